Background: an optimization exercise with open tools, aiming at small area. Do not read the settings as production practice.
In this exercise RTL edits were held to simulation tests only and were not proved equivalent to the original.
Order is by start time. A run may have started before the one above it ended, and the first run may already hold edits.
Some runs may be left out. An edit can pass the tests and still lose a function that they never use.
The clock cells of run 11 come from the design's own scripts or RTL, not from TritonCTS.
The clock port is modelled as an ideal driver, which makes a skipped or thinned clock tree look cheaper than it is; a real chip needs a root buffer or a tree.
Power and IR drop assume default switching activity.

==> design/flow/design.v <==
`timescale 1ns / 1ps
module LCD(input clk,input rst,output reg LCD_E,
output reg LCD_RS,
output reg LCD_RW,
output reg SF_D11,
output reg SF_D10,
output reg SF_D9,
output reg SF_D8);
reg [49:0]count;
always @(posedge clk)begin
if(rst)
count<=0;
else if(count==28100000)
count<=0;
else
count<=count+1;
end
always @(posedge clk)begin
if(rst)begin
LCD_E<=0;
LCD_RS<=0;
LCD_RW<=0;
SF_D11<=0;
SF_D10<=0;
SF_D9<=0;
SF_D8<=0;
end
else if(count==0)
LCD_E<=0;
else if(count==750000)begin
LCD_E<=1;
SF_D11<=0;
SF_D10<=0;
SF_D9<=1;
SF_D8<=1;
end
else if(count==750012)begin
LCD_E<=0;
end
else if(count==955012)begin
LCD_E<=1;
SF_D11<=0;
SF_D10<=0;
SF_D9<=1;
SF_D8<=1;
end
else if(count==955024)begin
LCD_E<=0;
end
else if(count==960024)begin
LCD_E<=1;
SF_D11<=0;
SF_D10<=0;
SF_D9<=1;
SF_D8<=1;
end
else if(count==960036)begin
LCD_E<=0;
end
else if(count==962036)begin
LCD_E<=1;
SF_D11<=0;
SF_D10<=0;
SF_D9<=1;
SF_D8<=0;
end
else if(count==962048)begin
LCD_E<=0;
end 
else if(count==964048)begin
LCD_E<=1;
LCD_RS<=0;
LCD_RW<=0;
SF_D11<=0;
SF_D10<=0;
SF_D9<=1;
SF_D8<=0;
end
else if(count==964060)begin
LCD_E<=0;
end
else if(count==964110)begin
LCD_E<=1;
LCD_RS<=0;
LCD_RW<=0;
SF_D11<=1;
SF_D10<=0;
SF_D9<=0;
SF_D8<=0;
end
else if(count==964122)begin
LCD_E<=0;
end 
else if(count==966122)begin
LCD_E<=1;
LCD_RS<=0;
LCD_RW<=0;
SF_D11<=0;
SF_D10<=0;
SF_D9<=0;
SF_D8<=0;
end
else if(count==966134)begin
LCD_E<=0;
end
else if(count==966184)begin
LCD_E<=1;
LCD_RS<=0;
LCD_RW<=0;
SF_D11<=0;
SF_D10<=1;
SF_D9<=0;
SF_D8<=0;
end
else if(count==966196)begin
LCD_E<=0;
end 
else if(count==968196)begin
LCD_E<=1;
LCD_RS<=0;
LCD_RW<=0;
SF_D11<=0;
SF_D10<=0;
SF_D9<=0;
SF_D8<=0;
end
else if(count==968208)begin
LCD_E<=0;
end
else if(count==968258)begin
LCD_E<=1;
LCD_RS<=0;
LCD_RW<=0;
SF_D11<=1;
SF_D10<=1;
SF_D9<=0;
SF_D8<=0;
end
else if(count==968270)begin
LCD_E<=0;
end 
else if(count==970270)begin
LCD_E<=1;
LCD_RS<=0;
LCD_RW<=0;
SF_D11<=0;
SF_D10<=0;
SF_D9<=0;
SF_D8<=0;
end
else if(count==970282)begin
LCD_E<=0;
end
else if(count==970332)begin
LCD_E<=1;
LCD_RS<=0;
LCD_RW<=0;
SF_D11<=0;
SF_D10<=0;
SF_D9<=0;
SF_D8<=1;
end
else if(count==970344)begin
LCD_E<=0;
end 
else if(count==1052344)begin
LCD_E<=1;
LCD_RS<=1;
LCD_RW<=0;
SF_D11<=0;
SF_D10<=0;
SF_D9<=1;
SF_D8<=1;
end
else if(count==1052356)begin
LCD_E<=0;
end
else if(count==1052406)begin
LCD_E<=1;
LCD_RS<=1;
LCD_RW<=0;
SF_D11<=0;
SF_D10<=0;
SF_D9<=0;
SF_D8<=0;
end
else if(count==1052418)begin
LCD_E<=0;
end 
else if(count==1054418)begin
LCD_E<=1;
LCD_RS<=0;
LCD_RW<=0;
SF_D11<=1;
SF_D10<=0;
SF_D9<=0;
SF_D8<=0;
end
else if(count==1054430)begin
LCD_E<=0;
end
else if(count==1054480)begin
LCD_E<=1;
LCD_RS<=0;
LCD_RW<=0;
SF_D11<=0;
SF_D10<=0;
SF_D9<=0;
SF_D8<=1;
end
else if(count==1054492)begin
LCD_E<=0;
end 
else if(count==2056492)begin
LCD_E<=1;
LCD_RS<=1;
LCD_RW<=0;
SF_D11<=0;
SF_D10<=0;
SF_D9<=1;
SF_D8<=1;
end
else if(count==2056504)begin
LCD_E<=0;
end
else if(count==2056554)begin
LCD_E<=1;
LCD_RS<=1;
LCD_RW<=0;
SF_D11<=0;
SF_D10<=0;
SF_D9<=1;
SF_D8<=0;
end
else if(count==2056566)begin
LCD_E<=0;
end 
else if(count==3058566)begin
LCD_E<=1;
LCD_RS<=0;
LCD_RW<=0;
SF_D11<=1;
SF_D10<=0;
SF_D9<=0;
SF_D8<=0;
end
else if(count==3058578)begin
LCD_E<=0;
end
else if(count==3058628)begin
LCD_E<=1;
LCD_RS<=0;
LCD_RW<=0;
SF_D11<=0;
SF_D10<=0;
SF_D9<=1;
SF_D8<=0;
end
else if(count==3058640)begin
LCD_E<=0;
end 
else if(count==4060640)begin
LCD_E<=1;
LCD_RS<=1;
LCD_RW<=0;
SF_D11<=0;
SF_D10<=0;
SF_D9<=1;
SF_D8<=1;
end
else if(count==4060652)begin
LCD_E<=0;
end
else if(count==4060702)begin
LCD_E<=1;
LCD_RS<=1;
LCD_RW<=0;
SF_D11<=0;
SF_D10<=0;
SF_D9<=0;
SF_D8<=1;
end
else if(count==4060714)begin
LCD_E<=0;
end 
else if(count==5062714)begin
LCD_E<=1;
LCD_RS<=0;
LCD_RW<=0;
SF_D11<=1;
SF_D10<=0;
SF_D9<=0;
SF_D8<=0;
end
else if(count==5062726)begin
LCD_E<=0;
end
else if(count==5062776)begin
LCD_E<=1;
LCD_RS<=0;
LCD_RW<=0;
SF_D11<=0;
SF_D10<=0;
SF_D9<=1;
SF_D8<=1;
end
else if(count==5062788)begin
LCD_E<=0;
end 
else if(count==6064788)begin
LCD_E<=1;
LCD_RS<=1;
LCD_RW<=0;
SF_D11<=0;
SF_D10<=0;
SF_D9<=1;
SF_D8<=1;
end
else if(count==6064800)begin
LCD_E<=0;
end
else if(count==6064850)begin
LCD_E<=1;
LCD_RS<=1;
LCD_RW<=0;
SF_D11<=0;
SF_D10<=0;
SF_D9<=0;
SF_D8<=1;
end
else if(count==6064862)begin
LCD_E<=0;
end 
else if(count==7066862)begin
LCD_E<=1;
LCD_RS<=0;
LCD_RW<=0;
SF_D11<=1;
SF_D10<=0;
SF_D9<=0;
SF_D8<=0;
end
else if(count==7066874)begin
LCD_E<=0;
end
else if(count==7066924)begin
LCD_E<=1;
LCD_RS<=0;
LCD_RW<=0;
SF_D11<=0;
SF_D10<=1;
SF_D9<=0;
SF_D8<=0;
end
else if(count==7066936)begin
LCD_E<=0;
end 
else if(count==8068936)begin
LCD_E<=1;
LCD_RS<=1;
LCD_RW<=0;
SF_D11<=0;
SF_D10<=0;
SF_D9<=1;
SF_D8<=1;
end
else if(count==8068948)begin
LCD_E<=0;
end
else if(count==8068998)begin
LCD_E<=1;
LCD_RS<=1;
LCD_RW<=0;
SF_D11<=0;
SF_D10<=0;
SF_D9<=1;
SF_D8<=0;
end
else if(count==8069010)begin
LCD_E<=0;
end 
else if(count==9071010)begin
LCD_E<=1;
LCD_RS<=0;
LCD_RW<=0;
SF_D11<=1;
SF_D10<=0;
SF_D9<=0;
SF_D8<=0;
end
else if(count==9071022)begin
LCD_E<=0;
end
else if(count==9071072)begin
LCD_E<=1;
LCD_RS<=0;
LCD_RW<=0;
SF_D11<=0;
SF_D10<=1;
SF_D9<=0;
SF_D8<=1;
end
else if(count==9071084)begin
LCD_E<=0;
end 
else if(count==10073084)begin
LCD_E<=1;
LCD_RS<=1;
LCD_RW<=0;
SF_D11<=0;
SF_D10<=0;
SF_D9<=1;
SF_D8<=1;
end
else if(count==10073096)begin
LCD_E<=0;
end
else if(count==10073146)begin
LCD_E<=1;
LCD_RS<=1;
LCD_RW<=0;
SF_D11<=0;
SF_D10<=1;
SF_D9<=1;
SF_D8<=0;
end
else if(count==10073158)begin
LCD_E<=0;
end 
else if(count==11075158)begin
LCD_E<=1;
LCD_RS<=0;
LCD_RW<=0;
SF_D11<=1;
SF_D10<=0;
SF_D9<=0;
SF_D8<=0;
end
else if(count==11075170)begin
LCD_E<=0;
end
else if(count==11075220)begin
LCD_E<=1;
LCD_RS<=0;
LCD_RW<=0;
SF_D11<=0;
SF_D10<=1;
SF_D9<=1;
SF_D8<=0;
end
else if(count==11075232)begin
LCD_E<=0;
end 
else if(count==12077232)begin
LCD_E<=1;
LCD_RS<=1;
LCD_RW<=0;
SF_D11<=0;
SF_D10<=0;
SF_D9<=1;
SF_D8<=1;
end
else if(count==12077244)begin
LCD_E<=0;
end
else if(count==12077294)begin
LCD_E<=1;
LCD_RS<=1;
LCD_RW<=0;
SF_D11<=0;
SF_D10<=0;
SF_D9<=0;
SF_D8<=1;
end
else if(count==12077306)begin
LCD_E<=0;
end 
else if(count==13079306)begin
LCD_E<=1;
LCD_RS<=0;
LCD_RW<=0;
SF_D11<=1;
SF_D10<=1;
SF_D9<=0;
SF_D8<=0;
end
else if(count==13079318)begin
LCD_E<=0;
end
else if(count==13079368)begin
LCD_E<=1;
LCD_RS<=0;
LCD_RW<=0;
SF_D11<=0;
SF_D10<=0;
SF_D9<=0;
SF_D8<=0;
end
else if(count==13079380)begin
LCD_E<=0;
end 
else if(count==14081380)begin
LCD_E<=1;
LCD_RS<=1;
LCD_RW<=0;
SF_D11<=0;
SF_D10<=0;
SF_D9<=1;
SF_D8<=1;
end
else if(count==14081392)begin
LCD_E<=0;
end
else if(count==14081442)begin
LCD_E<=1;
LCD_RS<=1;
LCD_RW<=0;
SF_D11<=0;
SF_D10<=0;
SF_D9<=0;
SF_D8<=0;
end
else if(count==14081454)begin
LCD_E<=0;
end 
else if(count==15083454)begin
LCD_E<=1;
LCD_RS<=0;
LCD_RW<=0;
SF_D11<=1;
SF_D10<=1;
SF_D9<=0;
SF_D8<=0;
end
else if(count==15083466)begin
LCD_E<=0;
end
else if(count==15083516)begin
LCD_E<=1;
LCD_RS<=0;
LCD_RW<=0;
SF_D11<=0;
SF_D10<=0;
SF_D9<=0;
SF_D8<=1;
end
else if(count==15083528)begin
LCD_E<=0;
end 
else if(count==16085528)begin
LCD_E<=1;
LCD_RS<=1;
LCD_RW<=0;
SF_D11<=0;
SF_D10<=0;
SF_D9<=1;
SF_D8<=1;
end
else if(count==16085540)begin
LCD_E<=0;
end
else if(count==16085590)begin
LCD_E<=1;
LCD_RS<=1;
LCD_RW<=0;
SF_D11<=0;
SF_D10<=0;
SF_D9<=1;
SF_D8<=0;
end
else if(count==16085602)begin
LCD_E<=0;
end 
else if(count==17087602)begin
LCD_E<=1;
LCD_RS<=0;
LCD_RW<=0;
SF_D11<=1;
SF_D10<=1;
SF_D9<=0;
SF_D8<=0;
end
else if(count==17087614)begin
LCD_E<=0;
end
else if(count==17087664)begin
LCD_E<=1;
LCD_RS<=0;
LCD_RW<=0;
SF_D11<=0;
SF_D10<=0;
SF_D9<=1;
SF_D8<=0;
end
else if(count==17087676)begin
LCD_E<=0;
end 
else if(count==18089676)begin
LCD_E<=1;
LCD_RS<=1;
LCD_RW<=0;
SF_D11<=0;
SF_D10<=0;
SF_D9<=1;
SF_D8<=1;
end
else if(count==18089688)begin
LCD_E<=0;
end
else if(count==18089738)begin
LCD_E<=1;
LCD_RS<=1;
LCD_RW<=0;
SF_D11<=0;
SF_D10<=0;
SF_D9<=0;
SF_D8<=1;
end
else if(count==18089750)begin
LCD_E<=0;
end 
else if(count==19091750)begin
LCD_E<=1;
LCD_RS<=0;
LCD_RW<=0;
SF_D11<=1;
SF_D10<=1;
SF_D9<=0;
SF_D8<=0;
end
else if(count==19091762)begin
LCD_E<=0;
end
else if(count==19091812)begin
LCD_E<=1;
LCD_RS<=0;
LCD_RW<=0;
SF_D11<=0;
SF_D10<=0;
SF_D9<=1;
SF_D8<=1;
end
else if(count==19091824)begin
LCD_E<=0;
end 
else if(count==20093824)begin
LCD_E<=1;
LCD_RS<=1;
LCD_RW<=0;
SF_D11<=0;
SF_D10<=0;
SF_D9<=1;
SF_D8<=1;
end
else if(count==20093836)begin
LCD_E<=0;
end
else if(count==20093886)begin
LCD_E<=1;
LCD_RS<=1;
LCD_RW<=0;
SF_D11<=0;
SF_D10<=0;
SF_D9<=0;
SF_D8<=1;
end
else if(count==20093898)begin
LCD_E<=0;
end 
else if(count==21095898)begin
LCD_E<=1;
LCD_RS<=0;
LCD_RW<=0;
SF_D11<=1;
SF_D10<=1;
SF_D9<=0;
SF_D8<=0;
end
else if(count==21095910)begin
LCD_E<=0;
end
else if(count==21095960)begin
LCD_E<=1;
LCD_RS<=0;
LCD_RW<=0;
SF_D11<=0;
SF_D10<=1;
SF_D9<=0;
SF_D8<=0;
end
else if(count==21095972)begin
LCD_E<=0;
end 
else if(count==22097972)begin
LCD_E<=1;
LCD_RS<=1;
LCD_RW<=0;
SF_D11<=0;
SF_D10<=0;
SF_D9<=1;
SF_D8<=1;
end
else if(count==22097984)begin
LCD_E<=0;
end
else if(count==22098034)begin
LCD_E<=1;
LCD_RS<=1;
LCD_RW<=0;
SF_D11<=0;
SF_D10<=0;
SF_D9<=1;
SF_D8<=0;
end
else if(count==22098046)begin
LCD_E<=0;
end 
else if(count==23000046)begin
LCD_E<=1;
LCD_RS<=0;
LCD_RW<=0;
SF_D11<=1;
SF_D10<=1;
SF_D9<=0;
SF_D8<=0;
end
else if(count==23000058)begin
LCD_E<=0;
end
else if(count==23000108)begin
LCD_E<=1;
LCD_RS<=0;
LCD_RW<=0;
SF_D11<=0;
SF_D10<=1;
SF_D9<=0;
SF_D8<=1;
end
else if(count==23000120)begin
LCD_E<=0;
end 
else if(count==24002120)begin
LCD_E<=1;
LCD_RS<=1;
LCD_RW<=0;
SF_D11<=0;
SF_D10<=0;
SF_D9<=1;
SF_D8<=1;
end
else if(count==24002132)begin
LCD_E<=0;
end
else if(count==24002182)begin
LCD_E<=1;
LCD_RS<=1;
LCD_RW<=0;
SF_D11<=0;
SF_D10<=1;
SF_D9<=1;
SF_D8<=0;
end
else if(count==24002194)begin
LCD_E<=0;
end 
else if(count==25004194)begin
LCD_E<=1;
LCD_RS<=0;
LCD_RW<=0;
SF_D11<=1;
SF_D10<=1;
SF_D9<=0;
SF_D8<=0;
end
else if(count==25004206)begin
LCD_E<=0;
end
else if(count==25004256)begin
LCD_E<=1;
LCD_RS<=0;
LCD_RW<=0;
SF_D11<=0;
SF_D10<=1;
SF_D9<=1;
SF_D8<=0;
end
else if(count==25004268)begin
LCD_E<=0;
end 
else if(count==26006268)begin
LCD_E<=1;
LCD_RS<=1;
LCD_RW<=0;
SF_D11<=0;
SF_D10<=0;
SF_D9<=1;
SF_D8<=1;
end
else if(count==26006280)begin
LCD_E<=0;
end
else if(count==26006330)begin
LCD_E<=1;
LCD_RS<=1;
LCD_RW<=0;
SF_D11<=0;
SF_D10<=0;
SF_D9<=0;
SF_D8<=1;
end
else if(count==26006342)begin
LCD_E<=0;
end 
else if(count==27008342)begin
LCD_E<=1;
LCD_RS<=0;
LCD_RW<=0;
SF_D11<=1;
SF_D10<=0;
SF_D9<=0;
SF_D8<=0;
end
else if(count==27008354)begin
LCD_E<=0;
end
else if(count==27008404)begin
LCD_E<=1;
LCD_RS<=0;
LCD_RW<=0;
SF_D11<=0;
SF_D10<=0;
SF_D9<=0;
SF_D8<=0;
end
else if(count==27008416)begin
LCD_E<=0;
end 
else if(count==28010416)begin
LCD_E<=1;
LCD_RS<=0;
LCD_RW<=1;
SF_D11<=1;
SF_D10<=0;
SF_D9<=0;
SF_D8<=0;
end
else if(count==28010428)begin
LCD_E<=0;
end
else
LCD_E<=LCD_E;
end
endmodule
==> design/flow/run.sh <==
#!/bin/bash
# synth_recipe.tcl (not shown) runs the flow's synth.tcl, then flattens the netlist and writes it again
# the make line also repeats each setting of config.mk as NAME=value (left out here)
make -C /OpenROAD-flow-scripts/flow DESIGN_CONFIG=/design/flow/config.mk WORK_HOME=/design/flow/orfs CLKGATE_MAP_FILE= SYNTH_SCRIPT=/design/flow/synth_recipe.tcl finish
==> design/flow/config.mk <==
export PLATFORM = sky130hd
export DESIGN_NAME = LCD
export DESIGN_NICKNAME = LCD
export VERILOG_FILES = /design/flow/design.v
export SDC_FILE = /design/flow/constraint.sdc
export NUM_CORES = 4
export LEC_CHECK = 0
export CAP_MARGIN = 20
export CORE_MARGIN = 2
export CORE_UTILIZATION = 40
export SLEW_MARGIN = 20
==> design/flow/constraint.sdc <==
create_clock -name core_clock -period 20.0 [get_ports {clk}]
set_input_delay 4.0000 -clock core_clock [delete_from_list [all_inputs] [get_ports {clk}]]
set_output_delay 4.0000 -clock core_clock [all_outputs]
set_load 0.01 [all_outputs]
==> results of run 1 <==
[through the flow]
step           setup slack (ns)  hold slack (ns)  total power [uW]
3_5_place_dp              14.17            0.447               128
4_1_cts                   14.49            0.456               291
2_1_floorplan             14.88            0.441               125
5_1_grt                   14.35            0.487               297
6_report                  14.49            0.455               290
3_3_place_gp              14.20            0.441               129
[placed cells by master (no fill, tap or decap), types with 7 or more instances in the layout]
master | Yosys | layout
nand2_1 | 91 | 91
a21oi_1 | 15 | 15
xnor2_1 | 15 | 15
buf_4 | 9 | 7
a22oi_1 | 10 | 10
xor2_1 | 30 | 30
nor2b_1 | 17 | 17
and4b_1 | 13 | 13
nand3_1 | 62 | 62
nor4b_1 | 8 | 8
clkdlybuf4s50_1 | 0 | 8
nor2_1 | 100 | 100
and3_1 | 13 | 13
inv_1 | 10 | 10
nor4_1 | 40 | 40
or3_1 | 8 | 8
and3b_1 | 8 | 8
dfxtp_1 | 57 | 57
clkbuf_16 | 0 | 9
nor4bb_1 | 10 | 10
o21ai_0 | 23 | 23
o22ai_1 | 9 | 9
nor3_1 | 51 | 51
nand4_1 | 41 | 41
[tightest hold or removal path, cell delays in order (launching register included)]
cell      delay [ns]
dfxtp_1         0.31
inv_1           0.05
a211oi_1        0.05
[logic make-up (layout without fill, tap and decap cells)]
group	after synthesis	count (layout)	synth area share
AO/OA/AOI/OAI	121	121	0.145
XOR/XNOR	45	45	0.0675
adder cells (fa/ha/maj)	3	3	0.00643
buffers and inverters	68	41	0.0585
flip-flops	57	57	0.195
AND/OR/NAND/NOR	527	527	0.528
[state kept, by name (all words and copies together), names as in the netlist]
signal	count
LCD_RW	1
LCD_E	1
count	50
SF_D11	1
SF_D10	1
LCD_RS	1
SF_D9	1
SF_D8	1
[worst min path at each step]
| stage | start | endpoint | slack, ns | cells past startpoint |
|---|---|---|---|---|
| after CTS | LCD_RS | LCD_RS | 0.46 | 2 |
| after detailed placement | LCD_RS | LCD_RS | 0.45 | 2 |
| final | LCD_RW | LCD_RW | 0.46 | 2 |
| after global routing | LCD_RW | LCD_RW | 0.49 | 2 |
| after global placement | LCD_RS | LCD_RS | 0.44 | 2 |
| after floorplan | count[0] | count[0] | 0.44 | 1 |
[power by group]
part	switching, uW	internal [uW]	total [uW]
sequential	1.13	114	115
combinational	8.58	2.95	11.5
clock	60.1	103	163
total	69.8	220	290
[per-layer routing]
layer,global-route usage,vias up,share of wire
li1,-,3043,-
met4,0.152,0,0.061
met1,0.458,3251,0.41
met5,0.0131,-,0
met2,0.455,558,0.39
met3,0.130,162,0.14
[final cells by class]
class / count / area [um^2] / area share
Tap cell: 184 / 230 / 0.0371
Multi-Input combinational cell: 696 / 4360 / 0.702
Timing Repair Buffer: 15 / 133 / 0.0214
Clock inverter: 4 / 51.3 / 0.00826
Clock buffer: 12 / 256 / 0.0413
Sequential cell: 57 / 1140 / 0.184
Inverter: 10 / 37.5 / 0.00605
==> flow_metrics.py, run 1 <==
metrics = {
    "floorplanning": {
        "dieWidth_um": 125,
        "core_um2": 14400,
        "ioPinCount": 9,
        "die_y_um": 125,
        "start_util": 0.405,
        "fp-row-count": 44,
        "die_area_um2": 15600,
    },
    "yosys": {
        "ys.warnings.count": 1,
        "synth.top_cell.area_share": 0.195,
        "synth_edf_count": 0,
        "synthArstFlopShare": 0,
        "avgSynthCellArea_um2": 7.11,
        "ys_top_cells_by_area": "dfxtp_1 (20%), nor2_1 (6.4%), nand2_1 (5.8%), nand3_1 (5.3%), xor2_1 (4.5%)",
        "synth_commonest_cells": "nor2_1 (100), nand2_1 (91), nand3_1 (62)",
        "synth-seq-cells": 57,
        "synth_area_um2": 5840,
        "syn_nets": 826,
        "synth_most_common_cell": "nor2_1",
        "synth.distinct_cells": 81,
        "syn_inst": 821,
        "netlist.top_cell.by_area": "dfxtp_1",
        "synthFlopType": "dfxtp_1",
        "seq_area_frac_synth": 0.195,
    },
    "critical_path": {
        "slowest_stage": "a41o_2",
        "start_kind": "input pin",
        "path_depth": 3,
        "rr_startpoint": "count[20]",
        "r2r_slack_ns": 15.77,
        "end_kind": "register",
        "crit_family": "compound AO/OA/AOI/OAI gates",
        "crit_end": "count[27]",
        "crit_fanout": 50,
        "critPathKind": "in2reg",
        "critPathBufInv": 1,
        "cp_cell_sequence": "clkdlybuf4s50_1, a41o_2, nor2_1",
        "max_stage_delay_ns": 0.78,
        "critPathRequiredTime_ns": 20.18,
        "cp-startpoint": "rst",
        "cp.arrival_ns": 5.69,
        "r2r-end": "SF_D11",
        "r2r_cells": 9,
    },
    "sta": {
        "finClkSkew_ns": 0.0201,
        "finalSetupViolCount": 0,
        "rsz0062_at_grt": "false",
        "period_minus_slack_ns": 5.51,
        "max_freq_ghz": 0.182,
        "worst_slew_pin_slew_ns": 1.19,
        "drv_slew": 0,
        "post-route-period-util": 0.275,
        "maxSlewHeadroom": 0.201,
        "setup_tns_ns": 0,
        "finalHoldViolations": 0,
    },
    "global_routing": {
        "grt_usage": 0.333,
        "grt_max_degree": 51,
        "grt_antenna_before_repair": 0,
        "grt.overflow.total": 0,
        "grt_pass1_wl_um": 39900,
        "grt_pass1_vias": 6431,
    },
    "routing": {
        "wl_per_cell_um": 27.1,
        "drc_errors": 0,
        "wirelength_um": 26500,
        "post_drt_via_cell_ratio": 7.17,
        "firstDrtPassIters": 10,
        "ant_nets": 0,
        "via_count": 7014,
        "first_iter_violations": 1666,
    },
    "cts": {
        "cts_setup_buffers": 0,
        "cts_root_buf": "clkbuf_16",
        "cts.sinks": 57,
        "h-tree-depth": 3,
        "cts-buffers-inserted": 9,
        "cts_hold_buf": 0,
        "cts-resized-gates": 0,
        "cts.clk_slew.worst_paths_ns": 0.06,
        "clk_latency_ns": 0.35,
        "cts_tree": "done",
        "clk_path_buf_depth": 2,
    },
    "pwr": {
        "p_per_area_nw_per_um2": 46.8,
        "ir_drop_v": 0.0000383,
        "p_leak_uw": 0.00194,
    },
    "layout": {
        "fillerInstances": 1549,
        "syn_to_final_growth_pct": 6.30,
        "stdcell_area_um2": 6210,
        "finalNetCount": 794,
        "final_core_util": 0.430,
        "layout-drive-gt1-share": 0.0831,
        "diodes": 0,
        "final_cells": 978,
    },
    "run": {
        "maxCapViolCount": 0,
    },
    "placement": {
        "dp_cells": 962,
        "dp_hpwl_um": 19800,
        "numPortBuffers": 8,
        "place.gp.congestion": 1.08,
        "placed_cell_area_um2": 5900,
    },
    "outcome": {
        "status": "finished clean",
    },
    "worst_hold_path": {
        "hp-class": "reg2reg",
    },
}
==> run 2: changes to the inputs <==
==> design/flow/design.v (replaced) <==
module LCD(input clk,input rst,output reg LCD_E,
output reg LCD_RS,
output reg LCD_RW,
output reg SF_D11,
output reg SF_D10,
output reg SF_D9,
output reg SF_D8);
reg [19:0] t;
reg [6:0] k;
wire last = k[6] & k[2];             
wire k12 = (k == 7'd12);
wire k58 = (k == 7'd58);
wire c61 = k[0] & (k[6:2] != 5'd0);    
wire clong = ~k[0] & (k[6:4] != 3'd0);  
wire cshort = (~k[0] & (k[6:4] == 3'd0) & (k[3:2] != 2'd0) & ~k12) | (k == 7'd3);
wire fire =
  (c61 & (~t[6]&t[8]&t[12]&t[19])) |
  (cshort & (t[0]&~t[1]&~t[2]&~t[6]&~t[10]&~t[14]&~t[17]&t[18]&~t[19])) |
  ((clong & ~k58) & (t[0]&t[1]&~t[2]&t[3]&~t[4]&~t[5]&~t[6]&~t[7]&t[8]&~t[9]&t[10]&t[11]&~t[12]&t[13]&t[15]&~t[16]&t[17]&~t[18]&t[19])) |
  (k58 & (t[0]&t[1]&t[2]&~t[3]&~t[4]&t[5]&t[6]&~t[7]&t[8]&~t[9]&~t[10]&t[11]&~t[13]&t[14]&~t[15]&~t[16]&t[17]&~t[18]&t[19])) |
  (k12 & (~t[2]&~t[3]&t[4]&~t[6]&t[7]&t[9]&t[11]&t[12]&~t[13]&t[14]&t[15]&t[16]&t[18]&t[19])) |
  ((k == 7'd0) & (~t[0]&~t[1]&~t[2]&~t[3]&t[4]&t[5]&~t[6]&t[8]&~t[9]&~t[10]&t[12]&t[13]&t[14]&~t[15]&t[16]&~t[17]&~t[18]&t[19])) |
  ((k == 7'd1) & (~t[0]&t[1]&~t[3]&~t[4]&t[5]&~t[7]&~t[8]&t[10]&t[12]&~t[13]&t[15]&~t[16]&~t[17]&~t[18]&t[19])) |
  ((k == 7'd2) & (t[0]&~t[2]&t[6]&t[7]&t[10]&t[13]&~t[14]&t[15]&~t[16]&~t[17]));
wire endE = (t[9]&~t[14]);
reg [4:0] rom;   
always @(*) begin
  case (k)
    7'd0: rom = 5'b00011;
    7'd1: rom = 5'b00011;
    7'd2: rom = 5'b00011;
    7'd3: rom = 5'b00010;
    7'd4: rom = 5'b00010;
    7'd5: rom = 5'b01000;
    7'd6: rom = 5'b00000;
    7'd7: rom = 5'b00100;
    7'd8: rom = 5'b00000;
    7'd9: rom = 5'b01100;
    7'd10: rom = 5'b00000;
    7'd11: rom = 5'b00001;
    7'd12: rom = 5'b10011;
    7'd13: rom = 5'b10000;
    7'd14: rom = 5'b01000;
    7'd15: rom = 5'b00001;
    7'd16: rom = 5'b10011;
    7'd17: rom = 5'b10010;
    7'd18: rom = 5'b01000;
    7'd19: rom = 5'b00010;
    7'd20: rom = 5'b10011;
    7'd21: rom = 5'b10001;
    7'd22: rom = 5'b01000;
    7'd23: rom = 5'b00011;
    7'd24: rom = 5'b10011;
    7'd25: rom = 5'b10001;
    7'd26: rom = 5'b01000;
    7'd27: rom = 5'b00100;
    7'd28: rom = 5'b10011;
    7'd29: rom = 5'b10010;
    7'd30: rom = 5'b01000;
    7'd31: rom = 5'b00101;
    7'd32: rom = 5'b10011;
    7'd33: rom = 5'b10110;
    7'd34: rom = 5'b01000;
    7'd35: rom = 5'b00110;
    7'd36: rom = 5'b10011;
    7'd37: rom = 5'b10001;
    7'd38: rom = 5'b01100;
    7'd39: rom = 5'b00000;
    7'd40: rom = 5'b10011;
    7'd41: rom = 5'b10000;
    7'd42: rom = 5'b01100;
    7'd43: rom = 5'b00001;
    7'd44: rom = 5'b10011;
    7'd45: rom = 5'b10010;
    7'd46: rom = 5'b01100;
    7'd47: rom = 5'b00010;
    7'd48: rom = 5'b10011;
    7'd49: rom = 5'b10001;
    7'd50: rom = 5'b01100;
    7'd51: rom = 5'b00011;
    7'd52: rom = 5'b10011;
    7'd53: rom = 5'b10001;
    7'd54: rom = 5'b01100;
    7'd55: rom = 5'b00100;
    7'd56: rom = 5'b10011;
    7'd57: rom = 5'b10010;
    7'd58: rom = 5'b01100;
    7'd59: rom = 5'b00101;
    7'd60: rom = 5'b10011;
    7'd61: rom = 5'b10110;
    7'd62: rom = 5'b01100;
    7'd63: rom = 5'b00110;
    7'd64: rom = 5'b10011;
    7'd65: rom = 5'b10001;
    7'd66: rom = 5'b01000;
    7'd67: rom = 5'b00000;
    7'd68: rom = 5'b01000;
    default: rom = 5'b00000;
  endcase
end
always @(posedge clk) begin
  if (rst) begin
    t <= 20'd619554;
    k <= 7'd0;
  end else if (fire) begin
    t <= 20'd290081;
    k <= last ? 7'd0 : k + 7'd1;
  end else
    t <= {t[18:0], t[19] ^ t[16]};
end
always @(posedge clk) begin
  if (rst) begin
    LCD_E <= 1'b0;
    LCD_RW <= 1'b0;
    {LCD_RS,SF_D11,SF_D10,SF_D9,SF_D8} <= 5'b0;
  end else if (fire) begin
    LCD_E <= 1'b1;
    {LCD_RS,SF_D11,SF_D10,SF_D9,SF_D8} <= rom;
    if (last) LCD_RW <= 1'b1;
    else if (k[6:2] != 5'd0) LCD_RW <= 1'b0;
  end else if (endE)
    LCD_E <= 1'b0;
end
endmodule
==> run 2 against run 1 <==
Largest cell class unchanged. Synthesized cell count decreased by 71%. Sequential power down 36%. Non-clock buffer count shrank 7. Total power decreased by 51%. Die area fell by 62%. Cell count decreased by 69%. Largest power group is now sequential cells.
==> flow_metrics.py, run 2 <==
metrics = {
    "outcome": {
        "status": "finished clean",
    },
    "sta": {
        "layout_setup_ws_ns": 14.06,
        "period_minus_slack_ns": 5.94,
        "finClkSkew_ns": 0.00572,
        "rsz0062_at_grt": "false",
        "drv_slew": 0,
        "setup_tns_ns": 0,
        "post-route-period-util": 0.297,
        "worst_slew_pin_slew_ns": 0.912,
        "maxSlewHeadroom": 0.390,
        "max_freq_ghz": 0.168,
        "finalHoldViolations": 0,
        "finalSetupViolCount": 0,
    },
    "routing": {
        "drc_errors": 0,
        "post_drt_via_cell_ratio": 6.23,
        "firstDrtPassIters": 5,
        "via_count": 1906,
        "first_iter_violations": 190,
        "wirelength_um": 5520,
        "wl_per_cell_um": 18.1,
        "ant_nets": 0,
    },
    "yosys": {
        "synth_edf_count": 0,
        "seq_area_frac_synth": 0.321,
        "netlist.top_cell.by_area": "dfxtp_1",
        "ys.warnings.count": 1,
        "synth.top_cell.area_share": 0.321,
        "syn_inst": 239,
        "synth_commonest_cells": "dfxtp_1 (34), nand2_1 (16), o21ai_0 (11)",
        "avgSynthCellArea_um2": 8.87,
        "ys_top_cells_by_area": "dfxtp_1 (32%), ha_1 (4.7%), nand2_1 (2.8%), o21ai_0 (2.6%), and3_2 (2.5%)",
        "synth.distinct_cells": 74,
        "synth_most_common_cell": "dfxtp_1",
        "synthFlopType": "dfxtp_1",
        "synth_area_um2": 2120,
        "synth-seq-cells": 34,
        "synthArstFlopShare": 0,
        "syn_nets": 249,
    },
    "floorplanning": {
        "start_util": 0.415,
        "fp-row-count": 26,
        "core_um2": 5110,
        "dieWidth_um": 76.8,
        "die_y_um": 76.8,
        "ioPinCount": 9,
        "die_area_um2": 5900,
    },
    "placement": {
        "dp_cells": 299,
        "place.gp.congestion": 0.839,
        "pre_cts_slack_ns": 13.78,
        "dp_hpwl_um": 3680,
        "numPortBuffers": 8,
        "placed_cell_area_um2": 2180,
    },
    "critical_path": {
        "crit_fanout": 23,
        "start_kind": "input pin",
        "critPathKind": "in2reg",
        "cp.arrival_ns": 6.16,
        "critPathRequiredTime_ns": 20.22,
        "end_kind": "register",
    },
    "pwr": {
        "p_seq_frac": 0.509,
        "ir_drop_v": 0.0000654,
        "p_leak_uw": 0.000804,
        "swShare": 0.214,
        "total_power_uw": 144,
        "clockPowerShare": 0.450,
        "p_int_uw": 113,
        "p_per_area_nw_per_um2": 62.6,
        "p_switching_uw": 30.7,
        "combPwrFrac": 0.041,
    },
    "global_routing": {
        "grtUsageMet3": 0.0318,
        "use_met2": 0.290,
        "grt_usage": 0.194,
        "grt_max_degree": 24,
        "grt_antenna_before_repair": 0,
        "grt_pass1_wl_um": 9260,
        "grt-busiest-layer": "met2",
        "grt_pass1_vias": 1815,
        "grt.overflow.total": 0,
        "grtUsageMet1": 0.278,
    },
    "run": {
        "maxCapViolCount": 0,
    },
    "cts": {
        "cts_root_buf": "clkbuf_8",
        "clk_latency_ns": 0.29,
        "cts_setup_buffers": 0,
        "cts_tree": "done",
        "cts-resized-gates": 0,
        "cts_hold_buf": 0,
        "cts-buffers-inserted": 5,
        "cts.clk_slew.worst_paths_ns": 0.07,
        "h-tree-depth": 2,
        "clk_path_buf_depth": 2,
        "cts.sinks": 34,
    },
    "layout": {
        "diodes": 0,
        "final_cells": 306,
        "layout-drive-gt1-share": 0.148,
        "final_cell_mix": "dfxtp_1 (34), nand2_1 (16), o21ai_0 (11)",
        "syn_to_final_growth_pct": 8.08,
        "top_regs": "t: 20 flops, k: 7 flops",
        "stdcell_area_um2": 2290,
        "regMostFlops": "t",
        "largest_reg_flops": 20,
        "finalNetCount": 246,
        "final_common_cell": "dfxtp_1",
    },
    "worst_hold_path": {
        "hp-class": "reg2reg",
    },
}
## run 2: cells by family (layout without fill, tap and decap cells)
family                   after synthesis  after routing  share of synthesized area
buffers and inverters                 29             26                     0.0708
AND/OR/NAND/NOR                       86             86                      0.254
XOR/XNOR                               2              2                    0.00826
adder cells (fa/ha/maj)                8              8                     0.0472
multiplexers                           2              2                    0.00944
AO/OA/AOI/OAI                         78             78                      0.290
flip-flops                            34             34                      0.321
## run 2: per-layer routing
metal / routed length, um / vias up / share of wire
li1: - / 916 / -
met1: 2530 / 905 / 0.46
met2: 2570 / 74 / 0.47
met3: 330 / 11 / 0.060
met4: 90 / 0 / 0.016
met5: 0 / - / 0
## run 2: path summary, 6_finish.rpt
path | start | endpoint | slack [ns] | cells past startpoint
worst min-delay path | SF_D9 | SF_D9 | 0.47 | 2
worst max-delay path | rst | k[3] | 14.06 | 5
worst min register to register | SF_D9 | SF_D9 | 0.47 | 2
worst max register to register | k[0] | t[7] | 16.79 | 8
## run 2: critical path: stages
cell and delay [ns]:
clkdlybuf4s50_1 0.84, inv_1 0.72, nand2_1 0.14, or3_1 0.35
o211ai_1 0.09
## run 2: through the flow
step | utilization | hold slack [ns]
after floorplan | - | 0.440
after global placement | 0.427 | 0.463
after detailed placement | 0.427 | 0.457
after CTS | 0.449 | 0.477
after global routing | 0.449 | 0.495
final | 0.449 | 0.469
## run 2: power by group through the flow
stage | clock network (uW) | registers [uW] | logic (uW)
2_1_floorplan | 0 | 73.4 | 4.84
3_3_place_gp | 0 | 74.5 | 5.83
3_5_place_dp | 0 | 74.5 | 5.93
4_1_cts | 65.6 | 73.0 | 5.91
5_1_grt | 68.4 | 73.4 | 6.37
6_report | 64.5 | 73.1 | 5.90
## run 2: final cells by class
| class | count | area (um^2) |
|---|---|---|
| fill | 528 | 2820 |
| multi-input combinational | 176 | 1290 |
| sequential | 34 | 681 |
| tap | 70 | 87.6 |
| clock buffer | 6 | 82.6 |
| timing repair buffer | 8 | 80.1 |
| inverter | 11 | 41.3 |
| clock inverter | 1 | 30.0 |
==> run 3: changes to the inputs <==
--- a/design/flow/config.mk
+++ b/design/flow/config.mk
@@ -8,4 +8,7 @@
 export CAP_MARGIN = 20
 export CORE_MARGIN = 2
 export CORE_UTILIZATION = 40
+export CTS_BUF_LIST = sky130_fd_sc_hd__clkbuf_4
+export CTS_CLUSTER_DIAMETER = 200
+export CTS_CLUSTER_SIZE = 50
 export SLEW_MARGIN = 20
==> run 3 against run 2 <==
Clock skew rose by 0.0010 ns. Die area did not move. Total power fell by 11%. Count of clock-buffer cells in the layout fell by 1. Synthesized cell count did not move. Sequential power barely moved. Core utilization fell by 0.81 points. Critical path depth did not move. Clock power fell by 24%. Sequential share of layout area rose by 0.54 points.
==> flow_metrics.py, run 3 <==
metrics = {
    "global_routing": {
        "grt_pass1_wl_um": 9250,
        "grt_pass1_vias": 1805,
        "grt_usage": 0.193,
        "grtUsageMet3": 0.0353,
        "use_met2": 0.293,
        "grt-busiest-layer": "met2",
        "grt_antenna_before_repair": 0,
        "grt.overflow.total": 0,
        "grt_max_degree": 24,
        "grtUsageMet1": 0.278,
    },
    "cts": {
        "clk_path_buf_depth": 2,
        "cts_root_buf": "clkbuf_4",
        "h-tree-depth": 2,
        "cts.sinks": 34,
        "cts-resized-gates": 0,
        "cts-buffers-inserted": 5,
        "cts_setup_buffers": 0,
        "cts_hold_buf": 0,
        "cts_tree": "done",
        "cts.clk_slew.worst_paths_ns": 0.11,
        "clk_latency_ns": 0.35,
    },
    "yosys": {
        "synth_edf_count": 0,
        "synthFlopType": "dfxtp_1",
        "syn_inst": 239,
        "synth.top_cell.area_share": 0.321,
        "synth-seq-cells": 34,
        "avgSynthCellArea_um2": 8.87,
        "syn_nets": 249,
        "synth_commonest_cells": "dfxtp_1 (34), nand2_1 (16), o21ai_0 (11)",
        "synth_area_um2": 2120,
        "ys_top_cells_by_area": "dfxtp_1 (32%), ha_1 (4.7%), nand2_1 (2.8%), o21ai_0 (2.6%), and3_2 (2.5%)",
        "ys.warnings.count": 1,
        "synth.distinct_cells": 74,
        "synthArstFlopShare": 0,
        "synth_most_common_cell": "dfxtp_1",
        "netlist.top_cell.by_area": "dfxtp_1",
        "seq_area_frac_synth": 0.321,
    },
    "layout": {
        "layout-drive-gt1-share": 0.144,
        "top_regs": "t: 20 flops, k: 7 flops",
        "finalNetCount": 246,
        "final_cells": 306,
        "stdcell_area_um2": 2250,
        "syn_to_final_growth_pct": 6.14,
        "diodes": 0,
        "final_common_cell": "dfxtp_1",
        "final_cell_mix": "dfxtp_1 (34), nand2_1 (16), o21ai_0 (11)",
        "fillerInstances": 532,
        "regMostFlops": "t",
        "largest_reg_flops": 20,
    },
    "critical_path": {
        "critPathKind": "in2reg",
        "cp_cell_sequence": "clkdlybuf4s50_1, inv_1, and4_1, o21ai_0, o211ai_1",
        "slowest_stage": "clkdlybuf4s50_1",
        "cp.arrival_ns": 6.12,
        "r2r_slack_ns": 16.81,
        "start_kind": "input pin",
        "end_kind": "register",
        "critPathRequiredTime_ns": 20.24,
        "crit_fanout": 23,
        "max_stage_delay_ns": 1.04,
    },
    "placement": {
        "dp_hpwl_um": 3680,
        "placed_cell_area_um2": 2180,
        "numPortBuffers": 8,
        "place.gp.congestion": 0.839,
        "dp_cells": 299,
    },
    "floorplanning": {
        "fp-row-count": 26,
        "start_util": 0.415,
        "die_area_um2": 5900,
        "ioPinCount": 9,
        "die_y_um": 76.8,
        "dieWidth_um": 76.8,
        "core_um2": 5110,
    },
    "sta": {
        "setup_tns_ns": 0,
        "finClkSkew_ns": 0.00673,
        "finalSetupViolCount": 0,
        "maxSlewHeadroom": 0.404,
        "period_minus_slack_ns": 5.89,
        "rsz0062_at_grt": "false",
        "finalHoldViolations": 0,
        "max_freq_ghz": 0.170,
        "drv_slew": 0,
        "timing.hold.ws_ns": 0.476,
        "worst_slew_pin_slew_ns": 0.890,
        "post-route-period-util": 0.294,
    },
    "routing": {
        "firstDrtPassIters": 6,
        "drc_errors": 0,
        "first_iter_violations": 194,
        "wirelength_um": 5560,
        "post_drt_via_cell_ratio": 6.31,
        "ant_nets": 0,
        "wl_per_cell_um": 18.2,
        "via_count": 1932,
    },
    "pwr": {
        "p_per_area_nw_per_um2": 56.9,
        "ir_drop_v": 0.0000446,
        "p_leak_uw": 0.000786,
    },
    "outcome": {
        "status": "finished clean",
    },
    "run": {
        "maxCapViolCount": 0,
    },
    "worst_hold_path": {
        "hp-class": "reg2reg",
    },
}
==> run 3: worst paths after layout <==
check	start	endpoint	depth (start not counted)
worst max-delay path	rst	k[3]	5
worst min-delay path	SF_D9	SF_D9	2
worst min register to register	SF_D9	SF_D9	2
worst max register to register	k[0]	t[7]	8
==> run 3: critical path, delay by kind of cell <==
family / cells / cell delay (ns)
AO/OA/AOI/OAI: 2 / 0.17
buffers and inverters: 2 / 1.61
AND/OR/NAND/NOR: 1 / 0.34
==> run 3: kinds of logic (layout without fill, tap and decap cells) <==
| logic type | after synthesis | in the layout | synth area share |
|---|---|---|---|
| and+or+nand+nor | 86 | 86 | 0.254 |
| AOI/OAI and AO/OA | 78 | 78 | 0.290 |
| DFF | 34 | 34 | 0.321 |
| buffers and inverters | 29 | 26 | 0.0708 |
| adders and majority gates | 8 | 8 | 0.0472 |
| xor gates and xnor gates | 2 | 2 | 0.00826 |
| muxes | 2 | 2 | 0.00944 |
==> run 3: area by class of cell <==
class,count,area (um^2),area share
multi-input combinational,176,1290,0.573
tap,70,87.6,0.0389
timing repair buffer,8,80.1,0.0356
clock buffer,5,37.5,0.0167
sequential,34,681,0.302
inverter,11,41.3,0.0183
clock inverter,2,33.8,0.0150
==> run 3: per-layer routing <==
layer,vias up,part of all wire
li1,918,-
met1,904,0.45
met2,100,0.45
met3,10,0.082
met4,0,0.014
met5,-,0
==> run 3: per-stage QoR <==
step | power (uW) | util | worst slack [ns]
4_1_cts | 129 | 0.441 | 14.15
2_1_floorplan | 78.2 | - | 15.23
5_1_grt | 133 | 0.441 | 13.94
3_3_place_gp | 80.4 | 0.427 | 13.84
3_5_place_dp | 80.4 | 0.427 | 13.78
6_report | 128 | 0.441 | 14.11
==> run 3: power by group <==
part	internal, uW	leakage [uW]	switching [uW]
combinational	2.89	0.000468	3.06
clock	25.2	0.0000387	23.8
sequential	70.1	0.000279	2.97
==> run 4: changes to the inputs <==
--- a/design/flow/config.mk
+++ b/design/flow/config.mk
@@ -8,7 +8,7 @@
 export CAP_MARGIN = 20
 export CORE_MARGIN = 2
 export CORE_UTILIZATION = 40
-export CTS_BUF_LIST = sky130_fd_sc_hd__clkbuf_4
+export CTS_BUF_LIST = sky130_fd_sc_hd__clkbuf_8
 export CTS_CLUSTER_DIAMETER = 200
 export CTS_CLUSTER_SIZE = 50
 export SLEW_MARGIN = 20
==> run 4 against run 3 <==
Largest power group unchanged. Sequential share of layout area fell by 0.54 points. Routed wire length decreased by 0.56%. Sequential power hardly changed. Largest cell class unchanged. Cell area grew 1.8%. Combinational power is 0.8% lower.
==> flow_metrics.py, run 4 <==
metrics = {
    "outcome": {
        "status": "finished clean",
    },
    "global_routing": {
        "grt_pass1_vias": 1815,
        "grt_pass1_wl_um": 9260,
        "grt_antenna_before_repair": 0,
        "grt_max_degree": 24,
        "grt.overflow.total": 0,
        "grt_usage": 0.194,
    },
    "layout": {
        "largest_reg_flops": 20,
        "regMostFlops": "t",
        "final_common_cell": "dfxtp_1",
        "stdcell_area_um2": 2290,
        "layout-drive-gt1-share": 0.148,
        "diodes": 0,
        "top_regs": "t: 20 flops, k: 7 flops",
        "syn_to_final_growth_pct": 8.08,
        "finalNetCount": 246,
        "final_cell_mix": "dfxtp_1 (34), nand2_1 (16), o21ai_0 (11)",
    },
    "yosys": {
        "synth_edf_count": 0,
        "syn_inst": 239,
        "avgSynthCellArea_um2": 8.87,
        "ys.warnings.count": 1,
        "synth.distinct_cells": 74,
        "synth_commonest_cells": "dfxtp_1 (34), nand2_1 (16), o21ai_0 (11)",
        "synthFlopType": "dfxtp_1",
        "seq_area_frac_synth": 0.321,
        "ys_top_cells_by_area": "dfxtp_1 (32%), ha_1 (4.7%), nand2_1 (2.8%), o21ai_0 (2.6%), and3_2 (2.5%)",
        "synth-seq-cells": 34,
        "synth_most_common_cell": "dfxtp_1",
        "netlist.top_cell.by_area": "dfxtp_1",
        "synthArstFlopShare": 0,
        "synth.top_cell.area_share": 0.321,
        "synth_area_um2": 2120,
        "syn_nets": 249,
    },
    "critical_path": {
        "cp-startpoint": "rst",
        "slowest_stage": "clkdlybuf4s50_1",
        "cp_cell_sequence": "clkdlybuf4s50_1, inv_1, nand2_1, or3_1, o211ai_1",
        "rr_startpoint": "k[0]",
        "cp.arrival_ns": 6.16,
        "end_kind": "register",
        "r2r_cells": 8,
        "critPathBufInv": 2,
        "crit_family": "buffers and inverters",
        "path_depth": 5,
        "r2r_slack_ns": 16.79,
        "critPathKind": "in2reg",
        "start_kind": "input pin",
        "max_stage_delay_ns": 0.84,
        "critPathRequiredTime_ns": 20.22,
        "crit_fanout": 23,
    },
    "floorplanning": {
        "core_um2": 5110,
        "start_util": 0.415,
        "die_y_um": 76.8,
        "die_area_um2": 5900,
        "ioPinCount": 9,
        "fp-row-count": 26,
        "dieWidth_um": 76.8,
    },
    "pwr": {
        "swShare": 0.214,
        "p_per_area_nw_per_um2": 62.6,
        "total_power_uw": 144,
        "p_switching_uw": 30.7,
        "p_leak_uw": 0.000804,
        "p_seq_frac": 0.509,
        "ir_drop_v": 0.0000654,
        "clockPowerShare": 0.450,
        "combPwrFrac": 0.041,
        "p_int_uw": 113,
    },
    "cts": {
        "cts-buffers-inserted": 5,
        "clk_latency_ns": 0.29,
        "cts_hold_buf": 0,
        "cts_root_buf": "clkbuf_8",
        "cts-resized-gates": 0,
        "h-tree-depth": 2,
        "cts_setup_buffers": 0,
        "cts_tree": "done",
        "cts.sinks": 34,
        "cts.clk_slew.worst_paths_ns": 0.07,
        "clk_path_buf_depth": 2,
    },
    "sta": {
        "finClkSkew_ns": 0.00572,
        "post-route-period-util": 0.297,
        "setup_tns_ns": 0,
        "period_minus_slack_ns": 5.94,
        "maxSlewHeadroom": 0.390,
        "drv_slew": 0,
        "timing.hold.ws_ns": 0.469,
        "max_freq_ghz": 0.168,
        "rsz0062_at_grt": "false",
        "worst_slew_pin_slew_ns": 0.912,
        "finalSetupViolCount": 0,
        "finalHoldViolations": 0,
    },
    "routing": {
        "drc_errors": 0,
        "via_count": 1906,
        "firstDrtPassIters": 5,
        "wl_per_cell_um": 18.1,
        "ant_nets": 0,
        "first_iter_violations": 190,
        "wirelength_um": 5520,
        "post_drt_via_cell_ratio": 6.23,
    },
    "placement": {
        "numPortBuffers": 8,
        "place.gp.congestion": 0.839,
        "placed_cell_area_um2": 2180,
        "dp_hpwl_um": 3680,
    },
    "worst_hold_path": {
        "min_from": "SF_D9",
        "hp-class": "reg2reg",
        "holdPathStages": 2,
    },
    "run": {
        "maxCapViolCount": 0,
    },
}
==> run 4: worst paths after layout <==
path | to
worst max register to register | t[7]
worst min register to register | SF_D9
worst min-delay path | SF_D9
worst max-delay path | k[3]
==> run 4: metal layers <==
layer  track usage  vias up  wire length [um]
met5             0        -                 0
met1         0.278      905              2530
met2         0.290       74              2570
met3        0.0318       11               330
li1              -      916                 -
met4        0.0727        0                90
==> run 4: logic make-up (layout without fill, tap and decap cells) <==
group	Yosys count	after routing	synth area share
AOI/OAI and AO/OA	78	78	0.290
DFF	34	34	0.321
adders and majority gates	8	8	0.0472
xor gates and xnor gates	2	2	0.00826
and+or+nand+nor	86	86	0.254
muxes	2	2	0.00944
buffers and inverters	29	26	0.0708
==> run 4: area by class of cell <==
class                           count  area (um^2)
Multi-Input combinational cell    176         1290
Sequential cell                    34          681
Clock inverter                      1         30.0
Fill cell                         528         2820
Tap cell                           70         87.6
Inverter                           11         41.3
Clock buffer                        6         82.6
Timing Repair Buffer                8         80.1
==> run 4: tightest hold or removal path, delay by kind of cell (launching register included) <==
kind / cells / cell delay (ns)
flops: 1 / 0.31
simple gates: 1 / 0.05
compound gates: 1 / 0.06
==> run 4: stage by stage <==
stage	setup WS [ns]	cells	util
after global placement	13.84	299	0.427
final	14.06	306	0.449
after floorplan	15.23	239	-
after global routing	13.87	306	0.449
after CTS	14.09	306	0.449
after detailed placement	13.78	299	0.427
==> run 4: power by group through the flow <==
stage	combinational, uW	sequential, uW	clock, uW
floorplan	4.84	73.4	0
global placement	5.83	74.5	0
detailed placement	5.93	74.5	0
CTS	5.91	73.0	65.6
global route	6.37	73.4	68.4
finish	5.90	73.1	64.5
==> run 5: changes to the inputs <==
--- a/design/flow/config.mk
+++ b/design/flow/config.mk
@@ -8,7 +8,5 @@
 export CAP_MARGIN = 20
 export CORE_MARGIN = 2
 export CORE_UTILIZATION = 40
-export CTS_BUF_LIST = sky130_fd_sc_hd__clkbuf_8
-export CTS_CLUSTER_DIAMETER = 200
-export CTS_CLUSTER_SIZE = 50
+export CTS_BUF_LIST = sky130_fd_sc_hd__clkbuf_16
 export SLEW_MARGIN = 20
==> run 5 against run 4 <==
Still clean. Maximum frequency shrank 0.39%. Global-route usage grew 0.27 points. Count of clock-buffer cells in the layout shrank 1. Clock skew shrank 0.0013 ns. Clock power grew 32%. Synthesized area is the same. First-iteration DRC count grew 15%. Critical endpoint unchanged. Largest cell class unchanged.
==> flow_metrics.py, run 5 <==
metrics = {
    "placement": {
        "place.gp.congestion": 0.839,
        "numPortBuffers": 8,
        "dp_hpwl_um": 3680,
    },
    "critical_path": {
        "cp_cell_sequence": "clkdlybuf4s50_1, inv_1, and4_1, o21ai_0, o211ai_1",
        "crit_fanout": 23,
        "critPathRequiredTime_ns": 20.16,
        "critPathKind": "in2reg",
        "cp.arrival_ns": 6.12,
        "max_stage_delay_ns": 1.02,
        "end_kind": "register",
        "start_kind": "input pin",
        "slowest_stage": "clkdlybuf4s50_1",
    },
    "yosys": {
        "avgSynthCellArea_um2": 8.87,
        "syn_inst": 239,
        "synth.top_cell.area_share": 0.321,
        "synth_area_um2": 2120,
        "synth_commonest_cells": "dfxtp_1 (34), nand2_1 (16), o21ai_0 (11)",
        "netlist.top_cell.by_area": "dfxtp_1",
        "synth_edf_count": 0,
        "seq_area_frac_synth": 0.321,
        "synth_fa_ha_area_frac": 0.0472,
        "synthMuxAreaShare": 0.00944,
        "synth_top_family_by_area": "compound AO/OA/AOI/OAI gates",
        "synth.distinct_cells": 74,
        "synth-seq-cells": 34,
        "synthFlopType": "dfxtp_1",
        "synth_compound_area_frac": 0.290,
        "ys_top_cells_by_area": "dfxtp_1 (32%), ha_1 (4.7%), nand2_1 (2.8%), o21ai_0 (2.6%), and3_2 (2.5%)",
        "synthXorXnorAreaFrac": 0.00826,
        "synthArstFlopShare": 0,
        "syn_nets": 249,
        "ys.warnings.count": 1,
        "synth-simple-area-share": 0.254,
        "synth_most_common_cell": "dfxtp_1",
    },
    "global_routing": {
        "grt_usage": 0.197,
        "grt_antenna_before_repair": 0,
        "grt_pass1_wl_um": 9360,
        "grt.overflow.total": 0,
        "grt_pass1_vias": 1790,
        "grt_max_degree": 24,
    },
    "floorplanning": {
        "core_um2": 5110,
        "dieWidth_um": 76.8,
        "die_y_um": 76.8,
        "ioPinCount": 9,
        "die_area_um2": 5900,
        "fp-row-count": 26,
        "start_util": 0.415,
    },
    "sta": {
        "post-route-period-util": 0.298,
        "finClkSkew_ns": 0.00443,
        "finalSetupViolCount": 0,
        "rsz0062_at_grt": "false",
        "drv_slew": 0,
        "maxSlewHeadroom": 0.409,
        "finalHoldViolations": 0,
        "setup_tns_ns": 0,
        "timing.hold.ws_ns": 0.472,
        "worst_slew_pin_slew_ns": 0.883,
        "max_freq_ghz": 0.168,
        "period_minus_slack_ns": 5.97,
    },
    "routing": {
        "first_iter_violations": 218,
        "wl_per_cell_um": 18.4,
        "firstDrtPassIters": 4,
        "post_drt_via_cell_ratio": 6.20,
        "ant_nets": 0,
        "drc_errors": 0,
        "wirelength_um": 5630,
        "via_count": 1896,
    },
    "layout": {
        "ff_latch_area_um2": 681,
        "largest_reg_flops": 20,
        "syn_to_final_growth_pct": 10.3,
        "finalNetCount": 246,
        "top_regs": "t: 20 flops, k: 7 flops",
        "final_cell_mix": "dfxtp_1 (34), nand2_1 (16), o21ai_0 (11)",
        "layout-drive-gt1-share": 0.144,
        "final_common_cell": "dfxtp_1",
        "regMostFlops": "t",
        "fillerInstances": 525,
        "diodes": 0,
        "multi_input_area_um2": 1290,
    },
    "worst_hold_path": {
        "hp-class": "reg2reg",
    },
    "pwr": {
        "clockPowerShare": 0.519,
        "ir_drop_v": 0.0000540,
        "p_per_area_nw_per_um2": 70.4,
        "p_seq_frac": 0.445,
        "combPwrFrac": 0.036,
        "swShare": 0.206,
        "p_leak_uw": 0.000824,
        "p_int_uw": 131,
        "p_switching_uw": 33.9,
    },
    "outcome": {
        "status": "finished clean",
    },
    "cts": {
        "cts_setup_buffers": 0,
        "cts.clk_slew.worst_paths_ns": 0.05,
        "cts_hold_buf": 0,
        "cts_tree": "done",
        "clk_path_buf_depth": 2,
        "cts-buffers-inserted": 5,
        "clk_latency_ns": 0.28,
        "cts-resized-gates": 0,
        "cts_root_buf": "clkbuf_16",
        "cts.sinks": 34,
        "h-tree-depth": 2,
    },
    "run": {
        "maxCapViolCount": 0,
    },
}
run 5: cell count changes in the layout (fill, tap and decap cells not counted), sizes merged:
cell / before / now
clkbuf: 6 / 5
clkinv: 0 / 1
run 5: worst max-delay path, delay by kind of cell:
family,cells,cell delay (ns)
AOI/OAI and AO/OA,2,0.17
and+or+nand+nor,1,0.35
buffers and inverters,2,1.60
run 5: routing by layer:
metal / part of all wire / track usage / vias up
met2: 0.45 / 0.301 / 70
met1: 0.46 / 0.280 / 899
met3: 0.075 / 0.0318 / 9
li1: - / - / 918
met5: 0 / 0 / -
met4: 0.018 / 0.0636 / 0
run 5: kinds of logic after synthesis:
group                    Yosys count
adder cells (fa/ha/maj)            8
flip-flops                        34
buffers and inverters             29
AO/OA/AOI/OAI                     78
XOR/XNOR                           2
AND/OR/NAND/NOR                   86
multiplexers                       2
run 5: final timing paths:
path	depth (start not counted)	slack, ns	start	to
setup reg to reg	8	16.80	k[0]	t[15]
hold reg to reg	2	0.47	SF_D9	SF_D9
hold / removal	2	0.47	SF_D9	SF_D9
setup / recovery	5	14.03	rst	k[3]
run 5: power by group through the flow:
stage	logic (uW)	registers, uW	clock network (uW)
2_1_floorplan	4.84	73.4	0
3_3_place_gp	5.83	74.5	0
3_5_place_dp	5.93	74.5	0
4_1_cts	5.95	73.1	86.6
5_1_grt	6.40	73.5	88.8
6_report	5.94	73.2	85.4
run 5: layout make-up:
class,count,share of cell area
multi-input combinational,176,0.552
timing repair buffer,8,0.0342
clock buffer,5,0.0535
tap,70,0.0375
clock inverter,2,0.0144
sequential,34,0.291
inverter,11,0.0177
run 5: stage by stage:
step	utilization	cell area (um^2)	setup WS, ns	power [uW]	instances
3_3_place_gp	0.427	2180	13.84	80.4	299
6_report	0.458	2340	14.03	165	306
4_1_cts	0.458	2340	14.07	166	306
3_5_place_dp	0.427	2180	13.78	80.4	299
2_1_floorplan	-	2120	15.23	78.2	239
5_1_grt	0.458	2340	13.86	169	306
==> run 6: changes to the inputs <==
==> design/flow/flow/run.sh (new file) <==
#!/bin/bash
# Own layout flow: the standard ORFS flow (standard.sh, unchanged synthesis, floorplan,
# power grid and tap cells), with two changes made through ORFS's own variables:
#  - port buffers use the smallest buffer cell (buf_1) instead of the resizer's default pick;
#  - clock tree synthesis uses clkbuf_4 buffers and inserts no dummy loads.
# Every tool's full output stays in orfs/logs; make's own output goes to standard.log here.
set -euo pipefail
export BUFFER_PORTS_ARGS="-buffer_cell sky130_fd_sc_hd__buf_1"
export CTS_ARGS="-sink_clustering_enable -repair_clock_nets -dont_use_dummy_load -buf_list sky130_fd_sc_hd__clkbuf_4"
bash standard.sh finish > standard.log 2>&1
==> design/flow/standard.sh (new file) <==
#!/bin/bash
# synth_recipe.tcl (not shown) runs the flow's synth.tcl, then flattens the netlist and writes it again
# the make line also repeats each setting of config.mk as NAME=value (left out here)
make -C /OpenROAD-flow-scripts/flow DESIGN_CONFIG=/design/flow/config.mk WORK_HOME=/design/flow/orfs CLKGATE_MAP_FILE= SYNTH_SCRIPT=/design/flow/synth_recipe.tcl "${@:-finish}"
--- a/design/flow/config.mk
+++ b/design/flow/config.mk
@@ -8,5 +8,4 @@
 export CAP_MARGIN = 20
 export CORE_MARGIN = 2
 export CORE_UTILIZATION = 40
-export CTS_BUF_LIST = sky130_fd_sc_hd__clkbuf_16
 export SLEW_MARGIN = 20
removed: design/flow/run.sh
==> run 6 against run 5 <==
Core utilization down 3.2 points. Combinational power grew 0.8%. Clock skew up 0.017 ns. Maximum frequency increased by 17%. Cell area decreased by 7.0%. First-iteration DRC count decreased by 7.8%. Count of clock-buffer cells in the layout unchanged. Via count decreased by 0.79%. Hold slack gained 0.0078 ns. Register-to-register slack better by 0.06 ns. Critical endpoint unchanged.
==> flow_metrics.py, run 6 <==
metrics = {
    "sta": {
        "period_minus_slack_ns": 5.10,
        "finClkSkew_ns": 0.0210,
        "finalHoldViolations": 0,
        "drv_slew": 0,
        "layout_setup_ws_ns": 14.90,
        "max_freq_ghz": 0.196,
        "rsz0062_at_grt": "false",
        "timing.hold.ws_ns": 0.479,
        "worst_slew_pin_slew_ns": 0.833,
        "finalSetupViolCount": 0,
        "post-route-period-util": 0.255,
        "setup_tns_ns": 0,
        "maxSlewHeadroom": 0.443,
    },
    "critical_path": {
        "critPathRequiredTime_ns": 20.26,
        "max_stage_delay_ns": 0.49,
        "start_kind": "input pin",
        "critPathKind": "in2reg",
        "crit_fanout": 23,
        "cp.arrival_ns": 5.36,
        "end_kind": "register",
        "crit_family": "buffers and inverters",
        "slowest_stage": "inv_1",
        "critPathBufInv": 3,
        "cp_cell_sequence": "buf_1, buf_4, inv_1, nand2_1, or3_1, o211ai_1",
    },
    "yosys": {
        "synth_compound_area_frac": 0.290,
        "synth.distinct_cells": 74,
        "netlist.top_cell.by_area": "dfxtp_1",
        "synthMuxAreaShare": 0.00944,
        "synth-simple-area-share": 0.254,
        "synth_commonest_cells": "dfxtp_1 (34), nand2_1 (16), o21ai_0 (11)",
        "synth_top_family_by_area": "compound AO/OA/AOI/OAI gates",
        "seq_area_frac_synth": 0.321,
        "synth_fa_ha_area_frac": 0.0472,
        "synthFlopType": "dfxtp_1",
        "synth_most_common_cell": "dfxtp_1",
        "synthArstFlopShare": 0,
        "syn_inst": 239,
        "synthXorXnorAreaFrac": 0.00826,
        "syn_nets": 249,
        "synth_edf_count": 0,
        "ys_top_cells_by_area": "dfxtp_1 (32%), ha_1 (4.7%), nand2_1 (2.8%), o21ai_0 (2.6%), and3_2 (2.5%)",
        "synth-seq-cells": 34,
        "ys.warnings.count": 1,
        "synth.top_cell.area_share": 0.321,
        "synth_area_um2": 2120,
        "avgSynthCellArea_um2": 8.87,
    },
    "cts": {
        "h-tree-depth": 2,
        "cts_root_buf": "clkbuf_4",
        "cts_setup_buffers": 0,
        "cts_hold_buf": 0,
        "clk_path_buf_depth": 2,
        "cts.sinks": 34,
        "cts.clk_slew.worst_paths_ns": 0.09,
        "cts-buffers-inserted": 5,
        "cts_tree": "done",
        "cts-resized-gates": 0,
        "clk_latency_ns": 0.35,
    },
    "global_routing": {
        "grt_pass1_vias": 1852,
        "grt_pass1_wl_um": 9290,
        "grt.overflow.total": 0,
        "grt_antenna_before_repair": 0,
        "grt_usage": 0.194,
        "grt_max_degree": 24,
    },
    "placement": {
        "placed_cell_area_um2": 2140,
        "place.gp.congestion": 0.845,
        "pre_cts_slack_ns": 14.57,
        "dp_cells": 300,
        "dp_hpwl_um": 3800,
        "numPortBuffers": 8,
    },
    "layout": {
        "top_regs": "t: 20 flops, k: 7 flops",
        "layout-drive-gt1-share": 0.145,
        "final_common_cell": "dfxtp_1",
        "diodes": 0,
        "final_cell_mix": "dfxtp_1 (34), nand2_1 (16), o21ai_0 (11)",
        "syn_to_final_growth_pct": 2.54,
        "fillerInstances": 549,
        "final_cells": 305,
        "largest_reg_flops": 20,
        "regMostFlops": "t",
        "stdcell_area_um2": 2170,
        "finalNetCount": 247,
    },
    "routing": {
        "post_drt_via_cell_ratio": 6.17,
        "via_count": 1881,
        "first_iter_violations": 201,
        "drc_errors": 0,
        "firstDrtPassIters": 4,
        "ant_nets": 0,
        "wirelength_um": 5570,
        "wl_per_cell_um": 18.2,
    },
    "run": {
        "maxCapViolCount": 0,
    },
    "floorplanning": {
        "die_area_um2": 5900,
        "core_um2": 5110,
        "start_util": 0.415,
        "ioPinCount": 9,
        "fp-row-count": 26,
        "dieWidth_um": 76.8,
        "die_y_um": 76.8,
    },
    "pwr": {
        "ir_drop_v": 0.0000344,
        "p_leak_uw": 0.000756,
        "p_per_area_nw_per_um2": 52.2,
    },
    "outcome": {
        "status": "finished clean",
    },
    "worst_hold_path": {
        "hp-class": "reg2reg",
    },
}
[run 6: cell counts after synthesis]
No cell type changed its count.
[run 6: final timing paths]
kind              startpoint     to  slack [ns]  cells after the start
setup / recovery         rst   k[3]       14.90                      6
hold / removal         SF_D9  SF_D9        0.48                      2
setup reg to reg        k[0]   t[9]       16.86                      8
hold reg to reg        SF_D9  SF_D9        0.48                      2
[run 6: layout make-up]
class	count	area [um^2]	share of cell area
clock buffers	5	37.5	0.0173
inverters	11	41.3	0.0190
multi-input cells	176	1290	0.593
flip-flops and latches	34	681	0.313
well taps	70	87.6	0.0403
repair buffers	9	37.5	0.0173
[run 6: report_power, final]
group	switching (uW)	internal, uW	total [uW]
clock network	22.7	11.8	34.4
logic	3.12	2.87	5.99
registers	2.97	70.1	73.0
[run 6: worst register-to-register path, cell delays in order, from the launching register on]
cell       delay, ns
dfxtp_1         0.46
inv_1           0.33
ha_1            0.43
a21oi_1         0.12
o221ai_1        0.24
a2111oi_2       0.08
a311o_1         0.49
nor2_2          0.67
and3_2          0.28
[run 6: logic make-up (layout without fill, tap and decap cells)]
kind of cell,Yosys count,after routing
mux,2,2
fa+ha+maj,8,8
buf+inv,29,25
simple gates,86,86
flops,34,34
compound gates,78,78
xor+xnor,2,2
[run 6: layer usage]
layer	track usage	vias up	part of all wire
met2	0.295	66	0.45
met4	0.0564	0	0.012
met5	0	-	0
met3	0.0365	9	0.069
met1	0.277	891	0.46
li1	-	915	-
[run 6: stage by stage]
step	util	power, uW
floorplan	-	78.2
global placement	0.418	80.3
detailed placement	0.418	80.4
CTS	0.426	113
global route	0.426	117
finish	0.426	113
==> run 7: changes to the inputs <==
--- a/design/flow/flow/run.sh
+++ b/design/flow/flow/run.sh
@@ -6,5 +6,5 @@
 # Every tool's full output stays in orfs/logs; make's own output goes to standard.log here.
 set -euo pipefail
 export BUFFER_PORTS_ARGS="-buffer_cell sky130_fd_sc_hd__buf_1"
-export CTS_ARGS="-sink_clustering_enable -repair_clock_nets -dont_use_dummy_load -buf_list sky130_fd_sc_hd__clkbuf_4"
+export CTS_ARGS="-repair_clock_nets -dont_use_dummy_load -buf_list sky130_fd_sc_hd__clkbuf_8 -root_buf sky130_fd_sc_hd__clkbuf_8 -sink_buffer_max_cap_derate 1.0"
 bash standard.sh finish > standard.log 2>&1
==> run 7 against run 6 <==
Still clean. Maximum frequency decreased by 1.2%. Non-clock buffer count stayed put. Combinational power is essentially flat. First-iteration DRC count decreased by 4.5%. Largest power group unchanged. Highest routed layer unchanged.
==> flow_metrics.py, run 7 <==
metrics = {
    "pwr": {
        "ir_drop_v": 0.0000463,
        "combPwrFrac": 0.048,
        "swShare": 0.239,
        "p_switching_uw": 30.0,
        "p_seq_frac": 0.583,
        "p_leak_uw": 0.000769,
        "clockPowerShare": 0.369,
        "p_per_area_nw_per_um2": 56.9,
        "p_int_uw": 95.4,
    },
    "critical_path": {
        "r2r_cells": 8,
        "crit_fanout": 23,
        "start_kind": "input pin",
        "cp_cell_sequence": "buf_1, buf_4, inv_1, nand2_1, or3_1, o211ai_1",
        "r2r_slack_ns": 16.86,
        "max_stage_delay_ns": 0.50,
        "cp.arrival_ns": 5.37,
        "slowest_stage": "inv_1",
        "r2r-end": "t[2]",
        "critPathRequiredTime_ns": 20.21,
        "rr_startpoint": "k[0]",
        "critPathKind": "in2reg",
        "end_kind": "register",
    },
    "global_routing": {
        "grt_max_degree": 24,
        "grt.overflow.total": 0,
        "use_met2": 0.296,
        "grt_antenna_before_repair": 0,
        "grt_pass1_vias": 1851,
        "grt_usage": 0.196,
        "grtUsageMet1": 0.276,
        "grtUsageMet3": 0.0435,
        "grt-busiest-layer": "met2",
        "grt_pass1_wl_um": 9320,
    },
    "sta": {
        "rsz0062_at_grt": "false",
        "setup_tns_ns": 0,
        "period_minus_slack_ns": 5.16,
        "drv_slew": 0,
        "maxSlewHeadroom": 0.422,
        "worst_slew_pin_slew_ns": 0.864,
        "max_freq_ghz": 0.194,
        "finClkSkew_ns": 0.0113,
        "post-route-period-util": 0.258,
        "finalSetupViolCount": 0,
        "layout_setup_ws_ns": 14.84,
        "finalHoldViolations": 0,
    },
    "routing": {
        "wirelength_um": 5630,
        "ant_nets": 0,
        "via_count": 1923,
        "wl_per_cell_um": 18.5,
        "drc_errors": 0,
        "first_iter_violations": 192,
        "post_drt_via_cell_ratio": 6.30,
        "firstDrtPassIters": 5,
    },
    "yosys": {
        "ys_top_cells_by_area": "dfxtp_1 (32%), ha_1 (4.7%), nand2_1 (2.8%), o21ai_0 (2.6%), and3_2 (2.5%)",
        "netlist.top_cell.by_area": "dfxtp_1",
        "synth-seq-cells": 34,
        "synth_most_common_cell": "dfxtp_1",
        "ys.warnings.count": 1,
        "synth_area_um2": 2120,
        "syn_nets": 249,
        "synthArstFlopShare": 0,
        "syn_inst": 239,
        "synth.distinct_cells": 74,
        "seq_area_frac_synth": 0.321,
        "synthFlopType": "dfxtp_1",
        "synth_edf_count": 0,
        "synth.top_cell.area_share": 0.321,
        "avgSynthCellArea_um2": 8.87,
        "synth_commonest_cells": "dfxtp_1 (34), nand2_1 (16), o21ai_0 (11)",
    },
    "floorplanning": {
        "start_util": 0.415,
        "dieWidth_um": 76.8,
        "core_um2": 5110,
        "ioPinCount": 9,
        "die_area_um2": 5900,
        "fp-row-count": 26,
        "die_y_um": 76.8,
    },
    "cts": {
        "clk_path_buf_depth": 2,
        "cts_tree": "done",
        "cts_hold_buf": 0,
        "cts.clk_slew.worst_paths_ns": 0.07,
        "cts_setup_buffers": 0,
        "cts.sinks": 34,
        "clk_latency_ns": 0.29,
        "h-tree-depth": 2,
        "cts-buffers-inserted": 5,
        "cts_root_buf": "clkbuf_8",
        "cts-resized-gates": 0,
    },
    "layout": {
        "syn_to_final_growth_pct": 4.01,
        "layout-drive-gt1-share": 0.145,
        "finalNetCount": 247,
        "top_regs": "t: 20 flops, k: 7 flops",
        "fillerInstances": 543,
        "largest_reg_flops": 20,
        "diodes": 0,
        "multi_input_area_um2": 1290,
        "regMostFlops": "t",
        "ff_latch_area_um2": 681,
        "final_common_cell": "dfxtp_1",
        "final_cell_mix": "dfxtp_1 (34), nand2_1 (16), o21ai_0 (11)",
        "stdcell_area_um2": 2210,
    },
    "placement": {
        "dp_hpwl_um": 3800,
        "place.gp.congestion": 0.845,
        "pre_cts_slack_ns": 14.57,
        "numPortBuffers": 8,
        "placed_cell_area_um2": 2140,
    },
    "worst_hold_path": {
        "min_to": "LCD_E",
        "holdPathStages": 2,
        "hp-class": "reg2reg",
        "min_from": "LCD_E",
    },
    "outcome": {
        "status": "finished clean",
    },
    "run": {
        "maxCapViolCount": 0,
    },
}
[run 7: cell counts after synthesis]
No cell type changed its count.
[run 7: final cells by class]
class	instances	share of cell area
Tap cell	70	0.0397
Clock buffer	5	0.0312
Inverter	11	0.0187
Timing Repair Buffer	9	0.0170
Sequential cell	34	0.309
Multi-Input combinational cell	176	0.585
[run 7: through the flow]
| step | utilization | hold WS [ns] | total power, uW | instances |
|---|---|---|---|---|
| global route | 0.432 | 0.503 | 130 | 305 |
| CTS | 0.432 | 0.475 | 125 | 305 |
| global placement | 0.418 | 0.455 | 80.3 | 300 |
| finish | 0.432 | 0.477 | 125 | 305 |
| floorplan | - | 0.440 | 78.2 | 239 |
| detailed placement | 0.418 | 0.453 | 80.4 | 300 |
[run 7: power groups by stage]
stage          registers [uW]  logic, uW  clock network, uW
6_report                 73.1       6.00               46.3
3_5_place_dp             74.5       5.94                  0
5_1_grt                  73.3       6.47               50.4
2_1_floorplan            73.4       4.84                  0
3_3_place_gp             74.5       5.84                  0
4_1_cts                  73.0       5.96               46.3
[run 7: routing by layer]
metal  routed length, um  vias to the layer above  share of wire
met5                   0                        -              0
met4                  70                        0          0.012
met3                 428                        9          0.076
met2                2520                       82           0.45
met1                2610                      917           0.46
li1                    -                      915              -
[run 7: critical path: cells and delay by family]
| kind | cells | cell delay, ns |
|---|---|---|
| AND/OR/NAND/NOR | 2 | 0.50 |
| buffers and inverters | 3 | 0.78 |
| AO/OA/AOI/OAI | 1 | 0.09 |
[run 7: cell families after synthesis]
kind of cell	synth area share
buffers and inverters	0.0708
AOI/OAI and AO/OA	0.290
xor gates and xnor gates	0.00826
adders and majority gates	0.0472
and+or+nand+nor	0.254
muxes	0.00944
DFF	0.321
[run 7: how the worst max path moves through the flow]
stage	endpoint	start	slack, ns	cells after the start
3_5_place_dp	k[3]	rst	14.57	6
5_1_grt	k[3]	rst	14.72	6
2_1_floorplan	k[2]	rst	15.23	3
4_1_cts	k[3]	rst	14.86	6
3_3_place_gp	k[3]	rst	14.61	6
6_report	k[3]	rst	14.84	6
==> run 8: changes to the inputs <==
--- a/design/flow/flow/run.sh
+++ b/design/flow/flow/run.sh
@@ -6,5 +6,5 @@
 # Every tool's full output stays in orfs/logs; make's own output goes to standard.log here.
 set -euo pipefail
 export BUFFER_PORTS_ARGS="-buffer_cell sky130_fd_sc_hd__buf_1"
-export CTS_ARGS="-repair_clock_nets -dont_use_dummy_load -buf_list sky130_fd_sc_hd__clkbuf_8 -root_buf sky130_fd_sc_hd__clkbuf_8 -sink_buffer_max_cap_derate 1.0"
+export CTS_ARGS="-sink_clustering_enable -sink_clustering_size 40 -sink_clustering_max_diameter 500 -sink_clustering_levels 1 -repair_clock_nets -dont_use_dummy_load -buf_list sky130_fd_sc_hd__clkbuf_8 -root_buf sky130_fd_sc_hd__clkbuf_8 -sink_buffer_max_cap_derate 1.0"
 bash standard.sh finish > standard.log 2>&1
==> run 8 against run 7 <==
Routed wire length did not move. Still clean. Clock power hardly changed. Sequential share of layout area unchanged. Highest routed layer unchanged. Non-clock buffer count did not move. Synthesized area stayed put. Critical endpoint unchanged. Die area stayed put. Maximum frequency stayed put. Critical path depth unchanged. Largest cell class unchanged. Synthesized cell count unchanged. Cell area unchanged. Clock skew unchanged.
==> flow_metrics.py, run 8 <==
metrics = {
    "layout": {
        "regMostFlops": "t",
        "syn_to_final_growth_pct": 4.01,
        "top_regs": "t: 20 flops, k: 7 flops",
        "final_common_cell": "dfxtp_1",
        "final_cell_mix": "dfxtp_1 (34), nand2_1 (16), o21ai_0 (11)",
        "final_cells": 305,
        "largest_reg_flops": 20,
        "stdcell_area_um2": 2210,
        "diodes": 0,
        "finalNetCount": 247,
        "layout-drive-gt1-share": 0.145,
    },
    "routing": {
        "first_iter_violations": 192,
        "ant_nets": 0,
        "via_count": 1923,
        "firstDrtPassIters": 5,
        "wl_per_cell_um": 18.5,
        "wirelength_um": 5630,
        "drc_errors": 0,
        "post_drt_via_cell_ratio": 6.30,
    },
    "floorplanning": {
        "start_util": 0.415,
        "fp-row-count": 26,
        "dieWidth_um": 76.8,
        "ioPinCount": 9,
        "die_area_um2": 5900,
        "die_y_um": 76.8,
        "core_um2": 5110,
    },
    "sta": {
        "rsz0062_at_grt": "false",
        "finalHoldViolations": 0,
        "max_freq_ghz": 0.194,
        "worst_slew_pin_slew_ns": 0.864,
        "finalSetupViolCount": 0,
        "maxSlewHeadroom": 0.422,
        "setup_tns_ns": 0,
        "post-route-period-util": 0.258,
        "finClkSkew_ns": 0.0113,
        "period_minus_slack_ns": 5.16,
        "drv_slew": 0,
    },
    "global_routing": {
        "grt_pass1_vias": 1851,
        "grt_max_degree": 24,
        "grt_antenna_before_repair": 0,
        "grt.overflow.total": 0,
        "grt_pass1_wl_um": 9320,
        "grt_usage": 0.196,
    },
    "yosys": {
        "synth-seq-cells": 34,
        "syn_nets": 249,
        "synth_most_common_cell": "dfxtp_1",
        "syn_inst": 239,
        "synth.distinct_cells": 74,
        "synth_commonest_cells": "dfxtp_1 (34), nand2_1 (16), o21ai_0 (11)",
        "seq_area_frac_synth": 0.321,
        "synth_edf_count": 0,
        "synth_area_um2": 2120,
        "synthFlopType": "dfxtp_1",
        "ys.warnings.count": 1,
        "synth.top_cell.area_share": 0.321,
        "avgSynthCellArea_um2": 8.87,
        "netlist.top_cell.by_area": "dfxtp_1",
        "ys_top_cells_by_area": "dfxtp_1 (32%), ha_1 (4.7%), nand2_1 (2.8%), o21ai_0 (2.6%), and3_2 (2.5%)",
        "synthArstFlopShare": 0,
    },
    "critical_path": {
        "cp.arrival_ns": 5.37,
        "start_kind": "input pin",
        "critPathRequiredTime_ns": 20.21,
        "critPathKind": "in2reg",
        "crit_fanout": 23,
        "end_kind": "register",
    },
    "cts": {
        "cts_tree": "done",
        "cts-buffers-inserted": 5,
        "cts.clk_slew.worst_paths_ns": 0.07,
        "clk_latency_ns": 0.29,
        "clk_path_buf_depth": 2,
        "cts_hold_buf": 0,
        "cts-resized-gates": 0,
        "h-tree-depth": 2,
        "cts_root_buf": "clkbuf_8",
        "cts.sinks": 34,
        "cts_setup_buffers": 0,
    },
    "pwr": {
        "p_leak_uw": 0.000769,
        "p_per_area_nw_per_um2": 56.9,
        "ir_drop_v": 0.0000463,
    },
    "placement": {
        "place.gp.congestion": 0.845,
        "dp_hpwl_um": 3800,
        "placed_cell_area_um2": 2140,
        "dp_cells": 300,
        "numPortBuffers": 8,
    },
    "worst_hold_path": {
        "hp-class": "reg2reg",
    },
    "outcome": {
        "status": "finished clean",
    },
    "run": {
        "maxCapViolCount": 0,
    },
}
run 8: kinds of logic after synthesis:
logic type,after synthesis,synth area share
AOI/OAI and AO/OA,78,0.290
xor gates and xnor gates,2,0.00826
adders and majority gates,8,0.0472
buffers and inverters,29,0.0708
DFF,34,0.321
muxes,2,0.00944
and+or+nand+nor,86,0.254
run 8: where the power goes:
part / switching, uW / internal, uW
clock: 23.9 / 22.4
combinational: 3.13 / 2.87
sequential: 2.99 / 70.1
run 8: final timing paths:
check	startpoint	endpoint	slack (ns)	cells past startpoint
worst max-delay path	rst	k[3]	14.84	6
worst min-delay path	LCD_E	LCD_E	0.48	2
worst max register to register	k[0]	t[2]	16.86	8
worst min register to register	LCD_E	LCD_E	0.48	2
run 8: metal layers:
layer	up-vias	share of wire	global-route usage
li1	915	-	-
met1	917	0.46	0.276
met2	82	0.45	0.296
met3	9	0.076	0.0435
met4	0	0.012	0.0618
met5	-	0	0
run 8: final cells by class:
type / count / area (um^2)
multi-input combinational: 176 / 1290
sequential: 34 / 681
inverter: 11 / 41.3
fill: 543 / 2900
tap: 70 / 87.6
timing repair buffer: 9 / 37.5
clock buffer: 5 / 68.8
run 8: stage by stage:
stage / hold slack [ns] / utilization / setup slack, ns / power, uW
2_1_floorplan: 0.440 / - / 15.23 / 78.2
3_3_place_gp: 0.455 / 0.418 / 14.61 / 80.3
3_5_place_dp: 0.453 / 0.418 / 14.57 / 80.4
4_1_cts: 0.475 / 0.432 / 14.86 / 125
5_1_grt: 0.503 / 0.432 / 14.72 / 130
6_report: 0.477 / 0.432 / 14.84 / 125
run 8: critical path, cell delays in order:
cell,delay [ns]
buf_1,0.07
buf_4,0.21
inv_1,0.50
nand2_1,0.15
or3_1,0.35
o211ai_1,0.09
==> run 9: changes to the inputs <==
==> design/flow/design.v (replaced) <==
module LCD(input clk,input rst,output reg LCD_E,
output reg LCD_RS,
output reg LCD_RW,
output reg SF_D11,
output reg SF_D10,
output reg SF_D9,
output reg SF_D8);
reg [19:0] t;
reg [6:0] k;
wire last = (k[6]&k[5]&k[2]);   
wire cmd = (~k[6]&k[2]) | (k[3]) | (k[4]) | (~k[5]) | (k[6]&~k[2]);   
wire c61 = (k[2]&k[0]) | (k[6]&k[0]) | (k[3]&k[0]) | (k[4]&k[0]);
wire c2011 = (~k[6]&~k[4]&~k[3]&~k[2]&k[1]&k[0]) | (~k[6]&~k[4]&~k[3]&k[2]&~k[0]) | (k[5]&~k[4]&k[3]&~k[2]&~k[0]) | (k[5]&~k[4]&k[2]&k[1]&~k[0]);
wire c5011 = (~k[6]&~k[4]&~k[3]&~k[2]&k[1]&~k[0]);
wire c82011 = (k[5]&~k[4]&k[3]&k[2]&~k[1]&~k[0]);
wire c205011 = (~k[6]&~k[4]&~k[3]&~k[2]&~k[1]&k[0]);
wire c839584 = (~k[6]&~k[4]&~k[3]&~k[2]&~k[1]&~k[0]);
wire c902011 = (~k[5]&k[4]&k[3]&~k[2]&k[1]&~k[0]);
wire c1002011 = (k[6]&~k[4]&~k[0]) | (~k[6]&k[4]&~k[0]) | (k[6]&~k[1]&~k[0]) | (k[6]&~k[3]&~k[0]) | (k[4]&k[2]&~k[0]);
wire fire =
  (c61 & (~t[7]&t[8]&~t[13]&t[15])) |
  (c2011 & (~t[0]&t[1]&~t[4]&~t[5]&~t[7]&t[11]&t[15]&t[18])) |
  (c5011 & (~t[0]&t[5]&~t[6]&~t[7]&t[9]&~t[10]&~t[14]&t[15]&t[18]&~t[19])) |
  (c82011 & (t[0]&t[2]&~t[4]&t[5]&~t[6]&t[7]&t[10]&t[11]&~t[13]&t[14]&~t[15]&~t[16]&~t[17]&~t[18])) |
  (c205011 & (~t[0]&t[1]&t[3]&t[5]&~t[6]&~t[7]&~t[8]&~t[10]&~t[11]&t[12]&~t[15]&~t[16]&~t[17]&t[18]&t[19])) |
  (c839584 & (~t[0]&t[1]&~t[2]&~t[3]&t[4]&t[5]&~t[6]&t[8]&t[9]&~t[10]&~t[11]&~t[12]&~t[13]&t[14]&t[15]&t[16]&t[17]&~t[18]&t[19])) |
  (c902011 & (~t[0]&~t[1]&t[2]&t[3]&~t[4]&t[5]&~t[6]&~t[7]&t[8]&~t[9]&~t[10]&t[11]&~t[12]&~t[13]&~t[14]&t[15]&~t[17]&t[18]&t[19])) |
  (c1002011 & (t[0]&t[1]&~t[2]&t[3]&t[4]&~t[5]&~t[6]&~t[7]&t[8]&t[9]&t[10]&t[11]&t[12]&t[13]&t[14]&~t[15]&~t[16]&t[17]&~t[18]&t[19]));
wire endE = (~t[6]&t[16]);
wire n_SF_D8 = (~k[6]&~k[4]&~k[3]&~k[2]&~k[0]) | (k[3]&k[2]&~k[1]&~k[0]) | (~k[5]&~k[1]&~k[0]) | (k[4]&~k[1]&~k[0]) | (k[5]&~k[4]&~k[3]&~k[2]&~k[1]) | (~k[5]&k[4]&~k[3]&~k[1]) | (~k[6]&~k[4]&k[3]&k[1]&k[0]) | (~k[5]&k[4]&~k[2]&k[1]&k[0]) | (k[5]&k[4]&~k[3]&k[2]&k[0]) | (~k[5]&~k[3]&k[2]&~k[1]) | (~k[6]&k[3]&k[2]&k[1]&k[0]) | (k[5]&k[4]&k[3]&~k[2]&~k[1]) | (~k[5]&k[3]&~k[2]&k[1]&k[0]);
wire n_SF_D9 = (~k[5]&~k[1]&~k[0]) | (~k[6]&~k[4]&~k[3]&~k[2]) | (k[4]&~k[1]&~k[0]) | (k[4]&k[3]&k[2]&~k[1]) | (~k[5]&k[3]&k[2]&k[0]) | (~k[6]&k[2]&~k[1]&~k[0]) | (~k[6]&~k[3]&~k[2]&k[0]) | (~k[5]&~k[4]&~k[3]&~k[2]&k[0]) | (k[6]&k[4]&k[3]&~k[1]) | (k[6]&~k[2]&~k[1]&~k[0]) | (k[5]&k[4]&~k[3]&k[1]&k[0]) | (k[4]&~k[3]&~k[2]&k[1]&k[0]);
wire n_SF_D10 = (~k[5]&~k[4]&~k[3]&~k[2]&k[0]) | (k[4]&k[3]&k[1]&k[0]) | (k[6]&k[3]&k[1]&~k[0]) | (~k[5]&k[4]&k[2]&k[1]) | (~k[5]&k[2]&k[1]&~k[0]) | (k[6]&k[4]&k[1]&~k[0]) | (~k[5]&k[4]&k[3]&k[2]&k[0]) | (~k[6]&~k[4]&k[3]&~k[2]&~k[1]&k[0]) | (k[5]&~k[4]&~k[3]&k[2]&k[1]&k[0]);
wire n_SF_D11 = (k[6]&k[1]&~k[0]) | (k[6]&k[5]&k[2]) | (k[3]&k[2]&k[1]&~k[0]) | (k[4]&k[1]&~k[0]) | (~k[6]&~k[4]&~k[3]&k[2]&~k[1]&k[0]) | (~k[6]&~k[4]&k[3]&~k[2]&~k[1]&k[0]);
wire n_LCD_RS = (~k[5]&~k[1]) | (k[6]&~k[2]&~k[1]) | (k[3]&k[2]&~k[1]) | (k[4]&~k[1]);
always @(posedge clk) begin
  if (rst) begin
    t <= 20'd291485;
    k <= 7'd32;
  end else if (fire) begin
    t <= 20'd402671;
    k <= last ? 7'd32 : k + 7'd1;
  end else
    t <= {t[18:0], t[19] ^ t[16]};
end
always @(posedge clk) begin
  if (rst) begin
    LCD_E <= 1'b0;
    LCD_RW <= 1'b0;
    {LCD_RS,SF_D11,SF_D10,SF_D9,SF_D8} <= 5'b0;
  end else if (fire) begin
    LCD_E <= 1'b1;
    {LCD_RS,SF_D11,SF_D10,SF_D9,SF_D8} <= {n_LCD_RS,n_SF_D11,n_SF_D10,n_SF_D9,n_SF_D8};
    if (last) LCD_RW <= 1'b1;
    else if (cmd) LCD_RW <= 1'b0;
  end else if (endE)
    LCD_E <= 1'b0;
end
endmodule
==> design/flow/flow/run.sh (replaced) <==
#!/bin/bash
# Own layout flow: the standard ORFS flow (standard.sh: the same synthesis script and
# registers, floorplan, power grid, tap cells, placement, routing), with three changes made
# through ORFS's own variables:
#  - synthesis maps the logic with an area-oriented ABC script (abc_area_deep.script here,
#    used in place of ORFS's abc_speed.script in a copy of ORFS's scripts folder);
#  - port buffers use the smallest buffer cell (buf_1);
#  - clock tree synthesis uses clkbuf_4 buffers and inserts no dummy loads.
# make's output goes to standard.log here; each tool's full log stays in orfs/logs/.
set -euo pipefail
here=$(pwd)
rm -rf "$here/scripts"
cp -r "$FLOW_HOME/scripts" "$here/scripts"
cp "$here/flow/abc_area_deep.script" "$here/scripts/abc_speed.script"
export SCRIPTS_DIR="$here/scripts"
export BUFFER_PORTS_ARGS="-buffer_cell sky130_fd_sc_hd__buf_1"
export CTS_ARGS="-sink_clustering_enable -repair_clock_nets -dont_use_dummy_load -buf_list sky130_fd_sc_hd__clkbuf_4"
bash standard.sh finish > standard.log 2>&1
==> design/flow/flow/abc_area_deep.script (new file) <==
strash
&get -n
&deepsyn -T 30
&put
dch -f
map -a
==> run 9 against run 8 <==
First-iteration DRC count down 31%. Largest power group unchanged. Core utilization up 2.4 points. Critical path type unchanged. Combinational power increased to 2.8 times the previous value.
==> flow_metrics.py, run 9 <==
metrics = {
    "outcome": {
        "status": "finished clean",
    },
    "yosys": {
        "synthFlopType": "dfxtp_1",
        "synth_fa_ha_area_frac": 0.00799,
        "syn_nets": 216,
        "seq_area_frac_synth": 0.435,
        "synth-simple-area-share": 0.275,
        "synthMuxAreaShare": 0,
        "avgSynthCellArea_um2": 7.35,
        "ys.warnings.count": 1,
        "synth.top_cell.area_share": 0.435,
        "synth_most_common_cell": "clkinv_1",
        "synth-seq-cells": 34,
        "synth_edf_count": 0,
        "synth_commonest_cells": "clkinv_1 (35), dfxtp_1 (34), nor2_1 (31)",
        "synth_top_family_by_area": "simple AND/OR/NAND/NOR gates",
        "synth_compound_area_frac": 0.187,
        "ys_top_cells_by_area": "dfxtp_1 (43%), clkinv_1 (8.4%), nor2_1 (7.4%), a21oi_1 (5.8%), nand2_1 (4.8%)",
        "synth.distinct_cells": 27,
        "synthXorXnorAreaFrac": 0.0112,
        "synthArstFlopShare": 0,
        "syn_inst": 213,
        "synth_area_um2": 1570,
        "netlist.top_cell.by_area": "dfxtp_1",
    },
    "pwr": {
        "p_leak_uw": 0.000572,
        "p_seq_frac": 0.625,
        "ir_drop_v": 0.0000534,
        "combPwrFrac": 0.131,
        "p_per_area_nw_per_um2": 75.3,
        "clockPowerShare": 0.244,
        "p_switching_uw": 37.0,
        "p_int_uw": 90.5,
        "swShare": 0.290,
    },
    "layout": {
        "final_cells": 274,
        "final_common_cell": "clkinv_1",
        "final_cell_mix": "clkinv_1 (35), dfxtp_1 (34), nor2_1 (31)",
        "layout-drive-gt1-share": 0.0487,
        "largest_reg_flops": 20,
        "ff_latch_area_um2": 681,
        "fillerInstances": 388,
        "regMostFlops": "t",
        "finalNetCount": 231,
        "stdcell_area_um2": 1690,
        "multi_input_area_um2": 753,
        "diodes": 0,
        "syn_to_final_growth_pct": 8.15,
        "top_regs": "t: 20 flops, k: 7 flops",
    },
    "floorplanning": {
        "fp-row-count": 22,
        "die_y_um": 66.6,
        "dieWidth_um": 66.6,
        "ioPinCount": 9,
        "start_util": 0.421,
        "core_um2": 3720,
        "die_area_um2": 4430,
    },
    "placement": {
        "numPortBuffers": 8,
        "dp_cells": 269,
        "place.gp.congestion": 0.950,
        "placed_cell_area_um2": 1660,
        "dp_hpwl_um": 3240,
    },
    "sta": {
        "worst_slew_pin_slew_ns": 0.705,
        "finalHoldViolations": 0,
        "maxSlewHeadroom": 0.528,
        "finalSetupViolCount": 0,
        "rsz0062_at_grt": "false",
        "setup_tns_ns": 0,
        "finClkSkew_ns": 0.0261,
        "drv_slew": 0,
        "period_minus_slack_ns": 5.35,
        "max_freq_ghz": 0.187,
        "post-route-period-util": 0.268,
    },
    "global_routing": {
        "grtUsageMet1": 0.321,
        "grt_pass1_vias": 1435,
        "grt_usage": 0.220,
        "grt.overflow.total": 0,
        "grt-busiest-layer": "met1",
        "grtUsageMet3": 0.0405,
        "grt_pass1_wl_um": 7170,
        "use_met2": 0.319,
        "grt_antenna_before_repair": 0,
        "grt_max_degree": 13,
    },
    "cts": {
        "cts_hold_buf": 0,
        "h-tree-depth": 2,
        "cts.sinks": 34,
        "cts-resized-gates": 0,
        "cts_tree": "done",
        "cts.clk_slew.worst_paths_ns": 0.11,
        "cts-buffers-inserted": 5,
        "clk_path_buf_depth": 2,
        "clk_latency_ns": 0.34,
        "cts_setup_buffers": 0,
        "cts_root_buf": "clkbuf_4",
    },
    "critical_path": {
        "crit_top_cell": "nor2_1",
        "cp.arrival_ns": 5.53,
        "start_kind": "input pin",
        "critPathKind": "in2reg",
        "end_kind": "register",
        "cp_cell_sequence": "buf_1, nor2_1, clkinv_1, nor2_1, nor2_1, clkinv_1, a2111oi_0",
        "critPathRequiredTime_ns": 20.18,
        "crit_fanout": 11,
        "slowest_stage": "nor2_1",
        "crit_family": "simple AND/OR/NAND/NOR gates",
        "max_stage_delay_ns": 0.57,
        "critPathBufInv": 3,
    },
    "routing": {
        "first_iter_violations": 132,
        "wl_per_cell_um": 15.7,
        "wirelength_um": 4300,
        "ant_nets": 0,
        "drc_errors": 0,
        "firstDrtPassIters": 4,
        "post_drt_via_cell_ratio": 5.70,
        "via_count": 1562,
    },
    "worst_hold_path": {
        "hp-class": "reg2reg",
    },
    "run": {
        "maxCapViolCount": 0,
    },
}
## run 9: changes by cell type after synthesis, sizes merged, moves of 9 or more
cell / previous run / this run
nor2: 7 / 31
inv: 11 / 0
buf: 10 / 0
a21oi: 9 / 18
clkinv: 0 / 35
## run 9: area by class of cell
cell class	instances	area share
multi-input combinational	144	0.445
tap	48	0.0355
sequential	34	0.402
clock buffer	5	0.0222
inverter	35	0.0776
timing repair buffer	8	0.0177
## run 9: path summary, 6_finish.rpt
check	to	from	cells after the start	slack [ns]
worst min-delay path	t[11]	t[10]	2	0.45
worst min register to register	t[11]	t[10]	2	0.45
worst max-delay path	k[4]	rst	7	14.65
worst max register to register	t[7]	k[3]	14	16.22
## run 9: kinds of logic after synthesis
family	Yosys count
AO/OA/AOI/OAI	47
XOR/XNOR	2
flip-flops	34
adder cells (fa/ha/maj)	1
buffers and inverters	35
AND/OR/NAND/NOR	94
## run 9: worst min-delay path, cell delays in order (launching register included)
cell and delay [ns]:
dfxtp_1 0.31, clkinv_1 0.08, nor2_1 0.05
## run 9: power by group through the flow
stage / registers [uW] / logic (uW) / clock network (uW)
3_3_place_gp: 81.2 / 16.5 / 0
2_1_floorplan: 79.4 / 11.4 / 0
6_report: 79.7 / 16.7 / 31.1
5_1_grt: 80.4 / 18.6 / 35.6
3_5_place_dp: 80.9 / 16.3 / 0
4_1_cts: 79.4 / 16.4 / 32.1
## run 9: routing by layer
layer,part of all wire,vias up
met3,0.075,12
met1,0.48,701
met2,0.43,76
met4,0.017,0
met5,0,-
li1,-,773
## run 9: stage by stage
stage	hold slack, ns	setup slack, ns	power, uW	utilization
2_1_floorplan	0.419	14.96	90.8	-
3_3_place_gp	0.455	14.42	97.7	0.445
3_5_place_dp	0.459	14.31	97.2	0.445
4_1_cts	0.448	14.67	128	0.456
5_1_grt	0.452	14.44	135	0.456
6_report	0.448	14.65	127	0.456
==> run 10: changes to the inputs <==
==> design/flow/design.v (replaced) <==
module LCD(input clk,input rst,output reg LCD_E,
output reg LCD_RS,
output reg LCD_RW,
output reg SF_D11,
output reg SF_D10,
output reg SF_D9,
output reg SF_D8);
reg [19:0] t;
reg [6:0] k;
wire last = (k[6]&k[5]&k[4]);   
wire cmd = (~k[5]) | (~k[6]&k[4]) | (k[6]&~k[4]);   
wire c61 = (k[4]&k[0]) | (k[6]&k[0]);
wire c2011 = (~k[6]&~k[3]&~k[0]) | (~k[6]&~k[4]&k[1]&k[0]) | (~k[6]&~k[2]&k[1]&~k[0]);
wire c5011 = (~k[6]&~k[4]&k[1]&~k[0]);
wire c82011 = (~k[6]&k[3]&~k[2]&~k[1]&~k[0]);
wire c205011 = (~k[6]&~k[4]&~k[1]&k[0]);
wire c839584 = (~k[6]&~k[4]&~k[1]&~k[0]);
wire c902011 = (k[6]&k[5]&~k[3]&k[2]&k[1]&~k[0]);
wire c1002011 = (~k[5]&~k[0]) | (k[6]&k[3]&~k[0]) | (k[4]&k[3]&k[2]&~k[0]) | (k[6]&~k[2]&~k[0]) | (k[6]&~k[1]&~k[0]);
wire fire =
  (c61 & (~t[7]&~t[8]&~t[13]&t[15])) |
  (c2011 & (t[0]&t[1]&t[4]&~t[5]&~t[7]&t[11]&t[15]&~t[18])) |
  (c5011 & (t[0]&t[5]&t[6]&~t[7]&t[9]&t[10]&t[14]&t[15]&~t[18]&~t[19])) |
  (c82011 & (~t[0]&~t[2]&t[4]&t[5]&t[6]&t[7]&~t[10]&t[11]&~t[13]&~t[14]&~t[15]&t[16]&~t[17]&t[18])) |
  (c205011 & (t[0]&t[1]&t[3]&t[5]&t[6]&~t[7]&t[8]&t[10]&~t[11]&~t[12]&~t[15]&t[16]&~t[17]&~t[18]&t[19])) |
  (c839584 & (t[0]&t[1]&t[2]&~t[3]&~t[4]&t[5]&t[6]&~t[8]&t[9]&t[10]&~t[11]&t[12]&~t[13]&~t[14]&t[15]&~t[16]&t[17]&t[18]&t[19])) |
  (c902011 & (t[0]&~t[1]&~t[2]&t[3]&t[4]&t[5]&t[6]&~t[7]&~t[8]&~t[9]&t[10]&t[11]&t[12]&~t[13]&t[14]&t[15]&~t[17]&~t[18]&t[19])) |
  (c1002011 & (~t[0]&t[1]&t[2]&t[3]&~t[4]&~t[5]&t[6]&~t[7]&~t[8]&t[9]&~t[10]&t[11]&~t[12]&t[13]&~t[14]&~t[15]&t[16]&t[17]&t[18]&t[19]));
wire endE = (t[6]&~t[16]);
wire n_SF_D8 = (~k[5]&~k[4]&~k[3]&~k[1]) | (~k[6]&~k[4]&~k[0]) | (k[3]&~k[1]&~k[0]) | (k[5]&~k[3]&k[2]&k[1]&k[0]) | (~k[5]&~k[4]&~k[2]&k[1]&k[0]) | (~k[4]&~k[1]&~k[0]) | (~k[5]&~k[1]&~k[0]) | (k[5]&~k[4]&k[3]&k[2]&~k[1]) | (~k[5]&k[4]&k[3]&k[2]&k[0]) | (k[6]&~k[3]&~k[2]&~k[1]&k[0]) | (k[4]&~k[3]&k[2]&k[1]&k[0]) | (~k[6]&k[3]&~k[2]&k[1]&k[0]);
wire n_SF_D9 = (~k[5]&~k[4]&~k[3]&~k[2]&k[1]&k[0]) | (~k[6]&~k[4]) | (~k[6]&~k[2]&~k[1]&~k[0]) | (~k[5]&~k[1]&~k[0]) | (~k[4]&~k[1]&~k[0]) | (k[6]&k[3]&~k[2]&~k[1]) | (~k[6]&k[3]&k[2]&k[0]) | (k[6]&k[4]&k[3]&k[1]&k[0]) | (~k[5]&~k[4]&k[3]&k[2]&k[0]) | (k[3]&~k[1]&~k[0]) | (k[5]&~k[4]&~k[3]&k[2]&~k[1]) | (k[5]&~k[4]&k[3]&~k[2]&k[0]);
wire n_SF_D10 = (~k[5]&~k[4]&k[3]&k[2]&k[0]) | (k[5]&~k[4]&~k[2]&k[1]) | (k[6]&k[4]&k[1]&~k[0]) | (k[5]&~k[4]&~k[3]&k[1]) | (~k[6]&~k[3]&k[2]&~k[1]&k[0]) | (~k[5]&~k[4]&k[2]&k[1]&k[0]) | (k[5]&~k[4]&k[3]&~k[2]&k[0]) | (~k[4]&k[3]&~k[2]&k[1]&k[0]) | (k[5]&~k[3]&~k[2]&k[1]&k[0]);
wire n_SF_D11 = (k[6]&k[1]&~k[0]) | (k[6]&k[5]&k[4]) | (k[4]&k[3]&k[1]&~k[0]) | (~k[6]&~k[3]&~k[1]&k[0]);
wire n_LCD_RS = (~k[5]&~k[1]) | (k[4]&k[3]&~k[1]) | (k[6]&~k[4]&~k[1]);
always @(posedge clk) begin
  if (rst) begin
    t <= 20'd75720;
    k <= 7'd44;
  end else if (fire) begin
    t <= 20'd225722;
    k <= last ? 7'd44 : k + 7'd1;
  end else
    t <= {t[18:0], t[19] ^ t[16]} ^ 20'd1048574;
end
always @(posedge clk) begin
  if (rst) begin
    LCD_E <= 1'b0;
    LCD_RW <= 1'b0;
    {LCD_RS,SF_D11,SF_D10,SF_D9,SF_D8} <= 5'b0;
  end else if (fire) begin
    LCD_E <= 1'b1;
    {LCD_RS,SF_D11,SF_D10,SF_D9,SF_D8} <= {n_LCD_RS,n_SF_D11,n_SF_D10,n_SF_D9,n_SF_D8};
    if (last) LCD_RW <= 1'b1;
    else if (cmd) LCD_RW <= 1'b0;
  end else if (endE)
    LCD_E <= 1'b0;
end
endmodule
==> run 10 against run 9 <==
Maximum frequency rose by 4.2%. Die area decreased by 4.2%. Routed wire length fell by 14%. Clock power is 6% higher. Synthesized cell count is 3.8% lower. Cell area fell by 4.1%. Clock skew fell by 0.0097 ns. Critical path depth shrank 3.
==> flow_metrics.py, run 10 <==
metrics = {
    "cts": {
        "clk_path_buf_depth": 2,
        "cts.sinks": 34,
        "h-tree-depth": 2,
        "cts_tree": "done",
        "clk_latency_ns": 0.34,
        "cts_root_buf": "clkbuf_4",
        "cts-resized-gates": 0,
        "cts.clk_slew.worst_paths_ns": 0.10,
        "cts-buffers-inserted": 5,
        "cts_hold_buf": 0,
        "cts_setup_buffers": 0,
    },
    "yosys": {
        "synth.distinct_cells": 22,
        "synth_edf_count": 0,
        "synthFlopType": "dfxtp_1",
        "avgSynthCellArea_um2": 7.29,
        "synth_most_common_cell": "nor2_1",
        "ys.warnings.count": 1,
        "synth.top_cell.area_share": 0.455,
        "synthArstFlopShare": 0,
        "synth_commonest_cells": "nor2_1 (35), dfxtp_1 (34), nand2_1 (31)",
        "synth-seq-cells": 34,
        "netlist.top_cell.by_area": "dfxtp_1",
        "ys_top_cells_by_area": "dfxtp_1 (46%), nor2_1 (8.8%), nand2_1 (7.8%), a21oi_1 (6.7%), clkinv_1 (6.3%)",
        "seq_area_frac_synth": 0.455,
        "synth_area_um2": 1500,
        "syn_inst": 205,
        "syn_nets": 208,
    },
    "routing": {
        "wirelength_um": 3720,
        "first_iter_violations": 85,
        "via_count": 1524,
        "drc_errors": 0,
        "ant_nets": 0,
        "post_drt_via_cell_ratio": 5.73,
        "wl_per_cell_um": 14.0,
        "firstDrtPassIters": 5,
    },
    "run": {
        "maxCapViolCount": 0,
    },
    "floorplanning": {
        "core_um2": 3630,
        "start_util": 0.412,
        "die_area_um2": 4240,
        "die_y_um": 65.1,
        "dieWidth_um": 65.1,
        "ioPinCount": 9,
        "fp-row-count": 22,
    },
    "global_routing": {
        "use_met2": 0.282,
        "grt_pass1_vias": 1380,
        "grt_pass1_wl_um": 6400,
        "grt.overflow.total": 0,
        "grt_antenna_before_repair": 0,
        "grtUsageMet3": 0.0599,
        "grtUsageMet1": 0.270,
        "grt_usage": 0.197,
        "grt_max_degree": 15,
        "grt-busiest-layer": "met2",
    },
    "pwr": {
        "ir_drop_v": 0.0000368,
        "p_switching_uw": 39.1,
        "p_seq_frac": 0.618,
        "combPwrFrac": 0.128,
        "total_power_uw": 130,
        "swShare": 0.302,
        "p_per_area_nw_per_um2": 79.8,
        "p_int_uw": 90.4,
        "p_leak_uw": 0.000585,
        "clockPowerShare": 0.254,
    },
    "layout": {
        "regMostFlops": "t",
        "diodes": 0,
        "top_regs": "t: 20 flops, k: 7 flops",
        "final_core_util": 0.447,
        "finalNetCount": 223,
        "fillerInstances": 399,
        "final_cell_mix": "nor2_1 (35), dfxtp_1 (34), nand2_1 (31)",
        "syn_to_final_growth_pct": 8.54,
        "largest_reg_flops": 20,
        "layout-drive-gt1-share": 0.0275,
        "final_common_cell": "nor2_1",
        "stdcell_area_um2": 1620,
    },
    "sta": {
        "finClkSkew_ns": 0.0164,
        "worst_slew_pin_slew_ns": 0.705,
        "maxSlewHeadroom": 0.528,
        "setup_tns_ns": 0,
        "drv_slew": 0,
        "post-route-period-util": 0.257,
        "finalSetupViolCount": 0,
        "timing.hold.ws_ns": 0.426,
        "max_freq_ghz": 0.195,
        "finalHoldViolations": 0,
        "period_minus_slack_ns": 5.14,
        "rsz0062_at_grt": "false",
    },
    "critical_path": {
        "critPathKind": "in2reg",
        "crit_fanout": 14,
        "r2r_cells": 12,
        "start_kind": "input pin",
        "cp_cell_sequence": "buf_1, nor2_1, clkinv_1, nor3_1",
        "critPathBufInv": 2,
        "r2r_slack_ns": 16.48,
        "crit_family": "simple AND/OR/NAND/NOR gates",
        "cp.arrival_ns": 5.41,
        "slowest_stage": "nor2_1",
        "critPathRequiredTime_ns": 20.27,
        "end_kind": "register",
        "path_depth": 4,
        "max_stage_delay_ns": 0.63,
    },
    "placement": {
        "place.gp.congestion": 0.899,
        "numPortBuffers": 8,
        "dp_hpwl_um": 2710,
        "placed_cell_area_um2": 1590,
    },
    "worst_hold_path": {
        "hp-class": "reg2reg",
        "holdPathStages": 1,
    },
    "outcome": {
        "status": "finished clean",
    },
}
[run 10: area by class of cell]
| class | instances | area (um^2) | area share |
|---|---|---|---|
| flip-flops and latches | 34 | 681 | 0.419 |
| well taps | 48 | 60.1 | 0.0370 |
| inverters | 25 | 93.8 | 0.0578 |
| repair buffers | 8 | 30.0 | 0.0185 |
| clock buffers | 5 | 37.5 | 0.0231 |
| multi-input cells | 146 | 721 | 0.444 |
[run 10: cell families (layout without fill, tap and decap cells)]
family | count (synthesis) | count (layout) | share of synthesized area
and+or+nand+nor | 94 | 94 | 0.273
AOI/OAI and AO/OA | 51 | 51 | 0.201
DFF | 34 | 34 | 0.455
buffers and inverters | 25 | 38 | 0.0628
adders and majority gates | 1 | 1 | 0.00837
[run 10: through the flow]
step	std cells	setup WS, ns
after global routing	266	14.72
after floorplan	205	15.19
after global placement	261	14.55
after CTS	266	14.87
final	266	14.86
after detailed placement	261	14.47
[run 10: power by group through the flow]
| stage | registers, uW | clock network, uW | logic, uW |
|---|---|---|---|
| 5_1_grt | 80.8 | 36.6 | 19.1 |
| 2_1_floorplan | 79.6 | 0 | 11.8 |
| 4_1_cts | 79.9 | 33.5 | 16.5 |
| 3_3_place_gp | 81.6 | 0 | 16.5 |
| 6_report | 80.0 | 32.9 | 16.6 |
| 3_5_place_dp | 81.4 | 0 | 16.5 |
[run 10: layer usage]
metal	up-vias	routed length [um]
met5	-	0
met4	0	88
met3	12	377
met2	87	1500
met1	675	1750
li1	750	-
[run 10: final timing paths]
| path | end | startpoint |
|---|---|---|
| setup / recovery | t[0] | rst |
| hold / removal | t[19] | t[18] |
| setup reg to reg | t[0] | k[3] |
| hold reg to reg | t[19] | t[18] |
==> run 11: changes to the inputs <==
==> design/flow/flow/run.sh (replaced) <==
#!/bin/bash
# Own layout flow: the standard ORFS flow (standard.sh: the same synthesis script and
# registers, floorplan, power grid, tap cells, placement, routing), with three changes made
# through ORFS's own variables:
#  - synthesis maps the logic with an area-oriented ABC script (abc_area_deep.script here,
#    used in place of ORFS's abc_speed.script in a copy of ORFS's scripts folder);
#  - port buffers use the smallest buffer cell (buf_1);
#  - the clock tree is one clkbuf_16 that drives all clock sinks (cts_one_buffer.tcl,
#    sourced by cts.tcl as its PRE_CTS_TCL hook).
# make's output goes to standard.log here; each tool's full log stays in orfs/logs/.
set -euo pipefail
here=$(pwd)
rm -rf "$here/scripts"
cp -r "$FLOW_HOME/scripts" "$here/scripts"
cp "$here/flow/abc_area_deep.script" "$here/scripts/abc_speed.script"
export SCRIPTS_DIR="$here/scripts"
export BUFFER_PORTS_ARGS="-buffer_cell sky130_fd_sc_hd__buf_1"
export PRE_CTS_TCL="$here/flow/cts_one_buffer.tcl"
bash standard.sh finish > standard.log 2>&1
==> design/flow/flow/cts_one_buffer.tcl (new file) <==
# Sourced by ORFS's cts.tcl just before clock tree synthesis (PRE_CTS_TCL).  The design has
# few registers, so the clock tree is a single clkbuf_16: it takes the clock port's net and
# drives every clock sink.  clock_tree_synthesis is replaced by a proc that builds it; the
# rest of cts.tcl (detailed placement, timing repair) runs as usual.
proc clock_tree_synthesis { args } {
  set block [ord::get_db_block]
  set port_net [[$block findBTerm clk] getNet]
  set master [[ord::get_db] findMaster sky130_fd_sc_hd__clkbuf_16]
  set buf [odb::dbInst_create $block $master clkbuf_0_clk]
  set leaf [odb::dbNet_create $block clknet_0_clk]
  $leaf setSigType CLOCK
  set sx 0
  set sy 0
  set n 0
  foreach it [$port_net getITerms] {
    set inst [$it getInst]
    set loc [$inst getLocation]
    set sx [expr { $sx + [lindex $loc 0] }]
    set sy [expr { $sy + [lindex $loc 1] }]
    incr n
    $it disconnect
    $it connect $leaf
  }
  [$buf findITerm A] connect $port_net
  [$buf findITerm X] connect $leaf
  $buf setLocation [expr { $sx / $n }] [expr { $sy / $n }]
  $buf setPlacementStatus PLACED
  puts "clock_tree_synthesis (cts_one_buffer.tcl): one clkbuf_16 drives $n clock sinks"
}
==> run 11 against run 10 <==
Still clean. Critical path depth stayed put. Sequential power hardly changed. First-iteration DRC count decreased by 11%. Global-route usage fell by 2.2 points. Synthesized cell count stayed put. Setup slack lost 0.15 ns. Maximum frequency shrank 2.8%. Core utilization decreased by 0.34 points. Register-to-register slack improved by 0.03 ns. Cell count decreased by 1.5%. Highest routed layer unchanged.
==> flow_metrics.py, run 11 <==
metrics = {
    "outcome": {
        "status": "finished clean",
    },
    "global_routing": {
        "grt_pass1_wl_um": 6140,
        "grt_antenna_before_repair": 0,
        "grt.overflow.total": 0,
        "grt_usage": 0.175,
        "grt_pass1_vias": 1313,
        "grt_max_degree": 35,
    },
    "floorplanning": {
        "ioPinCount": 9,
        "fp-row-count": 22,
        "die_y_um": 65.1,
        "start_util": 0.412,
        "die_area_um2": 4240,
        "dieWidth_um": 65.1,
        "core_um2": 3630,
    },
    "placement": {
        "pre_cts_slack_ns": 14.47,
        "dp_hpwl_um": 2710,
        "numPortBuffers": 8,
        "placed_cell_area_um2": 1590,
        "place.gp.congestion": 0.899,
    },
    "yosys": {
        "synth.top_cell.area_share": 0.455,
        "netlist.top_cell.by_area": "dfxtp_1",
        "synth.distinct_cells": 22,
        "synth_most_common_cell": "nor2_1",
        "seq_area_frac_synth": 0.455,
        "synthArstFlopShare": 0,
        "synthFlopType": "dfxtp_1",
        "synth_area_um2": 1500,
        "ys.warnings.count": 1,
        "synth_edf_count": 0,
        "syn_inst": 205,
        "synth_commonest_cells": "nor2_1 (35), dfxtp_1 (34), nand2_1 (31)",
        "ys_top_cells_by_area": "dfxtp_1 (46%), nor2_1 (8.8%), nand2_1 (7.8%), a21oi_1 (6.7%), clkinv_1 (6.3%)",
        "avgSynthCellArea_um2": 7.29,
        "syn_nets": 208,
        "synth-seq-cells": 34,
    },
    "sta": {
        "max_freq_ghz": 0.189,
        "finalHoldViolations": 0,
        "post-route-period-util": 0.264,
        "period_minus_slack_ns": 5.28,
        "rsz0062_at_grt": "false",
        "finalSetupViolCount": 0,
        "layout_setup_ws_ns": 14.72,
        "drv_slew": 0,
        "finClkSkew_ns": 0.00457,
        "setup_tns_ns": 0,
        "timing.hold.ws_ns": 0.429,
        "maxSlewHeadroom": 0.523,
        "worst_slew_pin_slew_ns": 0.713,
    },
    "cts": {
        "clk_latency_ns": 0.17,
        "cts-resized-gates": 0,
        "cts_hold_buf": 0,
        "cts.clk_slew.worst_paths_ns": 0.12,
        "cts_setup_buffers": 0,
    },
    "critical_path": {
        "max_stage_delay_ns": 0.63,
        "cp.arrival_ns": 5.39,
        "critPathKind": "in2reg",
        "rr_startpoint": "k[3]",
        "slowest_stage": "nor2_1",
        "cp-startpoint": "rst",
        "cp_cell_sequence": "buf_1, nor2_1, clkinv_1, nor3_1",
        "end_kind": "register",
        "start_kind": "input pin",
        "crit_fanout": 14,
        "critPathRequiredTime_ns": 20.11,
    },
    "pwr": {
        "p_per_area_nw_per_um2": 75.8,
        "ir_drop_v": 0.0000649,
        "p_int_uw": 88.1,
        "swShare": 0.278,
        "p_leak_uw": 0.000574,
        "p_seq_frac": 0.655,
        "clockPowerShare": 0.209,
        "total_power_uw": 122,
        "combPwrFrac": 0.136,
        "p_switching_uw": 34.0,
    },
    "layout": {
        "diodes": 0,
        "final_common_cell": "nor2_1",
        "syn_to_final_growth_pct": 7.70,
        "top_regs": "t: 20 flops, k: 7 flops",
        "layout-drive-gt1-share": 0.00935,
        "finalNetCount": 219,
        "fillerInstances": 396,
        "stdcell_area_um2": 1610,
        "regMostFlops": "t",
        "final_cell_mix": "nor2_1 (35), dfxtp_1 (34), nand2_1 (31)",
        "largest_reg_flops": 20,
    },
    "routing": {
        "firstDrtPassIters": 4,
        "wirelength_um": 3570,
        "drc_errors": 0,
        "first_iter_violations": 76,
        "post_drt_via_cell_ratio": 5.57,
        "ant_nets": 0,
        "via_count": 1460,
        "wl_per_cell_um": 13.6,
    },
    "worst_hold_path": {
        "hp-class": "reg2reg",
        "min_from": "t[18]",
    },
    "run": {
        "maxCapViolCount": 0,
    },
}
run 11: cell counts after synthesis:
Identical to the previous run, type by type.
run 11: critical path: cells and delay by family:
family        cells  cell delay (ns)
buf+inv           2             0.56
simple gates      2             0.82
run 11: cell type report:
cell class / instances / area (um^2) / share of cell area
Multi-Input combinational cell: 146 / 721 / 0.448
Sequential cell: 34 / 681 / 0.423
Inverter: 25 / 93.8 / 0.0583
Tap cell: 48 / 60.1 / 0.0373
Timing Repair Buffer: 8 / 30.0 / 0.0186
Buffer: 1 / 25.0 / 0.0155
run 11: final timing paths:
path,end,slack [ns],cells past startpoint
max,t[0],14.72,4
min,t[19],0.43,1
max reg2reg,t[0],16.51,12
min reg2reg,t[19],0.43,1
run 11: power by group through the flow:
stage / Clock, uW / Sequential, uW / Combinational (uW)
finish: 25.5 / 80.0 / 16.6
detailed placement: 0 / 81.4 / 16.5
global placement: 0 / 81.6 / 16.5
CTS: 19.4 / 81.5 / 16.5
floorplan: 0 / 79.6 / 11.8
global route: 29.2 / 80.8 / 19.0
run 11: through the flow:
stage               cells   util
CTS                   262  0.443
global route          262  0.443
floorplan             205      -
finish                262  0.443
global placement      261  0.436
detailed placement    261  0.436
run 11: kinds of logic (layout without fill, tap and decap cells):
group           Yosys count  after routing  synth area share
compound gates           51             51             0.201
simple gates             94             94             0.273
buf+inv                  25             34            0.0628
flops                    34             34             0.455
fa+ha+maj                 1              1           0.00837
run 11: per-layer routing:
layer  track usage  vias up  part of all wire
li1              -      742                 -
met1         0.265      654              0.50
met2         0.285       60              0.42
met3       0.00856        4             0.071
met4        0.0182        0            0.0098
met5             0        -                 0

==> afterwards: timing with drivers on the ports <==
How much do the figures lean on ideal ports? The routed layouts below were timed once more, with nothing changed but the port constraints. Step 1: set_driving_cell puts a clkbuf_16 on clk and a buf_2 on each other input, an assumption about the parent block. Step 2 times the ports against the registers' clock, not the clock port: input delays grow and output delays shrink by t, the midpoint of the rising clock arrivals with the driver on. Slacks: no drivers / after step 1 / after step 2; pairs: no drivers / after step 1.
run | t (ns) | setup slack, ns | hold slack, ns | worst setup path after step 2 | clock arrival spread, ns
run 1 | 0.381 | 14.493 / 14.512 / 14.131 | 0.455 / 0.455 / 0.455 | input to register | 0.021 / 0.020
run 2 | 0.313 | 14.057 / 14.058 / 13.745 | 0.469 / 0.469 / 0.469 | input to register | 0.005 / 0.006
run 3 | 0.367 | 14.113 / 14.108 / 13.741 | 0.476 / 0.476 / 0.476 | input to register | 0.007 / 0.007
run 4 | 0.313 | 14.057 / 14.058 / 13.745 | 0.469 / 0.469 / 0.469 | input to register | 0.005 / 0.006
run 5 | 0.311 | 14.033 / 14.039 / 13.728 | 0.472 / 0.472 / 0.472 | input to register | 0.004 / 0.004
run 6 | 0.363 | 14.905 / 14.908 / 14.544 | 0.479 / 0.479 / 0.479 | input to register | 0.021 / 0.021
run 7 | 0.313 | 14.845 / 14.850 / 14.537 | 0.477 / 0.477 / 0.477 | input to register | 0.011 / 0.012
run 8 | 0.313 | 14.845 / 14.850 / 14.537 | 0.477 / 0.477 / 0.477 | input to register | 0.011 / 0.012
run 9 | 0.348 | 14.646 / 14.650 / 14.302 | 0.448 / 0.448 / 0.448 | input to register | 0.026 / 0.026
run 10 | 0.356 | 14.864 / 14.868 / 14.512 | 0.426 / 0.426 / 0.426 | input to register | 0.017 / 0.016
run 11 | 0.201 | 14.718 / 14.728 / 14.527 | 0.429 / 0.429 / 0.429 | input to register | 0.004 / 0.004
After both steps setup and hold are still met in every run listed. For run 3, which loses most, drivers alone change the setup slack by -0.005 ns; drivers and shift together by -0.372 ns.
